What follows belongs to an exercise in optimizing a design on an open flow for small area; a production flow would make more cautious choices.
Only simulation tests tie the RTL to the original design; equivalence was not proved.
Runs are listed by start time; runs that overlapped did not see each other's results, and the first one shown may already differ from the original design.
The series may have gaps, and a smaller design here may also do less where the tests do not look.
Power and IR drop assume default switching activity.

==> design/flow/design.v <==
`timescale 1ns / 1ps
module uart_top #(
    parameter OPERAND_WIDTH = 512,
    parameter ADDER_WIDTH   = 32,
    parameter NBYTES        = OPERAND_WIDTH / 8,
    parameter CLK_FREQ      = 125_000_000,
    parameter BAUD_RATE     = 115_200
) (
    input wire iClk, iRst,
    input wire iRx,
    output wire oTx
);
    reg [511:0] rRing;
    reg [8:0]   rPh;
    reg [10:0]  rCyc;
    reg [3:0]   rBit;
    reg [6:0]   rByte;
    reg         rTx;      
    reg         rBusy;    
    reg         rC;       
    reg         rCout;    
    reg         rNext;    
    reg         rOut;
    wire wBnd   = rCyc[10] & rCyc[5] & rCyc[4] & rCyc[3] & rCyc[2];  
    wire wWin   = ~rCyc[10] & (rCyc[9] ^ rCyc[8]);                   
    wire wHit   = (rPh == {rByte[5:0], rBit[2:0]});
    wire wEn    = rBusy & ~rBit[3] & wWin & wHit;
    wire wInA   = ~rTx & rByte[6];
    wire wInB   = ~rTx & ~rByte[6];
    wire wLast  = &rPh;
    wire wCin   = rC | (wEn & wInB & iRx);
    wire wNew   = (wEn & wInA) ? iRx : (rRing[0] ^ wCin);
    wire wGen   = rRing[0] & wCin;
    wire wEnd   = rBusy & rBit[3] & (rBit[0] ^ ~rTx);
    wire wStart = ~rBusy & (rTx ? wBnd : ~iRx);
    always @(posedge iClk) begin
        rRing <= {wNew, rRing[511:1]};
        rPh   <= rPh + 1'b1;
        rC    <= wGen & ~wLast;
        rCout <= ~wInA & (rCout | (wGen & wLast));
        if (wBnd | (~rBusy & ~rTx & ~iRx)) rCyc <= 0;
        else                               rCyc <= rCyc + 1'b1;
        if (wStart)             rBit <= {4{~rTx}};
        else if (rBusy & wBnd)  rBit <= rBit + 1'b1;
        if (wEn) rNext <= (rTx & rByte[6]) ? (rCout & ~|rBit[2:0]) : rRing[0];
        if (iRst) begin
            rBusy <= 1'b0;
            rTx   <= 1'b0;
            rByte <= 7'd127;
            rOut  <= 1'b1;
        end else begin
            rBusy <= wStart | (rBusy & ~wEnd);
            if (wEnd) begin
                if (rTx & rByte[6]) rByte[6] <= 1'b0;
                else                rByte    <= rByte - 1'b1;
                if (rByte == 7'd0)  rTx      <= ~rTx;
            end
            if (~rBusy & rTx & wBnd) rOut <= 1'b0;
            else if (rBusy & wBnd)   rOut <= ~rTx | rBit[3] | rNext;
        end
    end
    assign oTx = rOut;
endmodule
==> design/flow/run.sh <==
#!/bin/bash
# synth_recipe.tcl (not shown) runs the flow's synth.tcl, then flattens the netlist and writes it again
# the make line also repeats each setting of config.mk as NAME=value (left out here)
make -C /OpenROAD-flow-scripts/flow DESIGN_CONFIG=/design/flow/config.mk WORK_HOME=/design/flow/orfs CLKGATE_MAP_FILE= SYNTH_SCRIPT=/design/flow/synth_recipe.tcl finish
==> design/flow/config.mk <==
export PLATFORM = sky130hd
export DESIGN_NAME = uart_top
export DESIGN_NICKNAME = uart_top
export VERILOG_FILES = /design/flow/design.v
export SDC_FILE = /design/flow/constraint.sdc
export NUM_CORES = 4
export LEC_CHECK = 0
export CAP_MARGIN = 20
export CORE_MARGIN = 2
export CORE_UTILIZATION = 40
export PLACE_DENSITY = 0.6
export SLEW_MARGIN = 20
==> design/flow/constraint.sdc <==
create_clock -name core_clock -period 13.0 [get_ports {iClk}]
set_input_delay 2.6000 -clock core_clock [delete_from_list [all_inputs] [get_ports {iClk}]]
set_output_delay 2.6000 -clock core_clock [all_outputs]
set_load 0.01 [all_outputs]
==> results of run 1 <==
[how the worst max path moves through the flow]
stage / start / to / slack [ns] / cells after the start
CTS: iRx / rCyc[10]$_SDFF_PP0_ / 8.77 / 4
floorplan: iRx / rCyc[2]$_SDFF_PP0_ / 9.46 / 4
finish: rOut$_SDFFE_PP1P_ / oTx / 9.02 / 1
global route: rOut$_SDFFE_PP1P_ / oTx / 8.95 / 1
global placement: iRx / rCyc[10]$_SDFF_PP0_ / 8.26 / 4
detailed placement: iRx / rCyc[10]$_SDFF_PP0_ / 8.19 / 4
[metrics by stage]
| step | setup slack (ns) | hold slack, ns | instances |
|---|---|---|---|
| 3_3_place_gp | 8.26 | 0.310 | 1096 |
| 5_1_grt | 8.95 | 0.322 | 1181 |
| 4_1_cts | 8.77 | 0.315 | 1181 |
| 3_5_place_dp | 8.19 | 0.312 | 1096 |
| 6_report | 9.02 | 0.318 | 1181 |
| 2_1_floorplan | 9.46 | 0.310 | 710 |
[registers in the layout (all words and copies together) (netlist names)]
name / count
rBit: 4
rBusy: 1
rByte: 7
rC: 1
rCout: 1
rCyc: 11
rNext: 1
rOut: 1
rPh: 9
rRing: 512
rTx: 1
[metal layers]
metal | track usage | routed length, µm | share of wire
met2 | 0.106 | 4270 | 0.35
met5 | 0 | 0 | 0
met1 | 0.126 | 7030 | 0.57
met3 | 0.0298 | 689 | 0.056
met4 | 0.0417 | 382 | 0.031
[cell usage after synthesis (all sizes together) (2+ instances only)]
cell    number  share of area
a21oi        5         0.0021
a31o         2         0.0014
and3         5         0.0026
and4         2         0.0014
buf          3         0.0018
clkbuf       4         0.0029
dfxtp      544           0.90
edfxtp       5          0.012
ha           8         0.0083
inv         10         0.0031
mux2i        2         0.0017
nand2       14         0.0043
nand3        7         0.0029
nand4        6         0.0031
nor2        21         0.0065
nor2b        3         0.0016
nor3         6         0.0029
nor4         2         0.0010
o21ai       12         0.0050
o21bai       3         0.0028
o31ai        2         0.0012
or3b         2         0.0014
or4          2         0.0012
xnor2       18          0.013
xor2         9         0.0065
[cells by family (layout without fill, tap and decap cells)]
family	Yosys count	after routing	share of synthesized area
compound gates	29	29	0.0158
xor+xnor	27	27	0.0195
fa+ha+maj	8	8	0.00827
buf+inv	17	98	0.00776
flops	549	549	0.912
mux	3	3	0.00258
simple gates	77	77	0.0337
[power by group through the flow]
| stage | Clock (W) | Combinational (W) | Sequential (W) |
|---|---|---|---|
| global route | 0.00161 | 0.0000200 | 0.00169 |
| CTS | 0.00155 | 0.0000175 | 0.00169 |
| finish | 0.00150 | 0.0000174 | 0.00169 |
| detailed placement | 0 | 0.0000174 | 0.00173 |
| global placement | 0 | 0.0000169 | 0.00173 |
| floorplan | 0 | 0.0000156 | 0.00173 |
[cell type report]
class                      instances  area [µm²]  area share
sequential                       549       11000       0.772
clock buffer                      67        1400      0.0976
multi-input combinational        144         967      0.0677
tap                              390         488      0.0341
clock inverter                    18         338      0.0236
inverter                          10        37.5     0.00263
timing repair buffer               3        30.0     0.00210
==> run summary, run 1 <==
Clock Power Share 0.467; Vias/cell about 3.9; Final setup violation count 0; Arrival @ worst endpoint approximately 1.4 ns; vias post-DR roughly 4,500; R2R cell count 6; slowest stage delay, CP 0.53 ns; period utilisation layout 0.306; Tmin final between 3 and 4 ns; Clock Latency Late Sink 0.53 ns; area delta synth->final 18.1%; ys flop type dfxtp_1; initial antenna violation count 0; synthesized net count between 700 and 800; crit path kind reg -> out; final WL between 10,000 and 15,000 µm; Worst Path Buf+Inv 1; Tot Pwr 0.00321 W; # clock sinks between 500 and 600; die area 31,700 µm²; Clock transition at path regs 0.06 ns; Post-CTS Resized 0; Post-Layout Inst Area 14,300 µm²; Worst EP required roughly 10 ns; HP Start rRing[181]$_DFF_P_; Syn Inst Count 710; R2R Setup Slk 10.97 ns; Power Dens Cells about 220 nW/µm²; Cell Area, Placed 12,600 µm²; # H-tree levels 2; CP cell instances clkdlybuf4s50_1; FILL cells 2,454; DPL Wire Length 5740 µm; initial DRC count 227; routability cong. 0.717; capturing point of the worst reg2reg path rRing[511]$_DFF_P_; CTS Buffer Depth 3; reg2reg start rBit[0]$_DFFE_PP_; Die Y 178 µm; Routed wire per std cell 10.5 µm; row count 63; Max Freq 0.251 GHz; clk root buf clkbuf_16; async set-reset flop share out of synthesis 0; Crit. End Element output port; core area 29,700 µm²; CP delay by family, top buffers and inverters; commonest non-fill, non-tap cell in the layout dfxtp_1; switch share 0.182; Max VDD drop 0.107 mV; ANT nets after route 0; Initial Utilization 0.407; Slew Viols, Final 0; status complete, no violations; total CTS buffers 47; # port buffers 3; WHS Path Cells 0; first-pass GRT wire length 21,600 µm; Comb pwr share 0.005; TNS Setup 0 ns; register area share after synthesis 0.912; Seq cells post-synth 549; Antenna diodes 0; slowest CP cell clkdlybuf4s50_1; CP max FO 2; Die Span X 178 µm; skew final approximately 0.0097 ns; commonest cells after routing, fill and taps aside dfxtp_1 (544), clkbuf_16 (50), nor2_1 (21), xnor2_1 (18), nand2_1 (14); max-cap viol count 0; Post-synth EDFFs 5; Final #Nets 766; Netlist cell types 44; Pint approximately 0.0026 W; Worst-Margin Slew between 0.7 and 0.8 ns; largest net degree at the start of global routing 19; Hold Path Class reg -> reg; drt drc 0; TritonCTS clock tree built; Slew HR 0.522; post-CTS setup buffers 0; Psw 0.000583 W; final hold violation count 0; Syn Area/Cell 17.0 µm²; grt ovf 0; I/O pins 4; RSZ-0062 raised after global routing false; Hold EP rRing[180]$_DFF_P_; Mapped Area 12,100 µm²; gr usage total 0.0842; startpoint types flip-flop; share of layout cells above drive strength 1 0.104; fin util 0.481; DR pass1 iterations 5; LEAKAGE between 5 and 6 nW; Seq pwr share 0.528; yosys warns 1; hold buffers post-CTS 0; vias in the first global route 4,540
==> run 2: changes to the inputs <==
==> design/flow/design.v (replaced) <==
`timescale 1ns / 1ps
module uart_top #(
    parameter OPERAND_WIDTH = 512,
    parameter ADDER_WIDTH   = 32,
    parameter NBYTES        = OPERAND_WIDTH / 8,
    parameter CLK_FREQ      = 125_000_000,
    parameter BAUD_RATE     = 115_200
) (
    input wire iClk, iRst,
    input wire iRx,
    output wire oTx
);
    reg [511:0] rRing;
    reg [8:0]   rPh;
    reg [10:0]  rCyc;
    reg [3:0]   rBit;
    reg [6:0]   rByte;
    reg         rTx;      
    reg         rC;       
    reg         rNext;    
    reg         rOut;
    wire wBnd   = rCyc[10] & rCyc[5] & rCyc[4] & rCyc[3] & rCyc[2];  
    wire wWin   = ~rCyc[10] & (rCyc[9] ^ rCyc[8]);                   
    wire wHit   = (rPh == {rByte[5:0], rBit[2:0]});
    wire wEn    = ~rBit[3] & wWin & wHit;
    wire wInA   = ~rTx & rByte[6];
    wire wInB   = ~rTx & ~rByte[6];
    wire wLast  = &rPh;
    wire wCin   = rC | (wEn & wInB & iRx);
    wire wNew   = (wEn & wInA) ? iRx : (rRing[0] ^ wCin);
    wire wGen   = rRing[0] & wCin;
    wire wBit8  = rBit[3] & ~rBit[0];
    wire wBit9  = rBit[3] & ~rBit[2] & rBit[0];
    wire wStart = ~rTx & ~iRx & rBit[3] & ~rBit[2];                  
    wire wByte  = wBit8 & (wBnd | wStart);
    always @(posedge iClk) begin
        rRing <= {wNew, rRing[511:1]};
        rPh   <= rPh + 1'b1;
        rC    <= wGen & ~wLast;
        if (wBnd | wStart) rCyc <= 0;
        else               rCyc <= rCyc + 1'b1;
        if (wInA)
            rNext <= 1'b0;
        else if (~rTx)
            rNext <= rNext | (wGen & wLast);
        else if (wEn)
            rNext <= rByte[6] ? (rNext & ~|rBit[2:0]) : rRing[0];
        if (iRst) begin
            rBit  <= 4'd9;
            rTx   <= 1'b0;
            rByte <= 7'd127;
            rOut  <= 1'b1;
        end else begin
            if (wStart)
                rBit <= 4'd15;
            else if (wBnd)
                rBit <= wBit9 ? {~rTx, 2'b00, ~rTx} : rBit + 1'b1;
            if (wByte) begin
                if (rTx & rByte[6]) rByte[6] <= 1'b0;
                else                rByte    <= rByte - 1'b1;
                if (rByte == 7'd0)  rTx      <= ~rTx;
            end
            if (rTx & wBnd) rOut <= ~wBit9 & (rBit[3] | rNext);
        end
    end
    assign oTx = rOut;
endmodule
--- a/design/flow/config.mk
+++ b/design/flow/config.mk
@@ -9,4 +9,5 @@
 export CORE_MARGIN = 2
 export CORE_UTILIZATION = 40
+export CTS_BUF_LIST = sky130_fd_sc_hd__clkbuf_8
 export PLACE_DENSITY = 0.6
 export SLEW_MARGIN = 20
==> run summary, run 2 <==
status complete, no violations; Post-synth EDFFs 0; Syn Area/Cell 17.1 µm²; # H-tree levels 3; Worst-Margin Slew 0.676 ns; total CTS buffers 76; post-synthesis simple-gate area fraction 0.0350; gr usage total 0.0886; Antenna diodes 0; hold buffers post-CTS 0; startpoint types flip-flop; top flop regs rRing x512, rCyc x11, rPh x9; routability cong. 0.723; ys flop type dfxtp_1; Yosys top cell area share 0.913; CP max FO 2; Multi-input gate area 992 µm²; commonest cells after routing, fill and taps aside dfxtp_1 (547), clkbuf_8 (99), inv_1 (27), nor2_1 (16), xnor2_1 (16); Cell Area, Placed 12,500 µm²; Worst EP required approximately 10 ns; Max VDD drop 0.0990 mV; die area 31,400 µm²; Post-Layout Inst Area 14,000 µm²; Hold Path Class reg -> reg; # port buffers 3; CP cell instances clkdlybuf4s50_1; Top reg by flops rRing; Tmin final 4.06 ns; core area 29,600 µm²; synth top area cells dfxtp_1 (91%), xnor2_1 (1.2%), ha_1 (0.83%); Crit. End Element output port; LEAKAGE 5.69 nW; commonest cells in the synthesized netlist dfxtp_1 (547), nor2_1 (16), xnor2_1 (16), nand3_1 (11); hold slack 0.317 ns; largest family of logic cells by synthesized area simple AND/OR/NAND/NOR gates; most common cell in the synthesized netlist dfxtp_1; area delta synth->final 17.0%; period utilisation layout 0.312; slowest CP cell clkdlybuf4s50_1; mux contribution to synthesized area 0.00271; ANT nets after route 0; Arrival @ worst endpoint 1.46 ns; area leader, netlist dfxtp_1; largest net degree at the start of global routing 22; first-pass GRT wire length between 20,000 and 25,000 µm; commonest non-fill, non-tap cell in the layout dfxtp_1; share of layout cells above drive strength 1 0.149; fin util 0.475; post-CTS setup buffers 0; DPL Wire Length between 6000 and 7000 µm; RSZ-0062 raised after global routing false; final WL 13,000 µm; Post-CTS Resized 0; Max Freq 0.246 GHz; Mapped Area roughly 12,000 µm²; skew final roughly 0.0091 ns; Compound-Gate Fraction of Synth Area 0.0198; initial antenna violation count 0; clk root buf clkbuf_8; Slew Viols, Final 0; Layout Cells excl Fill around 1,200; Synth Area in XOR/XNOR 0.0168; max-cap viol count 0; max reg flops 512; vias in the first global route 4,697; crit path kind reg -> out; CTS Buffer Depth 3; drt drc 0; yosys warns 1; slowest stage delay, CP approximately 0.54 ns; synthesized-area fraction occupied by adder cells 0.00834; TNS Setup 0 ns; Final setup violation count 0; I/O pins 4; Final #Nets about 790; # clock sinks 547; Syn Inst Count 701; FILL cells 2,566; async set-reset flop share out of synthesis 0; vias post-DR approximately 4,700; Worst Path Buf+Inv 1; Clock transition at path regs 0.06 ns; Clock Latency Late Sink 0.56 ns; Netlist cell types 44; grt ovf 0; register area share after synthesis 0.913; Register Area 11,000 µm²; Vias/cell 3.83; CP delay by family, top buffers and inverters; initial DRC count 219; Initial Utilization 0.406; Die Span X 177 µm; DR pass1 iterations 4; Routed wire per std cell ~11 µm; row count 63; Die Y 177 µm; placed insts 1,088; final hold violation count 0; TritonCTS clock tree built; synthesized net count 712; Seq cells post-synth 547; Power Dens Cells between 200 and 250 nW/µm²; Slew HR 0.549
[run 2: path summary, 6_finish.rpt]
path | start | endpoint | slack [ns] | cells after the start
min | rRing[260]$_DFF_P_ | rRing[259]$_DFF_P_ | 0.32 | 0
min reg2reg | rRing[260]$_DFF_P_ | rRing[259]$_DFF_P_ | 0.32 | 0
max | rOut$_SDFFE_PP1P_ | oTx | 8.94 | 1
max reg2reg | rTx$_SDFFE_PP0P_ | rTx$_SDFFE_PP0P_ | 10.98 | 4
[run 2: cells by family after synthesis]
| logic type | Yosys count |
|---|---|
| buffers and inverters | 13 |
| XOR/XNOR | 23 |
| AND/OR/NAND/NOR | 76 |
| adder cells (fa/ha/maj) | 8 |
| flip-flops | 547 |
| multiplexers | 3 |
| AO/OA/AOI/OAI | 31 |
[run 2: worst register-to-register path, delay by kind of cell (launching register included)]
kind / cells / cell delay (ns)
simple gates: 2 / 0.91
flops: 1 / 0.46
mux: 1 / 0.36
compound gates: 1 / 0.18
[run 2: per-stage QoR]
step	worst slack [ns]	total power, W
CTS	8.89	0.00302
finish	8.94	0.00297
global route	8.89	0.00310
global placement	8.47	0.00173
floorplan	9.01	0.00173
detailed placement	8.47	0.00173
[run 2: per-layer routing]
layer,GRT usage,up-vias,part of all wire
met5,0,-,0
met4,0.0613,0,0.034
met3,0.0337,36,0.047
li1,-,2434,-
met1,0.131,2131,0.56
met2,0.103,78,0.35
[run 2: layout make-up]
type	count	area share
clock buffer	99	0.0971
clock inverter	34	0.0131
inverter	6	0.00160
multi-input combinational	141	0.0707
sequential	547	0.780
tap	390	0.0348
timing repair buffer	4	0.00267
[run 2: where the power goes]
group	leakage, nW	total [W]	switching (W)	internal [W]
combinational	0.412	0.0000128	0.00000673	0.00000605
clock	0.875	0.00128	0.000574	0.000703
sequential	4.40	0.00168	0.00000418	0.00168
==> run 3: changes to the inputs <==
--- a/design/flow/config.mk
+++ b/design/flow/config.mk
@@ -10,4 +10,6 @@
 export CORE_UTILIZATION = 40
 export CTS_BUF_LIST = sky130_fd_sc_hd__clkbuf_8
+export CTS_CLUSTER_DIAMETER = 60
+export CTS_CLUSTER_SIZE = 22
 export PLACE_DENSITY = 0.6
 export SLEW_MARGIN = 20
==> run summary, run 3 <==
status complete, no violations; CP max FO 2; # port buffers 3; TNS Setup 0 ns; Top reg by flops rRing; Antenna diodes 0; Slew HR 0.544; commonest cells in the synthesized netlist dfxtp_1 (547), nor2_1 (16), xnor2_1 (16), nand3_1 (11); area delta synth->final 8.08%; Post-CTS Resized 0; Pint ~0.0019 W; most common cell in the synthesized netlist dfxtp_1; area leader, netlist dfxtp_1; LEAKAGE 5.08 nW; ANT nets after route 0; Clock transition at path regs 0.12 ns; skew final about 0.016 ns; Die Y 177 µm; Psw 0.000456 W; commonest non-fill, non-tap cell in the layout dfxtp_1; async set-reset flop share out of synthesis 0; RSZ-0062 raised after global routing false; Layout Cells excl Fill 1,125; CP cell instances clkdlybuf4s50_1; initial DRC count 207; Final setup violation count 0; yosys warns 1; Worst Path Buf+Inv 1; Final #Nets 740; final hold violation count 0; startpoint types flip-flop; Slew Viols, Final 0; commonest cells after routing, fill and taps aside dfxtp_1 (547), clkbuf_8 (29), nor2_1 (16), xnor2_1 (16), nand3_1 (11); Syn Area/Cell 17.1 µm²; core area around 30,000 µm²; # clock sinks 547; ys flop type dfxtp_1; max reg flops 512; Mapped Area approximately 12,000 µm²; GRT busiest layer met1; max-cap viol count 0; Comb pwr share 0.005; Vias/cell 3.90; largest net degree at the start of global routing 23; CTS Buffer Depth 3; Register Area between 10,000 and 15,000 µm²; Post-synth EDFFs 0; drt drc 0; Power Dens Cells 183 nW/µm²; Worst EP required 10.40 ns; Netlist cell types 44; GR Util met2 0.0953; Seq cells post-synth 547; total CTS buffers 29; grt ovf 0; Max VDD drop 0.0727 mV; DPL Wire Length ~6000 µm; Crit. End Element output port; Die Span X 177 µm; Routed wire per std cell 10.7 µm; CP delay by family, top buffers and inverters; routability cong. between 0.7 and 0.8; Clock Latency Late Sink 0.59 ns; slowest stage delay, CP 0.54 ns; Max Freq 0.244 GHz; I/O pins 4; Arrival @ worst endpoint 1.50 ns; Syn Inst Count 701; row count 63; share of layout cells above drive strength 1 0.0626; Initial Utilization 0.406; synth top area cells dfxtp_1 (91%), xnor2_1 (1.2%), ha_1 (0.83%); synthesized net count a little over 700; die area 31,400 µm²; final WL 12,000 µm; vias post-DR 4,384; GR Util met1 0.129; slowest CP cell clkdlybuf4s50_1; switch share 0.192; Seq pwr share 0.710; placed insts 1,088; Tot Pwr between 0.002 and 0.0025 W; Multi-input gate area between 900 and 1000 µm²; R2R Setup Slk about 11 ns; FILL cells around 2,600; register area share after synthesis 0.913; post-CTS setup buffers 0; hold buffers post-CTS 0; Tmin final around 4 ns; Hold Path Class reg -> reg; crit path kind reg -> out; Clock Power Share 0.285; vias in the first global route 4,154; hold slack approximately 0.33 ns; Yosys top cell area share 0.913; # H-tree levels 1; initial antenna violation count 0; first-pass GRT wire length 20,400 µm; Worst-Margin Slew slightly below 0.7 ns; DR pass1 iterations 4; gr usage total 0.0797; TritonCTS clock tree built; GRT met3 Usage 0.0219; top flop regs rRing x512, rCyc x11, rPh x9; period utilisation layout 0.315; clk root buf clkbuf_8
run 3: cell counts after synthesis:
Identical to the previous run, type by type.
run 3: area by class of cell:
class,instances,share of cell area
inverters,6,0.00174
flip-flops and latches,547,0.844
repair buffers,4,0.00289
clock inverters,8,0.00608
clock buffers,29,0.0308
multi-input cells,141,0.0765
well taps,390,0.0376
run 3: metrics by stage:
stage,area [µm²],worst slack [ns],util
global placement,12500,8.47,0.423
global route,13000,8.82,0.439
finish,13000,8.90,0.439
CTS,13000,8.83,0.439
floorplan,12000,9.01,-
detailed placement,12500,8.47,0.423
run 3: worst paths after layout:
path | startpoint | cells past startpoint | end
setup / recovery | rOut$_SDFFE_PP1P_ | 1 | oTx
hold / removal | rRing[47]$_DFF_P_ | 0 | rRing[46]$_DFF_P_
setup reg to reg | rTx$_SDFFE_PP0P_ | 4 | rTx$_SDFFE_PP0P_
hold reg to reg | rRing[47]$_DFF_P_ | 0 | rRing[46]$_DFF_P_
run 3: power groups by stage:
stage | clock network [W] | registers, W | logic [W]
global placement | 0 | 0.00172 | 0.0000127
detailed placement | 0 | 0.00172 | 0.0000129
finish | 0.000674 | 0.00168 | 0.0000128
CTS | 0.000709 | 0.00168 | 0.0000129
floorplan | 0 | 0.00172 | 0.00000979
global route | 0.000773 | 0.00168 | 0.0000145
run 3: per-layer routing:
metal / wire, µm / vias to the layer above
li1: - / 2290
met3: 441 / 33
met5: 0 / -
met4: 402 / 0
met1: 7070 / 2012
met2: 4070 / 49
run 3: logic make-up after synthesis:
family | Yosys count | share of synthesized area
AO/OA/AOI/OAI | 31 | 0.0198
XOR/XNOR | 23 | 0.0168
adder cells (fa/ha/maj) | 8 | 0.00834
buffers and inverters | 13 | 0.00469
flip-flops | 547 | 0.913
multiplexers | 3 | 0.00271
AND/OR/NAND/NOR | 76 | 0.0350
==> run 4: changes to the inputs <==
--- a/design/flow/config.mk
+++ b/design/flow/config.mk
@@ -9,7 +9,7 @@
 export CORE_MARGIN = 2
 export CORE_UTILIZATION = 40
-export CTS_BUF_LIST = sky130_fd_sc_hd__clkbuf_8
+export CTS_BUF_LIST = sky130_fd_sc_hd__clkbuf_16
 export CTS_CLUSTER_DIAMETER = 60
-export CTS_CLUSTER_SIZE = 22
+export CTS_CLUSTER_SIZE = 32
 export PLACE_DENSITY = 0.6
 export SLEW_MARGIN = 20
==> run summary, run 4 <==
total CTS buffers 24; placed insts between 1,000 and 1,500; crit path kind reg -> out; Pint 0.00206 W; routability cong. 0.723; hold buffers post-CTS 0; CP delay by family, top buffers and inverters; drt drc 0; Tmin final 4.04 ns; ys flop type dfxtp_1; yosys warns 1; RSZ-0062 raised after global routing false; CP cell instances clkdlybuf4s50_1; TNS Setup 0 ns; gr usage total 0.0783; Die Y 177 µm; synth top area cells dfxtp_1 (91%), xnor2_1 (1.2%), ha_1 (0.83%); skew final 0.0164 ns; register area share after synthesis 0.913; Antenna diodes 0; Routed wire per std cell 10.6 µm; commonest non-fill, non-tap cell in the layout dfxtp_1; area delta synth->final 10.6%; die area about 31,000 µm²; Slew Viols, Final 0; slowest stage delay, CP 0.54 ns; Initial Utilization 0.406; top flop regs rRing x512, rCyc x11, rPh x9; Worst-Margin Slew between 0.6 and 0.7 ns; row count 63; largest net degree at the start of global routing 33; Yosys top cell area share 0.913; most common cell in the synthesized netlist dfxtp_1; Netlist cell types 44; Layout Cells excl Fill 1,125; slowest CP cell clkdlybuf4s50_1; Syn Area/Cell 17.1 µm²; Clock transition at path regs roughly 0.11 ns; vias in the first global route just over 4,000; Hold Path Class reg -> reg; Top reg by flops rRing; grt ovf 0; DR pass1 iterations 4; Vias/cell between 3 and 4; FILL cells between 2,000 and 3,000; startpoint types flip-flop; Seq cells post-synth 547; Multi-input gate area 992 µm²; Post-synth EDFFs 0; CP max FO 2; max-cap viol count 0; status complete, no violations; Post-CTS Resized 0; final WL about 12,000 µm; commonest cells after routing, fill and taps aside dfxtp_1 (547), clkbuf_16 (25), nor2_1 (16), xnor2_1 (16), nand3_1 (11); Die Span X ~180 µm; Final setup violation count 0; Worst Path Buf+Inv 1; Final #Nets 735; # H-tree levels 1; synthesized net count a little over 700; Mapped Area around 12,000 µm²; switch share 0.200; Slew HR 0.547; period utilisation layout 0.311; DPL Wire Length 6000 µm; Comb pwr share 0.005; vias post-DR 4,325; area leader, netlist dfxtp_1; Clock Latency Late Sink 0.54 ns; first-pass GRT wire length 20,100 µm; Max Freq roughly 0.25 GHz; max reg flops 512; Worst EP required ~10 ns; Psw 0.000514 W; initial antenna violation count 0; share of layout cells above drive strength 1 0.0667; CTS Buffer Depth 3; commonest cells in the synthesized netlist dfxtp_1 (547), nor2_1 (16), xnor2_1 (16), nand3_1 (11); Clock Power Share 0.341; Seq pwr share 0.654; Arrival @ worst endpoint ~1.4 ns; # port buffers 3; ANT nets after route 0; async set-reset flop share out of synthesis 0; Syn Inst Count 701; I/O pins 4; Power Dens Cells 194 nW/µm²; LEAKAGE 5.20 nW; post-CTS setup buffers 0; core area 29,600 µm²; # clock sinks 547; clk root buf clkbuf_16; TritonCTS clock tree built; initial DRC count 192; Register Area roughly 11,000 µm²; Max VDD drop 0.117 mV; Crit. End Element output port; final hold violation count 0
run 4: cell counts after synthesis:
Identical to the previous run, type by type.
run 4: metrics by stage:
stage	worst slack (ns)	util	total power [W]	hold WS (ns)	instance area (µm²)
floorplan	9.01	-	0.00173	0.310	12000
global placement	8.47	0.423	0.00173	0.310	12500
detailed placement	8.47	0.423	0.00173	0.312	12500
CTS	8.92	0.449	0.00261	0.324	13300
global route	8.91	0.449	0.00267	0.322	13300
finish	8.96	0.449	0.00257	0.318	13300
run 4: layer usage:
layer	share of wire	wire [µm]	global-route usage
met1	0.60	7130	0.127
met4	0.029	347	0.0324
met5	0	0	0
met3	0.037	440	0.0202
met2	0.34	4040	0.0952
run 4: cell type report:
cell class                 count  share of cell area
timing repair buffer           4             0.00283
sequential                   547               0.825
tap                          390              0.0368
inverter                       6             0.00170
multi-input combinational    141              0.0748
clock inverter                12              0.0115
clock buffer                  25              0.0471
run 4: power by group through the flow:
stage / clock network (W) / logic, W / registers, W
floorplan: 0 / 0.00000979 / 0.00172
global placement: 0 / 0.0000127 / 0.00172
detailed placement: 0 / 0.0000129 / 0.00172
CTS: 0.000910 / 0.0000129 / 0.00168
global route: 0.000971 / 0.0000145 / 0.00168
finish: 0.000877 / 0.0000128 / 0.00168
run 4: worst paths after layout:
path	slack [ns]	cells after the start	endpoint	start
hold / removal	0.32	0	rRing[170]$_DFF_P_	rRing[171]$_DFF_P_
setup reg to reg	10.97	4	rTx$_SDFFE_PP0P_	rTx$_SDFFE_PP0P_
setup / recovery	8.96	1	oTx	rOut$_SDFFE_PP1P_
hold reg to reg	0.32	0	rRing[170]$_DFF_P_	rRing[171]$_DFF_P_
run 4: logic make-up (layout without fill, tap and decap cells):
kind of cell             after synthesis  count (layout)  share of synthesized area
AO/OA/AOI/OAI                         31              31                     0.0198
XOR/XNOR                              23              23                     0.0168
adder cells (fa/ha/maj)                8               8                    0.00834
buffers and inverters                 13              47                    0.00469
flip-flops                           547             547                      0.913
multiplexers                           3               3                    0.00271
AND/OR/NAND/NOR                       76              76                     0.0350
==> run 5: changes to the inputs <==
--- a/design/flow/design.v
+++ b/design/flow/design.v
@@ -20,6 +20,6 @@
     reg         rNext;    
     reg         rOut;
-    wire wBnd   = rCyc[10] & rCyc[5] & rCyc[4] & rCyc[3] & rCyc[2];  
-    wire wWin   = ~rCyc[10] & (rCyc[9] ^ rCyc[8]);                   
+    wire wBnd   = rCyc[10] & rCyc[6];    
+    wire wWin   = rCyc[9];               
     wire wHit   = (rPh == {rByte[5:0], rBit[2:0]});
     wire wEn    = ~rBit[3] & wWin & wHit;
@@ -38,5 +38,5 @@
         rPh   <= rPh + 1'b1;
         rC    <= wGen & ~wLast;
-        if (wBnd | wStart) rCyc <= 0;
+        if (wBnd | wStart) rCyc <= 11'd4;
         else               rCyc <= rCyc + 1'b1;
         if (wInA)
==> design/flow/flow/run.sh (new file) <==
#!/bin/bash
# The standard layout, with clock tree synthesis told not to add dummy loads.
set -euo pipefail
export CTS_ARGS="-sink_clustering_enable -repair_clock_nets -dont_use_dummy_load -buf_list sky130_fd_sc_hd__clkbuf_8 -sink_clustering_size 22 -sink_clustering_max_diameter 60"
bash standard.sh > standard.log 2>&1
==> design/flow/standard.sh (new file) <==
#!/bin/bash
# synth_recipe.tcl (not shown) runs the flow's synth.tcl, then flattens the netlist and writes it again
# the make line also repeats each setting of config.mk as NAME=value (left out here)
make -C /OpenROAD-flow-scripts/flow DESIGN_CONFIG=/design/flow/config.mk WORK_HOME=/design/flow/orfs CLKGATE_MAP_FILE= SYNTH_SCRIPT=/design/flow/synth_recipe.tcl "${@:-finish}"
--- a/design/flow/config.mk
+++ b/design/flow/config.mk
@@ -9,7 +9,7 @@
 export CORE_MARGIN = 2
 export CORE_UTILIZATION = 40
-export CTS_BUF_LIST = sky130_fd_sc_hd__clkbuf_16
+export CTS_BUF_LIST = sky130_fd_sc_hd__clkbuf_8
 export CTS_CLUSTER_DIAMETER = 60
-export CTS_CLUSTER_SIZE = 32
+export CTS_CLUSTER_SIZE = 22
 export PLACE_DENSITY = 0.6
 export SLEW_MARGIN = 20
removed: design/flow/run.sh
==> run summary, run 5 <==
max reg flops 512; Power Dens Cells 182 nW/µm²; reg2reg start rBit[2]$_SDFFE_PP0P_; initial DRC count 200; total CTS buffers 30; row count 63; fin util 0.436; Syn Inst Count around 700; # port buffers 3; FILL cells 2,618; Post-synth EDFFs 0; Tmin final 4.09 ns; CP max FO 3; Seq pwr share 0.720; Clock Power Share 0.274; initial antenna violation count 0; commonest non-fill, non-tap cell in the layout dfxtp_1; async set-reset flop share out of synthesis 0; most common cell in the synthesized netlist dfxtp_1; startpoint types primary input; Vias/cell 3.87; Psw 0.000444 W; switch share 0.190; ys flop type dfxtp_1; clk root buf clkbuf_8; commonest cells in the synthesized netlist dfxtp_1 (547), nand2_1 (17), xnor2_1 (17), nor2_1 (16), nand3_1 (10); Hold Path Class reg -> reg; TNS Setup 0 ns; LEAKAGE 5.03 nW; drt drc 0; Routed wire per std cell 10.7 µm; TritonCTS clock tree built; Clock transition at path regs 0.12 ns; grt ovf 0; Antenna diodes 0; ANT nets after route 0; Yosys top cell area share 0.913; Slew Viols, Final 0; Seq cells post-synth between 500 and 600; skew final between 0.05 and 0.06 ns; final WL 12,000 µm; post-CTS setup buffers 0; Mapped Area 12,000 µm²; DPL Wire Length roughly 6000 µm; share of layout cells above drive strength 1 0.0550; Max Freq between 0.2 and 0.25 GHz; largest net degree at the start of global routing 23; Netlist cell types 45; RSZ-0062 raised after global routing false; I/O pins 4; # clock sinks roughly 550; Initial Utilization 0.406; CTS Buffer Depth 3; routability cong. slightly below 0.8; Clock Latency Late Sink 0.58 ns; core area 29,600 µm²; Crit. End Element flip-flop; register area share after synthesis 0.913; gr usage total 0.0806; Tot Pwr between 0.002 and 0.0025 W; Comb pwr share 0.005; synth top area cells dfxtp_1 (91%), xnor2_1 (1.2%), ha_1 (0.83%); slowest CP cell clkdlybuf4s50_1; Max VDD drop 0.0917 mV; slowest stage delay, CP 0.48 ns; Cell Area, Placed 12,500 µm²; Top reg by flops rRing; max-cap viol count 0; die area 31,400 µm²; Slew HR 0.647; HP Start rRing[240]$_DFF_P_; Worst EP required 13.43 ns; Die Y 177 µm; status complete, no violations; area leader, netlist dfxtp_1; DR pass1 iterations 4; Pint ~0.0019 W; Worst-Margin Slew 0.528 ns; Critical Path Start iRx; Post-Layout Inst Area 12,900 µm²; first-pass GRT wire length 20,900 µm; Arrival @ worst endpoint 4.51 ns; synthesized net count a little over 700; Syn Area/Cell 17.1 µm²; Final #Nets 740; Final setup violation count 0; # H-tree levels 1; Post-CTS Resized 0; CP cell instances clkdlybuf4s50_1 > a31o_2 > ha_1 > and3b_1 > a2111oi_0 > nor3_1 > or3_1; vias in the first global route ~4,200; yosys warns 1; hold buffers post-CTS 0; final hold violation count 0; Die Span X 177 µm; commonest cells after routing, fill and taps aside dfxtp_1 (547), clkbuf_8 (30), nand2_1 (17), xnor2_1 (17), nor2_1 (16); crit path kind in -> reg; period utilisation layout 0.314; area delta synth->final 7.30%; vias post-DR roughly 4,300; top flop regs rRing x512, rCyc x11, rPh x9
-- run 5: cell count changes after synthesis, sizes merged, moves of 3 or more --
cell    change
nand2       +8
nand4       -4
a21o        -3
a31o        -3
o211ai      +3
o21bai      -3
-- run 5: critical path, delay by kind of cell --
kind | cells | cell delay, ns
buffers and inverters | 1 | 0.48
adder cells (fa/ha/maj) | 1 | 0.18
AO/OA/AOI/OAI | 2 | 0.61
AND/OR/NAND/NOR | 3 | 0.64
-- run 5: layer usage --
layer	wire length, µm	track usage	up-vias
li1	-	-	2249
met5	0	0	-
met4	369	0.0286	0
met1	7100	0.129	1990
met3	509	0.0226	31
met2	4010	0.100	57
-- run 5: cell type report --
class,count,area [µm²],share of cell area
Sequential cell,547,11000,0.851
Multi-Input combinational cell,139,962,0.0747
Tap cell,390,488,0.0379
Clock buffer,30,413,0.0321
Timing Repair Buffer,3,30.0,0.00233
Inverter,8,30.0,0.00233
-- run 5: final timing paths --
path	end	slack, ns	depth (start not counted)
hold / removal	rRing[239]$_DFF_P_	0.26	0
setup reg to reg	rNext$_SDFFE_PP0P_	10.47	9
hold reg to reg	rRing[239]$_DFF_P_	0.26	0
setup / recovery	rNext$_SDFFE_PP0P_	8.91	7
-- run 5: metrics by stage --
stage / worst slack, ns / hold WS [ns] / cells
6_report: 8.91 / 0.260 / 1117
3_5_place_dp: 8.37 / 0.312 / 1087
2_1_floorplan: 9.00 / 0.310 / 701
3_3_place_gp: 8.39 / 0.310 / 1087
4_1_cts: 8.94 / 0.267 / 1117
5_1_grt: 8.80 / 0.259 / 1117
-- run 5: kinds of logic (layout without fill, tap and decap cells) --
kind of cell / Yosys count / in the layout / share of synthesized area
flops: 547 / 547 / 0.913
simple gates: 78 / 78 / 0.0356
xor+xnor: 26 / 26 / 0.0190
compound gates: 25 / 25 / 0.0155
buf+inv: 15 / 41 / 0.00709
fa+ha+maj: 8 / 8 / 0.00834
mux: 2 / 2 / 0.00177
-- run 5: power groups by stage --
stage	Sequential, W	Combinational (W)	Clock, W
6_report	0.00168	0.0000123	0.000641
5_1_grt	0.00169	0.0000143	0.000738
4_1_cts	0.00168	0.0000124	0.000675
3_5_place_dp	0.00172	0.0000124	0
3_3_place_gp	0.00172	0.0000121	0
2_1_floorplan	0.00172	0.0000107	0
==> run 6: changes to the inputs <==
==> design/flow/flow/run.sh (replaced) <==
#!/bin/bash
# The standard layout with two changes:
#  - synthesis maps the logic with an area-oriented ABC script (flow/abc_area.script);
#    everything else in synth_recipe.tcl, and so every register, stays as it is;
#  - clock tree synthesis adds no dummy loads.
set -euo pipefail
here=$(pwd)
{
  echo 'proc abc {args} {'
  echo '  set i [lsearch -exact $args -script]'
  echo "  lset args [expr {\$i+1}] $here/flow/abc_area.script"
  echo '  yosys abc {*}$args'
  echo '}'
  cat synth_recipe.tcl
} > area_synth.tcl
sed "s#SYNTH_SCRIPT=[^ ]*#SYNTH_SCRIPT=$here/area_synth.tcl#" standard.sh > area_standard.sh
grep -q "SYNTH_SCRIPT=$here/area_synth.tcl" area_standard.sh
export CTS_ARGS="-sink_clustering_enable -repair_clock_nets -dont_use_dummy_load -buf_list sky130_fd_sc_hd__clkbuf_8 -sink_clustering_size 22 -sink_clustering_max_diameter 60"
bash area_standard.sh > standard.log 2>&1
==> design/flow/flow/abc_area.script (new file) <==
&get -n
&st
&syn2
&synch2
&dch -f
&nf -a
&put
strash
dch -f
map -a
topo
stime -c
==> run summary, run 6 <==
Max Freq 0.217 GHz; Layout Cells excl Fill 1,126; pre-CTS setup slack 7.82 ns; synth top area cells dfxtp_1 (93%), clkinv_1 (0.98%), ha_1 (0.85%); WHS Path Cells 0; share of layout cells above drive strength 1 0.0418; RSZ-0062 raised after global routing false; # port buffers 3; most common cell in the synthesized netlist dfxtp_1; Clock Latency Late Sink 0.58 ns; row count between 60 and 70; Clock transition at path regs approximately 0.12 ns; drt drc 0; skew final between 0.03 and 0.04 ns; top flop regs rRing x512, rCyc x11, rPh x9; commonest cells in the synthesized netlist dfxtp_1 (547), clkinv_1 (31), nor2_1 (21), nand2_1 (17), o21ai_0 (16); Mapped Area 11,800 µm²; Final setup violation count 0; core area 28,900 µm²; Slew HR 0.701; final hold violation count 0; area delta synth->final 7.69%; vias post-DR roughly 4,300; Routed wire per std cell 10.4 µm; initial DRC count between 200 and 250; vias in the first global route 4,123; TNS Setup 0 ns; Final #Nets 755; Syn Area/Cell 16.7 µm²; startpoint types primary input; grt ovf 0; initial antenna violation count 0; Syn Inst Count just over 700; commonest cells after routing, fill and taps aside dfxtp_1 (547), clkinv_1 (31), clkbuf_8 (29), nor2_1 (21), nand2_1 (17); Vias/cell 3.83; Seq cells post-synth 547; first-pass GRT wire length 20,200 µm; # H-tree levels 1; ys flop type dfxtp_1; R2R cell count 11; clk root buf clkbuf_8; Antenna diodes 0; CTS Buffer Depth 3; total CTS buffers 29; routed wl met3 502 µm; final WL 11,700 µm; LEAKAGE slightly below 5 nW; Post-synth EDFFs 0; post-CTS setup buffers 0; async set-reset flop share out of synthesis 0; fin util 0.440; Crit. End Element flip-flop; Arrival @ worst endpoint 5.02 ns; synthesized net count 721; Post-CTS Resized 0; largest net degree at the start of global routing 23; DRT met1 WL 7000 µm; Hold Path Class reg -> reg; Yosys top cell area share 0.926; CP max FO 10; Max VDD drop between 0.07 and 0.08 mV; Final WS setup 8.40 ns; hold buffers post-CTS 0; Top reg by flops rRing; DR pass1 iterations 4; commonest non-fill, non-tap cell in the layout dfxtp_1; die area 31,000 µm²; period utilisation layout 0.354; max layer used met4; area leader, netlist dfxtp_1; gr usage total 0.0785; Worst-Margin Slew 0.449 ns; max reg flops 512; crit path kind in -> reg; TritonCTS clock tree built; I/O pins 4; met2 routed WL 3800 µm; Power Dens Cells about 180 nW/µm²; Die Span X ~180 µm; hold slack between 0.2 and 0.3 ns; Tmin final roughly 4.6 ns; register area share after synthesis 0.926; max-cap viol count 0; DPL Wire Length 5850 µm; ANT nets after route 0; Worst EP required 13.43 ns; FILL cells roughly 2,500; # clock sinks 547; R2R Setup Slk 10.07 ns; Die Y around 180 µm; routability cong. ~0.76; placed insts about 1,100; status complete, no violations; yosys warns 1; Netlist cell types 22; Initial Utilization 0.409; Slew Viols, Final 0
[run 6: cell types whose count changed after synthesis, sizes merged, moves of 4 or more]
cell and delta:
or3 -4, buf -6, a21oi +11, xnor2 -15
nand3 +4, inv -8, o21ai +11, nor2 +5
clkinv +31
[run 6: worst paths after layout]
path	startpoint	to
max	iRx	rByte[5]$_SDFFE_PP1P_
min	rRing[201]$_DFF_P_	rRing[200]$_DFF_P_
max reg2reg	rCyc[6]$_SDFF_PP0_	rByte[5]$_SDFFE_PP1P_
min reg2reg	rRing[201]$_DFF_P_	rRing[200]$_DFF_P_
[run 6: kinds of logic after synthesis]
logic type	share of synthesized area
fa+ha+maj	0.00846
buf+inv	0.00984
xor+xnor	0.00888
simple gates	0.0253
flops	0.926
compound gates	0.0219
[run 6: final cells by class]
type	count	area, µm²	share of cell area
multi-input cells	132	763	0.0599
clock buffers	29	399	0.0313
flip-flops and latches	547	11000	0.860
repair buffers	3	30.0	0.00236
inverters	31	116	0.00913
well taps	384	480	0.0377
[run 6: per-stage QoR]
step | area, µm² | power, W
floorplan | 11800 | 0.00173
global placement | 12300 | 0.00173
detailed placement | 12300 | 0.00174
finish | 12700 | 0.00233
global route | 12700 | 0.00243
CTS | 12700 | 0.00236
[run 6: metal layers]
| layer | GRT usage | vias up |
|---|---|---|
| met5 | 0 | - |
| met4 | 0.0317 | 0 |
| met3 | 0.0205 | 28 |
| met2 | 0.0935 | 58 |
| met1 | 0.130 | 1941 |
| li1 | - | 2287 |
[run 6: critical path: stages]
cell,delay (ns)
clkdlybuf4s50_1,0.44
clkinv_1,0.07
nand3_1,0.15
nand2_1,0.33
clkinv_1,0.17
nor3_1,0.29
clkinv_1,0.14
a21oi_1,0.39
nand2_1,0.15
o21ai_0,0.20
nand3_1,0.10
[run 6: power by group]
group,switching [W],internal (W),total (W)
clock network,0.000429,0.000202,0.000631
registers,0.00000418,0.00168,0.00168
logic,0.00000798,0.00000523,0.0000132
total,0.000441,0.00189,0.00233
==> run 7: changes to the inputs <==
--- a/design/flow/flow/run.sh
+++ b/design/flow/flow/run.sh
@@ -1,5 +1,6 @@
 #!/bin/bash
 # The standard layout with two changes:
-#  - synthesis maps the logic with an area-oriented ABC script (flow/abc_area.script);
+#  - synthesis maps the logic with an area-oriented ABC script (flow/abc_area.script)
+#    and leaves adders to ABC instead of mapping them to half/full adder cells first;
 #    everything else in synth_recipe.tcl, and so every register, stays as it is;
 #  - clock tree synthesis adds no dummy loads.
@@ -7,4 +8,5 @@
 here=$(pwd)
 {
+  echo 'set ::env(ADDER_MAP_FILE) ""'
   echo 'proc abc {args} {'
   echo '  set i [lsearch -exact $args -script]'
==> design/flow/flow/abc_area.script (replaced) <==
&get -n
&st
&synch2
&dch -f
&nf -a -R 1000
&put
stime -c
==> run summary, run 7 <==
Antenna diodes 0; Syn Inst Count about 680; drt drc 0; die area 30,700 µm²; grt ovf 0; core area 28,800 µm²; Die Span X ~180 µm; first-pass GRT wire length just under 20,000 µm; ys flop type dfxtp_1; most common cell in the synthesized netlist dfxtp_1; I/O pins 4; Slew HR 0.535; Power Dens Cells 184 nW/µm²; Post-Layout Inst Area 12,600 µm²; Syn Area/Cell roughly 17 µm²; TNS Setup 0 ns; commonest non-fill, non-tap cell in the layout dfxtp_1; largest net degree at the start of global routing 23; register area share after synthesis 0.935; Critical Path Sink rByte[4]$_SDFFE_PP1P_; Seq cells post-synth between 500 and 600; hold buffers post-CTS 0; final hold violation count 0; placed insts 1,064; Final #Nets between 700 and 800; RSZ-0062 raised after global routing false; Top reg by flops rRing; Worst-Margin Slew just under 0.7 ns; Critical Path Start iRx; Die Y 175 µm; routability cong. 0.723; Netlist cell types 31; Mapped Area ~12,000 µm²; fin util 0.439; capturing point of the worst reg2reg path rByte[4]$_SDFFE_PP1P_; post-CTS setup buffers 0; Post-synth EDFFs 0; # H-tree levels 1; synthesized net count 680; max-cap viol count 0; synth top area cells dfxtp_1 (94%), xor2_1 (0.82%), nor2_1 (0.67%); TritonCTS clock tree built; reg2reg start rBit[3]$_SDFFE_PP1P_; Post-CTS Resized 0; Slew Viols, Final 0; crit path kind in -> reg; Final setup violation count 0; R2R Setup Slk approximately 10 ns; status complete, no violations; row count 62; commonest cells after routing, fill and taps aside dfxtp_1 (547), clkbuf_8 (29), nor2_1 (21), nand2_1 (13), nor3_1 (12); Routed wire per std cell slightly above 10 µm; max reg flops 512; R2R cell count 11; Layout Cells excl Fill 1,093; Yosys top cell area share 0.935; area leader, netlist dfxtp_1; area delta synth->final 7.77%; CTS Buffer Depth 3; final WL 11,300 µm; vias post-DR 4,116; gr usage total 0.0763; LEAKAGE ~5 nW; Vias/cell 3.77; skew final 0.0480 ns; Arrival @ worst endpoint 4.93 ns; Crit. End Element flip-flop; period utilisation layout 0.345; total CTS buffers 29; Clock Latency Late Sink roughly 0.60 ns; Clock transition at path regs 0.12 ns; initial DRC count around 220; Max Freq 0.223 GHz; Hold Path Class reg -> reg; yosys warns 1; # port buffers 3; Tmin final 4.49 ns; Worst EP required between 10 and 15 ns; Max VDD drop 0.0885 mV; clk root buf clkbuf_8; Cell Area, Placed between 10,000 and 15,000 µm²; # clock sinks 547; async set-reset flop share out of synthesis 0; ANT nets after route 0; DR pass1 iterations 4; initial antenna violation count 0; CP max FO 12; top flop regs rRing x512, rCyc x11, rPh x9; commonest cells in the synthesized netlist dfxtp_1 (547), nor2_1 (21), nand2_1 (13), nor3_1 (12), xor2_1 (11); vias in the first global route 3,972; share of layout cells above drive strength 1 0.0409; Initial Utilization 0.407; DPL Wire Length 5470 µm; startpoint types primary input
[run 7: layout make-up]
class                           instances  area (µm²)
Tap cell                              384         480
Sequential cell                       547       11000
Multi-Input combinational cell        127         749
Timing Repair Buffer                    3        30.0
Fill cell                            2494       16200
Clock buffer                           29         399
Inverter                                3        11.3
[run 7: worst min path at each step]
stage	start	end	cells after the start
floorplan	rRing[1]$_DFF_P_	rRing[0]$_DFF_P_	0
CTS	rRing[20]$_DFF_P_	rRing[19]$_DFF_P_	0
finish	rRing[20]$_DFF_P_	rRing[19]$_DFF_P_	0
global route	rRing[407]$_DFF_P_	rRing[406]$_DFF_P_	0
detailed placement	rRing[272]$_DFF_P_	rRing[271]$_DFF_P_	0
global placement	rRing[21]$_DFF_P_	rRing[20]$_DFF_P_	0
[run 7: cell families (layout without fill, tap and decap cells)]
group / Yosys count / in the layout / synth area share
flip-flops: 547 / 547 / 0.935
AO/OA/AOI/OAI: 28 / 28 / 0.0149
multiplexers: 1 / 1 / 0.000855
XOR/XNOR: 19 / 19 / 0.0142
buffers and inverters: 3 / 35 / 0.000961
AND/OR/NAND/NOR: 79 / 79 / 0.0341
[run 7: power by group]
part	internal (W)	switching, W
Combinational	0.00000414	0.00000468
Clock	0.000202	0.000430
Sequential	0.00168	0.00000266
[run 7: layer usage]
metal	vias up	track usage	share of wire
li1	2184	-	-
met1	1861	0.122	0.59
met2	40	0.0948	0.34
met3	31	0.0194	0.034
met4	0	0.0333	0.038
met5	-	0	0
[run 7: critical path, cell delays in order]
cell and delay (ns):
clkdlybuf4s50_1 0.47, nand2b_1 0.23, nand2_1 0.33, nand3b_1 0.21
a21o_1 0.21, or2_0 0.25, nor2_1 0.21, nand2_1 0.16
a21oi_1 0.16, o21ai_0 0.09
[run 7: through the flow]
stage	setup WS [ns]	power (W)	hold slack, ns
5_1_grt	8.29	0.00242	0.294
4_1_cts	8.53	0.00236	0.292
2_1_floorplan	8.76	0.00173	0.310
6_report	8.51	0.00232	0.289
3_3_place_gp	7.98	0.00173	0.311
3_5_place_dp	7.92	0.00173	0.312
==> run 8: changes to the inputs <==
--- a/design/flow/flow/run.sh
+++ b/design/flow/flow/run.sh
@@ -4,4 +4,5 @@
 #    and leaves adders to ABC instead of mapping them to half/full adder cells first;
 #    everything else in synth_recipe.tcl, and so every register, stays as it is;
+#  - the port buffers are the smallest buffer cell;
 #  - clock tree synthesis adds no dummy loads.
 set -euo pipefail
@@ -18,4 +19,5 @@
 sed "s#SYNTH_SCRIPT=[^ ]*#SYNTH_SCRIPT=$here/area_synth.tcl#" standard.sh > area_standard.sh
 grep -q "SYNTH_SCRIPT=$here/area_synth.tcl" area_standard.sh
-export CTS_ARGS="-sink_clustering_enable -repair_clock_nets -dont_use_dummy_load -buf_list sky130_fd_sc_hd__clkbuf_8 -sink_clustering_size 22 -sink_clustering_max_diameter 60"
+export BUFFER_PORTS_ARGS="-buffer_cell sky130_fd_sc_hd__buf_1"
+export CTS_ARGS="-sink_clustering_enable -repair_clock_nets -dont_use_dummy_load -buf_list sky130_fd_sc_hd__clkbuf_8 -sink_clustering_size 24 -sink_clustering_max_diameter 60"
 bash area_standard.sh > standard.log 2>&1
==> run summary, run 8 <==
slowest CP cell nand2_1; Die Span X 175 µm; final WL between 10,000 and 15,000 µm; max reg flops slightly above 500; startpoint types primary input; Routed wire per std cell 10.2 µm; clk root buf clkbuf_8; RSZ-0062 raised after global routing false; CP cell instances buf_1 > nand2b_1 > nand2_1 > nand3b_1 > a21o_1 > or2_0 > nor2_1 > nand2_1 > nor3_1 > nor2_1 > nand2_1; Mapped Area 11,700 µm²; commonest cells in the synthesized netlist dfxtp_1 (547), nor2_1 (21), nand2_1 (13), nor3_1 (12), xor2_1 (11); skew final 0.0309 ns; # clock sinks between 500 and 600; period utilisation layout 0.322; die area between 30,000 and 40,000 µm²; # H-tree levels 1; area delta synth->final 7.37%; Tot Pwr 0.00231 W; hold buffers post-CTS 0; routability cong. roughly 0.75; placed insts 1,064; yosys warns 1; fin util 0.437; Slew HR 0.560; Hold Path Class reg -> reg; pre-CTS setup slack 8.28 ns; ANT nets after route 0; # port buffers 3; TNS Setup 0 ns; Arrival @ worst endpoint between 4 and 5 ns; max layer used met4; DPL Wire Length 5380 µm; Layout Cells excl Fill between 1,000 and 1,500; Worst-Margin Slew 0.654 ns; DRT met1 WL 6680 µm; Yosys top cell area share 0.935; Syn Area/Cell 17.3 µm²; total CTS buffers 27; Syn Inst Count 677; Final setup violation count 0; Initial Utilization 0.407; Post-synth EDFFs 0; Antenna diodes 0; Vias/cell roughly 3.8; Top reg by flops rRing; post-CTS setup buffers 0; Final WS setup 8.81 ns; LEAKAGE 4.84 nW; CP max FO 12; Netlist cell types 31; CTS Buffer Depth 3; crit-path most repeated cell nand2_1; gr usage total 0.0753; Worst EP required 13.48 ns; area leader, netlist dfxtp_1; vias in the first global route 4,009; Tmin final around 4.2 ns; Seq cells post-synth 547; I/O pins 4; commonest cells after routing, fill and taps aside dfxtp_1 (547), clkbuf_8 (27), nor2_1 (21), nand2_1 (13), nor3_1 (12); Die Y 175 µm; Slew Viols, Final 0; Post-CTS Resized 0; core area around 29,000 µm²; grt ovf 0; register area share after synthesis 0.935; status complete, no violations; ys flop type dfxtp_1; vias post-DR 4,139; drt drc 0; commonest non-fill, non-tap cell in the layout dfxtp_1; most common cell in the synthesized netlist dfxtp_1; Power Dens Cells around 180 nW/µm²; first-pass GRT wire length 19,300 µm; met2 routed WL 3670 µm; DR pass1 iterations 3; crit path kind in -> reg; slowest stage delay, CP between 0.3 and 0.4 ns; max-cap viol count 0; Max VDD drop 0.116 mV; final hold violation count 0; Clock Latency Late Sink 0.55 ns; synthesized net count 680; Max Freq 0.239 GHz; row count 62; initial DRC count 178; largest net degree at the start of global routing 25; routed wl met3 463 µm; Crit. End Element flip-flop; synth top area cells dfxtp_1 (94%), xor2_1 (0.82%), nor2_1 (0.67%); top flop regs rRing x512, rCyc x11, rPh x9; Clock transition at path regs approximately 0.12 ns; Final #Nets 712; async set-reset flop share out of synthesis 0; TritonCTS clock tree built; share of layout cells above drive strength 1 0.0382; initial antenna violation count 0
[run 8: critical path, delay by kind of cell]
| kind | cells | cell delay [ns] |
|---|---|---|
| AND/OR/NAND/NOR | 9 | 1.74 |
| AO/OA/AOI/OAI | 1 | 0.21 |
| buffers and inverters | 1 | 0.13 |
[run 8: metrics by stage]
stage          cell area [µm²]  hold slack, ns
2_1_floorplan            11700           0.310
3_3_place_gp             12200           0.311
3_5_place_dp             12200           0.312
4_1_cts                  12600           0.300
5_1_grt                  12600           0.297
6_report                 12600           0.299
[run 8: logic make-up after synthesis]
family	synth area share
DFF	0.935
and+or+nand+nor	0.0341
AOI/OAI and AO/OA	0.0149
xor gates and xnor gates	0.0142
buffers and inverters	0.000961
muxes	0.000855
[run 8: per-layer routing]
| layer | global-route usage | up-vias |
|---|---|---|
| met5 | 0 | - |
| met4 | 0.0236 | 0 |
| met3 | 0.0220 | 21 |
| met2 | 0.0937 | 34 |
| met1 | 0.122 | 1891 |
| li1 | - | 2193 |
[run 8: layout make-up]
cell class | count | area [µm²]
fill | 2483 | 16200
sequential | 547 | 11000
multi-input combinational | 127 | 749
tap | 384 | 480
clock buffer | 27 | 372
timing repair buffer | 3 | 11.3
inverter | 3 | 11.3
[run 8: worst paths after layout]
path | start | endpoint | slack (ns) | cells after the start
min reg2reg | rRing[490]$_DFF_P_ | rRing[489]$_DFF_P_ | 0.30 | 0
max reg2reg | rBit[3]$_SDFFE_PP1P_ | rByte[5]$_SDFFE_PP1P_ | 10.11 | 12
max | iRx | rByte[5]$_SDFFE_PP1P_ | 8.81 | 11
min | rRing[490]$_DFF_P_ | rRing[489]$_DFF_P_ | 0.30 | 0
[run 8: report_power, final]
group          switching (W)  internal, W
combinational     0.00000484   0.00000374
clock               0.000427     0.000189
sequential        0.00000260      0.00168
total               0.000434      0.00187
==> run 9: changes to the inputs <==
--- a/design/flow/flow/run.sh
+++ b/design/flow/flow/run.sh
@@ -20,4 +20,4 @@
 grep -q "SYNTH_SCRIPT=$here/area_synth.tcl" area_standard.sh
 export BUFFER_PORTS_ARGS="-buffer_cell sky130_fd_sc_hd__buf_1"
-export CTS_ARGS="-sink_clustering_enable -repair_clock_nets -dont_use_dummy_load -buf_list sky130_fd_sc_hd__clkbuf_8 -sink_clustering_size 24 -sink_clustering_max_diameter 60"
+export CTS_ARGS="-sink_clustering_enable -repair_clock_nets -dont_use_dummy_load -buf_list sky130_fd_sc_hd__clkbuf_8 -sink_clustering_size 22 -sink_clustering_max_diameter 60"
 bash area_standard.sh > standard.log 2>&1
==> run summary, run 9 <==
status complete, no violations; total CTS buffers 29; Die Span X 175 µm; Slew HR 0.573; Max VDD drop 0.113 mV; max layer used met4; commonest cells in the synthesized netlist dfxtp_1 (547), nor2_1 (21), nand2_1 (13), nor3_1 (12), xor2_1 (11); Worst-Margin Slew 0.635 ns; share of layout cells above drive strength 1 0.0409; Final setup violation count 0; synth top area cells dfxtp_1 (94%), xor2_1 (0.82%), nor2_1 (0.67%); clk root buf clkbuf_8; Crit. End Element flip-flop; drt drc 0; synthesized-area fraction occupied by adder cells 0; Initial Utilization 0.407; synthesized net count 680; CP max FO 12; Antenna diodes 0; Netlist cell types 31; async set-reset flop share out of synthesis 0; largest net degree at the start of global routing 23; Yosys top cell area share 0.935; DPL Wire Length 5380 µm; core area 28,800 µm²; commonest cells after routing, fill and taps aside dfxtp_1 (547), clkbuf_8 (29), nor2_1 (21), nand2_1 (13), nor3_1 (12); post-synthesis simple-gate area fraction 0.0341; final hold violation count 0; Hold Path Class reg -> reg; Post-CTS Resized 0; Seq cells post-synth 547; gr usage total 0.0759; first-pass GRT wire length 19,500 µm; Cell Area, Placed 12,200 µm²; max-cap viol count 0; TNS Setup 0 ns; CTS Buffer Depth 3; DRT met1 WL around 6800 µm; Compound-Gate Fraction of Synth Area 0.0149; Routed wire per std cell approximately 10 µm; Mapped Area 11,700 µm²; Post-synth EDFFs 0; area delta synth->final 7.61%; crit path kind in -> reg; Syn Inst Count ~680; ANT nets after route 0; initial DRC count 185; register area share after synthesis 0.935; Post-Layout Inst Area ~13,000 µm²; fin util 0.438; Vias/cell 3.79; FILL cells between 2,000 and 2,500; row count 62; Final #Nets 714; post-CTS setup buffers 0; vias post-DR approximately 4,100; Top reg by flops rRing; startpoint types primary input; max reg flops 512; final WL 11,200 µm; period utilisation layout 0.321; vias in the first global route just over 4,000; Clock Latency Late Sink ~0.6 ns; Syn Area/Cell 17.3 µm²; # clock sinks 547; Power Dens Cells ~180 nW/µm²; yosys warns 1; LEAKAGE 4.85 nW; Worst EP required 13.50 ns; routability cong. 0.746; skew final 0.0361 ns; I/O pins 4; area leader, netlist dfxtp_1; Clock transition at path regs between 0.1 and 0.15 ns; initial antenna violation count 0; hold buffers post-CTS 0; largest family of logic cells by synthesized area simple AND/OR/NAND/NOR gates; TritonCTS clock tree built; Die Y 175 µm; most common cell in the synthesized netlist dfxtp_1; Synth Area in XOR/XNOR 0.0142; top flop regs rRing x512, rCyc x11, rPh x9; commonest non-fill, non-tap cell in the layout dfxtp_1; met2 routed WL between 3000 and 4000 µm; grt ovf 0; ys flop type dfxtp_1; # H-tree levels 1; # port buffers 3; Max Freq between 0.2 and 0.25 GHz; Slew Viols, Final 0; routed wl met3 about 390 µm; RSZ-0062 raised after global routing false; die area 30,700 µm²; mux contribution to synthesized area 0.000855; Tmin final 4.18 ns; DR pass1 iterations 3; Arrival @ worst endpoint roughly 4.7 ns
[run 9: power breakdown]
part	switching, W	internal (W)
Sequential	0.00000260	0.00168
Combinational	0.00000488	0.00000374
Clock	0.000432	0.000202
Total	0.000439	0.00188
[run 9: critical path: stages]
cell and delay (ns):
buf_1 0.13, nand2b_1 0.21, nand2_1 0.36, nand3b_1 0.22, a21o_1 0.21, or2_0 0.25
nor2_1 0.22, nand2_1 0.16, nor3_1 0.18, nor2_1 0.06, nand2_1 0.08
[run 9: logic make-up (layout without fill, tap and decap cells)]
kind of cell	count (synthesis)	after routing
buffers and inverters	3	35
and+or+nand+nor	79	79
muxes	1	1
AOI/OAI and AO/OA	28	28
DFF	547	547
xor gates and xnor gates	19	19
[run 9: layout make-up]
class / instances / area [µm²] / area share
clock buffer: 29 / 399 / 0.0317
inverter: 3 / 11.3 / 0.000894
multi-input combinational: 127 / 749 / 0.0595
sequential: 547 / 11000 / 0.869
tap: 384 / 480 / 0.0381
timing repair buffer: 3 / 11.3 / 0.000894
[run 9: worst paths after layout]
path	start	to	slack, ns	cells after the start
max	iRx	rByte[5]$_SDFFE_PP1P_	8.82	11
min	rRing[234]$_DFF_P_	rRing[233]$_DFF_P_	0.30	0
max reg2reg	rBit[3]$_SDFFE_PP1P_	rByte[5]$_SDFFE_PP1P_	10.10	12
min reg2reg	rRing[234]$_DFF_P_	rRing[233]$_DFF_P_	0.30	0
[run 9: per-stage QoR]
stage / hold slack, ns / power, W / setup slack [ns] / instances
after floorplan: 0.310 / 0.00173 / 8.76 / 677
after global placement: 0.311 / 0.00173 / 8.35 / 1064
after detailed placement: 0.312 / 0.00173 / 8.28 / 1064
after CTS: 0.301 / 0.00236 / 8.88 / 1093
after global routing: 0.304 / 0.00241 / 8.64 / 1093
final: 0.296 / 0.00232 / 8.82 / 1093
[run 9: layer usage]
| metal | vias up | global-route usage |
|---|---|---|
| li1 | 2191 | - |
| met5 | - | 0 |
| met1 | 1890 | 0.123 |
| met2 | 38 | 0.0942 |
| met4 | 0 | 0.0292 |
| met3 | 28 | 0.0200 |
==> run 10: changes to the inputs <==
==> design/flow/flow/abc_area.script (replaced) <==
&get -n
&st
&synch2
&dch -f
&nf -a -R 1000
&put
strash
&get -n
&synch2
&dch -f
&nf -a -R 1000
&put
stime -c
==> run summary, run 10 <==
Final setup violation count 0; DR pass1 iterations 4; max-cap viol count 0; ANT nets after route 0; max reg flops ~510; area leader, netlist dfxtp_1; CP max FO 12; initial antenna violation count 0; register area share after synthesis 0.936; Die Span X 175 µm; TritonCTS clock tree built; I/O pins 4; initial DRC count roughly 190; Clock Latency Late Sink 0.58 ns; Netlist cell types 26; async set-reset flop share out of synthesis 0; # H-tree levels 1; grt ovf 0; RSZ-0062 raised after global routing false; clk root buf clkbuf_8; final hold violation count 0; total CTS buffers 30; Routed wire per std cell about 10 µm; LEAKAGE 4.86 nW; Critical Path Start iRx; placed insts 1,063; top flop regs rRing x512, rCyc x11, rPh x9; Post-synth EDFFs 0; Seq cells post-synth between 500 and 600; Final #Nets 714; startpoint types primary input; vias in the first global route between 3,000 and 4,000; Clock transition at path regs approximately 0.12 ns; gr usage total 0.0744; Vias/cell 3.82; CTS Buffer Depth 3; largest net degree at the start of global routing 23; Arrival @ worst endpoint 4.62 ns; TNS Setup 0 ns; share of layout cells above drive strength 1 0.0423; # clock sinks 547; DPL Wire Length 5300 µm; Slew HR 0.616; Max VDD drop 0.0812 mV; Layout Cells excl Fill approximately 1,100; commonest cells after routing, fill and taps aside dfxtp_1 (547), clkbuf_8 (30), nor2_1 (20), a21oi_1 (14), nand2_1 (13); crit path kind in -> reg; row count 62; Die Y 175 µm; reg2reg start rBit[3]$_SDFFE_PP1P_; die area 30,600 µm²; status complete, no violations; hold buffers post-CTS 0; period utilisation layout 0.319; Post-Layout Inst Area approximately 13,000 µm²; Worst EP required 13.47 ns; # port buffers 3; post-CTS setup buffers 0; Syn Inst Count 676; yosys warns 1; Max Freq ~0.24 GHz; final WL 11,000 µm; Initial Utilization 0.406; synthesized net count 679; commonest cells in the synthesized netlist dfxtp_1 (547), nor2_1 (20), a21oi_1 (14), nand2_1 (13), xnor2_1 (12); Cell Area, Placed 12,200 µm²; HP Start rRing[308]$_DFF_P_; synth top area cells dfxtp_1 (94%), xnor2_1 (0.90%), nor2_1 (0.64%); Tmin final 4.15 ns; Post-CTS Resized 0; skew final 0.0412 ns; Syn Area/Cell 17.3 µm²; first-pass GRT wire length about 19,000 µm; routability cong. 0.686; Worst-Margin Slew 0.576 ns; Hold Path Class reg -> reg; Slew Viols, Final 0; most common cell in the synthesized netlist dfxtp_1; Top reg by flops rRing; Crit. End Element flip-flop; core area 28,800 µm²; Power Dens Cells roughly 190 nW/µm²; vias post-DR 4,173; commonest non-fill, non-tap cell in the layout dfxtp_1; drt drc 0; R2R Setup Slk 10.46 ns; Antenna diodes 0; ys flop type dfxtp_1; Yosys top cell area share 0.936; area delta synth->final 7.74%; Mapped Area 11,700 µm²
## run 10: cell types whose count changed after synthesis, sizes merged, moves of 3 or more
cell and change:
and2 -3, nor3 -5, xnor2 +4, xor2 -3
o21ai +5, a21oi +5, and3 +4, nand3 -3
## run 10: final timing paths
path | to | cells after the start
setup / recovery | rByte[4]$_SDFFE_PP1P_ | 9
hold / removal | rRing[307]$_DFF_P_ | 0
setup reg to reg | rByte[4]$_SDFFE_PP1P_ | 9
hold reg to reg | rRing[307]$_DFF_P_ | 0
## run 10: area by class of cell
class	count	area, µm²
Fill cell	2502	16200
Sequential cell	547	11000
Multi-Input combinational cell	125	729
Tap cell	384	480
Clock buffer	30	413
Inverter	4	15.0
Timing Repair Buffer	3	11.3
## run 10: metal layers
layer | wire [µm] | track usage | vias up
met2 | 3550 | 0.0865 | 40
li1 | - | - | 2191
met5 | 0 | 0 | -
met3 | 421 | 0.0209 | 30
met4 | 415 | 0.0313 | 0
met1 | 6610 | 0.123 | 1912
## run 10: through the flow
| stage | power [W] | setup slack, ns | hold slack, ns | utilization |
|---|---|---|---|---|
| final | 0.00233 | 8.85 | 0.292 | 0.438 |
| after global routing | 0.00243 | 8.61 | 0.303 | 0.438 |
| after CTS | 0.00236 | 8.90 | 0.295 | 0.438 |
| after detailed placement | 0.00173 | 8.22 | 0.312 | 0.423 |
| after global placement | 0.00173 | 8.28 | 0.311 | 0.423 |
| after floorplan | 0.00173 | 8.66 | 0.310 | - |
## run 10: cells by family after synthesis
logic type | after synthesis | share of synthesized area
flip-flops | 547 | 0.936
buffers and inverters | 4 | 0.00128
XOR/XNOR | 20 | 0.0150
AO/OA/AOI/OAI | 35 | 0.0177
AND/OR/NAND/NOR | 70 | 0.0297
## run 10: report_power, final
| part | leakage [nW] | switching, W | total [W] | internal, W |
|---|---|---|---|---|
| sequential | 4.41 | 0.00000358 | 0.00168 | 0.00168 |
| combinational | 0.244 | 0.00000518 | 0.0000100 | 0.00000484 |
| clock | 0.216 | 0.000430 | 0.000638 | 0.000208 |
## run 10: critical path, stage by stage
cell and delay [ns]:
buf_1 0.10, or3_1 0.40, nand2_1 0.34, nand3b_1 0.18, a21o_1 0.23, nor3_1 0.30
nand2_1 0.20, a21oi_1 0.17, o21ai_0 0.10
==> run 11: changes to the inputs <==
--- a/design/flow/config.mk
+++ b/design/flow/config.mk
@@ -8,8 +8,8 @@
 export CAP_MARGIN = 20
 export CORE_MARGIN = 2
-export CORE_UTILIZATION = 40
+export CORE_UTILIZATION = 55
 export CTS_BUF_LIST = sky130_fd_sc_hd__clkbuf_8
 export CTS_CLUSTER_DIAMETER = 60
 export CTS_CLUSTER_SIZE = 22
-export PLACE_DENSITY = 0.6
+export PLACE_DENSITY = 0.7
 export SLEW_MARGIN = 20
==> run summary, run 11 <==
status complete, no violations; row count 53; Seq cells post-synth about 550; TritonCTS clock tree built; crit-path most repeated cell nand2_1; Final WS setup 8.76 ns; # H-tree levels 1; # port buffers 3; Post-Layout Inst Area ~12,000 µm²; core area 21,000 µm²; register area share after synthesis 0.936; R2R cell count 9; Die Span X 150 µm; Final setup violation count 0; Power Dens Cells about 190 nW/µm²; Max Freq between 0.2 and 0.25 GHz; hold slack 0.259 ns; ys flop type dfxtp_1; Slew HR 0.632; final WL 12,300 µm; async set-reset flop share out of synthesis 0; gr usage total 0.117; most common cell in the synthesized netlist dfxtp_1; startpoint types primary input; Netlist cell types 26; commonest non-fill, non-tap cell in the layout dfxtp_1; DPL Wire Length 6530 µm; CTS Buffer Depth 3; slowest CP cell or3_1; Max VDD drop 0.0709 mV; Comb pwr share 0.004; CP max FO 12; # clock sinks 547; crit path kind in -> reg; Critical Path Start iRx; Arrival @ worst endpoint approximately 4.7 ns; Yosys top cell area share 0.936; synthesized net count roughly 680; Seq pwr share 0.723; period utilisation layout 0.326; Clock transition at path regs about 0.11 ns; initial DRC count 168; Worst Path Buf+Inv 1; CP delay by family, top simple AND/OR/NAND/NOR gates; final hold violation count 0; HP Start rRing[350]$_DFF_P_; Tmin final 4.24 ns; Routed wire per std cell roughly 13 µm; die area 22,400 µm²; Worst EP required between 10 and 15 ns; TNS Setup 0 ns; pre-CTS setup slack 8.20 ns; Syn Area/Cell ~17 µm²; Final #Nets 714; commonest cells after routing, fill and taps aside dfxtp_1 (547), clkbuf_8 (30), nor2_1 (20), a21oi_1 (14), nand2_1 (13); synth top area cells dfxtp_1 (94%), xnor2_1 (0.90%), nor2_1 (0.64%); reg2reg start rBit[3]$_SDFFE_PP1P_; Clock Power Share 0.272; Clock Latency Late Sink 0.59 ns; Slew Viols, Final 0; skew final 0.0626 ns; switch share 0.187; drt drc 0; Worst-Margin Slew 0.552 ns; commonest cells in the synthesized netlist dfxtp_1 (547), nor2_1 (20), a21oi_1 (14), nand2_1 (13), xnor2_1 (12); first-pass GRT wire length 21,200 µm; max-cap viol count 0; LEAKAGE between 4 and 5 nW; Initial Utilization 0.558; total CTS buffers 30; Syn Inst Count 676; yosys warns 1; Post-synth EDFFs 0; Hold EP rRing[349]$_DFF_P_; Cell Area, Placed 12,100 µm²; Pint 0.00189 W; CP cell instances buf_1 > or3_1 > nand2_1 > nand3b_1 > a21o_1 > nor3_1 > nand2_1 > a21oi_1 > o21ai_0; ANT nets after route 0; capturing point of the worst reg2reg path rByte[4]$_SDFFE_PP1P_; area delta synth->final 6.57%; vias in the first global route 4,324; share of layout cells above drive strength 1 0.0423; routability cong. between 0.7 and 0.8; Top reg by flops rRing; Vias/cell about 4.3; Mapped Area between 10,000 and 15,000 µm²; area leader, netlist dfxtp_1; post-CTS setup buffers 0; Crit. End Element flip-flop; RSZ-0062 raised after global routing false; initial antenna violation count 0; Hold Path Class reg -> reg; largest net degree at the start of global routing 23; grt ovf 0; R2R Setup Slk approximately 10 ns; Post-CTS Resized 0; vias post-DR 4,257; slowest stage delay, CP 0.41 ns; Die Y 150 µm; max reg flops 512; Psw approximately 0.00043 W; I/O pins 4; DR pass1 iterations 4; clk root buf clkbuf_8; hold buffers post-CTS 0; top flop regs rRing x512, rCyc x11, rPh x9; WHS Path Cells 0; Antenna diodes 0
run 11: cell counts in the layout (fill, tap and decap cells not counted):
No cell type changed its count.
run 11: power groups by stage:
stage / registers [W] / logic [W] / clock network (W)
6_report: 0.00168 / 0.0000101 / 0.000633
3_5_place_dp: 0.00172 / 0.0000102 / 0
4_1_cts: 0.00168 / 0.0000102 / 0.000667
3_3_place_gp: 0.00172 / 0.00000977 / 0
2_1_floorplan: 0.00172 / 0.00000790 / 0
5_1_grt: 0.00168 / 0.0000115 / 0.000724
run 11: routing by layer:
metal / track usage / vias to the layer above / part of all wire
li1: - / 2190 / -
met1: 0.177 / 1972 / 0.53
met2: 0.164 / 61 / 0.40
met3: 0.0250 / 34 / 0.035
met4: 0.0472 / 0 / 0.032
met5: 0 / - / 0
run 11: final cells by class:
type / instances / area [µm²]
clock buffer: 30 / 413
fill: 1580 / 8490
inverter: 4 / 15.0
multi-input combinational: 125 / 729
sequential: 547 / 11000
tap: 275 / 344
timing repair buffer: 3 / 11.3
run 11: worst max-delay path by stage:
stage / end / cells past startpoint
after floorplan: rByte[4]$_SDFFE_PP1P_ / 8
after global placement: rByte[5]$_SDFFE_PP1P_ / 9
after detailed placement: rByte[4]$_SDFFE_PP1P_ / 9
after CTS: rByte[4]$_SDFFE_PP1P_ / 9
after global routing: rByte[4]$_SDFFE_PP1P_ / 9
final: rByte[4]$_SDFFE_PP1P_ / 9
run 11: logic make-up after synthesis:
logic type	after synthesis	share of synthesized area
flops	547	0.936
buf+inv	4	0.00128
xor+xnor	20	0.0150
compound gates	35	0.0177
simple gates	70	0.0297
run 11: worst register-to-register path, cell delays in order, from the launching register on:
cell	delay [ns]
dfxtp_1	0.46
nand2b_1	0.11
or3_1	0.37
nand2_1	0.34
nand3b_1	0.20
a21o_1	0.23
nor3_1	0.32
nand2_1	0.19
a21oi_1	0.17
o21ai_0	0.09
run 11: through the flow:
step,power [W],cells,utilization
finish,0.00233,984,0.595
global route,0.00242,984,0.595
CTS,0.00236,984,0.595
detailed placement,0.00173,954,0.575
global placement,0.00173,954,0.575
floorplan,0.00173,676,-
==> run 12: changes to the inputs <==
--- a/design/flow/flow/run.sh
+++ b/design/flow/flow/run.sh
@@ -20,4 +20,4 @@
 grep -q "SYNTH_SCRIPT=$here/area_synth.tcl" area_standard.sh
 export BUFFER_PORTS_ARGS="-buffer_cell sky130_fd_sc_hd__buf_1"
-export CTS_ARGS="-sink_clustering_enable -repair_clock_nets -dont_use_dummy_load -buf_list sky130_fd_sc_hd__clkbuf_8 -sink_clustering_size 22 -sink_clustering_max_diameter 60"
+export CTS_ARGS="-sink_clustering_enable -repair_clock_nets -dont_use_dummy_load -buf_list sky130_fd_sc_hd__clkbuf_8 -sink_clustering_size 24 -sink_clustering_max_diameter 60"
 bash area_standard.sh > standard.log 2>&1
--- a/design/flow/config.mk
+++ b/design/flow/config.mk
@@ -11,5 +11,5 @@
 export CTS_BUF_LIST = sky130_fd_sc_hd__clkbuf_8
 export CTS_CLUSTER_DIAMETER = 60
-export CTS_CLUSTER_SIZE = 22
+export CTS_CLUSTER_SIZE = 24
 export PLACE_DENSITY = 0.7
 export SLEW_MARGIN = 20
==> run summary, run 12 <==
status complete, no violations; Pint approximately 0.0019 W; # port buffers 3; drt drc 0; hold buffers post-CTS 0; synth top area cells dfxtp_1 (94%), xnor2_1 (0.90%), nor2_1 (0.64%); R2R Setup Slk 10.41 ns; Max Freq about 0.24 GHz; Comb pwr share 0.004; Arrival @ worst endpoint 4.66 ns; capturing point of the worst reg2reg path rByte[4]$_SDFFE_PP1P_; most common cell in the synthesized netlist dfxtp_1; commonest cells in the synthesized netlist dfxtp_1 (547), nor2_1 (20), a21oi_1 (14), nand2_1 (13), xnor2_1 (12); Clock transition at path regs between 0.1 and 0.15 ns; Mapped Area 11,700 µm²; Die Span X ~150 µm; Layout Cells excl Fill 982; gr usage total 0.114; Worst EP required around 13 ns; Top reg by flops rRing; Final setup violation count 0; DPL Wire Length 6530 µm; core area 21,000 µm²; Post-CTS Resized 0; Hold EP rRing[509]$_DFF_P_; largest net degree at the start of global routing 25; RSZ-0062 raised after global routing false; register area share after synthesis 0.936; Clock Latency Late Sink 0.57 ns; Psw 0.000432 W; Syn Inst Count just under 700; skew final 0.0547 ns; mux contribution to synthesized area 0; ys flop type dfxtp_1; Antenna diodes 0; R2R cell count 9; Syn Area/Cell 17.3 µm²; Compound-Gate Fraction of Synth Area 0.0177; synthesized net count 679; switch share 0.187; max reg flops 512; Hold Path Class reg -> reg; vias post-DR 4,186; grt ovf 0; CP max FO 12; Power Dens Cells 186 nW/µm²; # clock sinks roughly 550; DR pass1 iterations 4; FILL cells 1,585; HP Start rRing[510]$_DFF_P_; TritonCTS clock tree built; crit path kind in -> reg; die area between 20,000 and 25,000 µm²; row count 53; Netlist cell types 26; vias in the first global route 4,272; top flop regs rRing x512, rCyc x11, rPh x9; post-synthesis simple-gate area fraction 0.0297; reg2reg start rBit[2]$_SDFFE_PP0P_; max-cap viol count 0; fin util 0.593; initial DRC count between 150 and 200; async set-reset flop share out of synthesis 0; Crit. End Element flip-flop; Slew Viols, Final 0; first-pass GRT wire length 20,800 µm; Critical Path Start iRx; CTS Buffer Depth 3; yosys warns 1; Yosys top cell area share 0.936; post-CTS setup buffers 0; Seq pwr share 0.728; total CTS buffers 28; Routed wire per std cell 12.5 µm; area leader, netlist dfxtp_1; startpoint types primary input; # H-tree levels 1; final WL 12,300 µm; final hold violation count 0; Die Y 150 µm; Post-synth EDFFs 0; commonest non-fill, non-tap cell in the layout dfxtp_1; routability cong. between 0.7 and 0.8; Max VDD drop 0.0888 mV; Tmin final between 4 and 5 ns; TNS Setup 0 ns; synthesized-area fraction occupied by adder cells 0; Vias/cell 4.26; Slew HR 0.635; Seq cells post-synth 547; Worst-Margin Slew 0.548 ns; Initial Utilization 0.558; I/O pins 4; Synth Area in XOR/XNOR 0.0150; Clock Power Share 0.268; area delta synth->final 6.33%; LEAKAGE 4.85 nW; Final #Nets 712; ANT nets after route 0; period utilisation layout 0.327; clk root buf clkbuf_8; commonest cells after routing, fill and taps aside dfxtp_1 (547), clkbuf_8 (28), nor2_1 (20), a21oi_1 (14), nand2_1 (13); placed insts 954; share of layout cells above drive strength 1 0.0396; initial antenna violation count 0; WHS Path Cells 0; largest family of logic cells by synthesized area simple AND/OR/NAND/NOR gates
## run 12: changes by cell type in the layout (fill, tap and decap cells not counted)
cell | before | now
clkbuf_8 | 30 | 28
## run 12: cell type report
| type | count | area (µm²) | share of cell area |
|---|---|---|---|
| multi-input cells | 125 | 729 | 0.0587 |
| well taps | 275 | 344 | 0.0277 |
| flip-flops and latches | 547 | 11000 | 0.881 |
| inverters | 4 | 15.0 | 0.00121 |
| repair buffers | 3 | 11.3 | 0.000906 |
| clock buffers | 28 | 385 | 0.0310 |
## run 12: how the worst max path moves through the flow
stage                            end  slack (ns)  depth (start not counted)
2_1_floorplan  rByte[4]$_SDFFE_PP1P_        8.66                          8
6_report       rByte[4]$_SDFFE_PP1P_        8.75                          9
3_5_place_dp   rByte[4]$_SDFFE_PP1P_        8.20                          9
4_1_cts        rByte[5]$_SDFFE_PP1P_        8.77                          9
3_3_place_gp   rByte[5]$_SDFFE_PP1P_        8.30                          9
5_1_grt        rByte[5]$_SDFFE_PP1P_        8.55                          9
## run 12: per-stage QoR
| stage | power (W) | hold WS, ns | instance area [µm²] | setup slack (ns) |
|---|---|---|---|---|
| 2_1_floorplan | 0.00173 | 0.310 | 11700 | 8.66 |
| 3_3_place_gp | 0.00173 | 0.312 | 12100 | 8.30 |
| 3_5_place_dp | 0.00173 | 0.312 | 12100 | 8.20 |
| 4_1_cts | 0.00234 | 0.279 | 12400 | 8.77 |
| 5_1_grt | 0.00240 | 0.273 | 12400 | 8.55 |
| 6_report | 0.00231 | 0.278 | 12400 | 8.75 |
## run 12: metal layers
metal / routed length (µm) / track usage / part of all wire / vias up
li1: - / - / - / 2186
met1: 6650 / 0.175 / 0.54 / 1920
met2: 4850 / 0.161 / 0.40 / 54
met3: 447 / 0.0235 / 0.036 / 26
met4: 312 / 0.0396 / 0.025 / 0
met5: 0 / 0 / 0 / -
## run 12: worst max-delay path, cell delays in order
cell and delay (ns):
buf_1 0.12, or3_1 0.41, nand2_1 0.34, nand3b_1 0.20
a21o_1 0.23, nor3_1 0.31, nand2_1 0.19, a21oi_1 0.17
o21ai_0 0.10
## run 12: kinds of logic (layout without fill, tap and decap cells)
logic type | after synthesis | count (layout)
and+or+nand+nor | 70 | 70
DFF | 547 | 547
xor gates and xnor gates | 20 | 20
AOI/OAI and AO/OA | 35 | 35
buffers and inverters | 4 | 35
## run 12: power groups by stage
stage / registers, W / logic (W) / clock network (W)
global route: 0.00168 / 0.0000115 / 0.000701
global placement: 0.00172 / 0.00000977 / 0
CTS: 0.00168 / 0.0000102 / 0.000645
detailed placement: 0.00172 / 0.0000102 / 0
finish: 0.00168 / 0.0000100 / 0.000619
floorplan: 0.00172 / 0.00000790 / 0
==> run 13: changes to the inputs <==
--- a/design/flow/flow/run.sh
+++ b/design/flow/flow/run.sh
@@ -20,4 +20,4 @@
 grep -q "SYNTH_SCRIPT=$here/area_synth.tcl" area_standard.sh
 export BUFFER_PORTS_ARGS="-buffer_cell sky130_fd_sc_hd__buf_1"
-export CTS_ARGS="-sink_clustering_enable -repair_clock_nets -dont_use_dummy_load -buf_list sky130_fd_sc_hd__clkbuf_8 -sink_clustering_size 24 -sink_clustering_max_diameter 60"
+export CTS_ARGS="-sink_clustering_enable -repair_clock_nets -dont_use_dummy_load -buf_list sky130_fd_sc_hd__clkbuf_8 -root_buf sky130_fd_sc_hd__clkbuf_16 -sink_clustering_size 22 -sink_clustering_max_diameter 60"
 bash area_standard.sh > standard.log 2>&1
--- a/design/flow/config.mk
+++ b/design/flow/config.mk
@@ -8,8 +8,8 @@
 export CAP_MARGIN = 20
 export CORE_MARGIN = 2
-export CORE_UTILIZATION = 55
+export CORE_UTILIZATION = 40
 export CTS_BUF_LIST = sky130_fd_sc_hd__clkbuf_8
 export CTS_CLUSTER_DIAMETER = 60
-export CTS_CLUSTER_SIZE = 24
-export PLACE_DENSITY = 0.7
+export CTS_CLUSTER_SIZE = 22
+export PLACE_DENSITY = 0.6
 export SLEW_MARGIN = 20
==> run summary, run 13 <==
I/O pins 4; Hold Path Class reg -> reg; commonest cells in the synthesized netlist dfxtp_1 (547), nor2_1 (20), a21oi_1 (14), nand2_1 (13), xnor2_1 (12); status complete, no violations; period utilisation layout 0.324; die area roughly 30,000 µm²; CP max FO 12; Seq cells post-synth between 500 and 600; ys flop type dfxtp_1; Die Span X 175 µm; gr usage total 0.0746; Post-CTS Resized 0; final WL 11,000 µm; RSZ-0062 raised after global routing false; Psw around 0.00044 W; startpoint types primary input; Post-synth EDFFs 0; hold buffers post-CTS 0; hold slack a little under 0.3 ns; commonest cells after routing, fill and taps aside dfxtp_1 (547), clkbuf_8 (27), nor2_1 (20), a21oi_1 (14), nand2_1 (13); # port buffers 3; Hold EP rRing[307]$_DFF_P_; Max VDD drop 0.0814 mV; final hold violation count 0; area delta synth->final 8.02%; HP Start rRing[308]$_DFF_P_; ANT nets after route 0; drt drc 0; routability cong. 0.686; Clock Latency Late Sink 0.52 ns; Final setup violation count 0; Seq pwr share 0.715; R2R cell count 9; Vias/cell 3.82; TritonCTS clock tree built; Power Dens Cells between 150 and 200 nW/µm²; Comb pwr share 0.004; max reg flops a little over 500; Arrival @ worst endpoint 4.62 ns; initial antenna violation count 0; # clock sinks 547; core area 28,800 µm²; Crit. End Element flip-flop; top flop regs rRing x512, rCyc x11, rPh x9; skew final 0.0403 ns; Antenna diodes 0; CTS Buffer Depth 3; Pint ~0.0019 W; commonest non-fill, non-tap cell in the layout dfxtp_1; Netlist cell types 26; Max Freq 0.238 GHz; DPL Wire Length 5300 µm; row count between 60 and 70; Initial Utilization 0.406; share of layout cells above drive strength 1 0.0423; register area share after synthesis 0.936; Slew HR 0.618; # H-tree levels 1; LEAKAGE 4.88 nW; vias post-DR 4,170; WHS Path Cells 0; crit path kind in -> reg; clk root buf clkbuf_16; post-CTS setup buffers 0; TNS Setup 0 ns; Syn Area/Cell approximately 17 µm²; Clock transition at path regs 0.12 ns; Worst-Margin Slew 0.573 ns; first-pass GRT wire length 19,000 µm; capturing point of the worst reg2reg path rByte[4]$_SDFFE_PP1P_; Yosys top cell area share 0.936; R2R Setup Slk roughly 10 ns; reg2reg start rBit[3]$_SDFFE_PP1P_; synth top area cells dfxtp_1 (94%), xnor2_1 (0.90%), nor2_1 (0.64%); vias in the first global route around 3,900; Slew Viols, Final 0; max-cap viol count 0; Routed wire per std cell 10.1 µm; grt ovf 0; switch share 0.187; Mapped Area 11,700 µm²; synthesized net count 679; Syn Inst Count around 680; Clock Power Share 0.281; Final #Nets roughly 700; Cell Area, Placed 12,200 µm²; largest net degree at the start of global routing 23; Die Y 175 µm; Top reg by flops rRing; yosys warns 1; Post-Layout Inst Area about 13,000 µm²; total CTS buffers 30; Worst EP required 13.41 ns; Tmin final around 4.2 ns; async set-reset flop share out of synthesis 0; most common cell in the synthesized netlist dfxtp_1; DR pass1 iterations 4; initial DRC count 172; area leader, netlist dfxtp_1
## run 13: cell counts after synthesis
Identical to the previous run, type by type.
## run 13: how the worst max path moves through the flow
stage	startpoint	to	slack [ns]	cells after the start
finish	iRx	rByte[4]$_SDFFE_PP1P_	8.79	9
CTS	iRx	rByte[4]$_SDFFE_PP1P_	8.81	9
floorplan	iRx	rByte[4]$_SDFFE_PP1P_	8.66	8
detailed placement	iRx	rByte[4]$_SDFFE_PP1P_	8.22	9
global route	iRx	rByte[4]$_SDFFE_PP1P_	8.53	9
global placement	iRx	rByte[5]$_SDFFE_PP1P_	8.28	10
## run 13: cell type report
| cell class | instances | area (µm²) |
|---|---|---|
| Multi-Input combinational cell | 125 | 729 |
| Sequential cell | 547 | 11000 |
| Fill cell | 2497 | 16100 |
| Inverter | 4 | 15.0 |
| Timing Repair Buffer | 3 | 11.3 |
| Tap cell | 384 | 480 |
| Clock buffer | 30 | 447 |
## run 13: per-layer routing
metal,share of wire,track usage,wire length (µm)
met5,0,0,0
met4,0.038,0.0295,422
met3,0.038,0.0209,414
met2,0.32,0.0876,3580
met1,0.60,0.124,6600
## run 13: logic make-up (layout without fill, tap and decap cells)
family,Yosys count,count (layout),share of synthesized area
AOI/OAI and AO/OA,35,35,0.0177
buffers and inverters,4,37,0.00128
and+or+nand+nor,70,70,0.0297
xor gates and xnor gates,20,20,0.0150
DFF,547,547,0.936
## run 13: per-stage QoR
stage / setup slack, ns / total power, W / utilization / instances
final: 8.79 / 0.00235 / 0.439 / 1093
after global routing: 8.53 / 0.00245 / 0.439 / 1093
after CTS: 8.81 / 0.00239 / 0.439 / 1093
after detailed placement: 8.22 / 0.00173 / 0.423 / 1063
after global placement: 8.28 / 0.00173 / 0.423 / 1063
after floorplan: 8.66 / 0.00173 / - / 676
## run 13: worst max-delay path, cell delays in order
cell and delay [ns]:
buf_1 0.10, or3_1 0.40, nand2_1 0.34, nand3b_1 0.18, a21o_1 0.23, nor3_1 0.30
nand2_1 0.20, a21oi_1 0.17, o21ai_0 0.10
## run 13: power by group through the flow
stage | combinational [W] | clock (W) | sequential [W]
floorplan | 0.00000790 | 0 | 0.00172
global placement | 0.00000981 | 0 | 0.00172
detailed placement | 0.0000100 | 0 | 0.00172
CTS | 0.0000101 | 0.000697 | 0.00168
global route | 0.0000114 | 0.000756 | 0.00168
finish | 0.0000100 | 0.000662 | 0.00168
==> run 14: changes to the inputs <==
--- a/design/flow/flow/run.sh
+++ b/design/flow/flow/run.sh
@@ -20,4 +20,4 @@
 grep -q "SYNTH_SCRIPT=$here/area_synth.tcl" area_standard.sh
 export BUFFER_PORTS_ARGS="-buffer_cell sky130_fd_sc_hd__buf_1"
-export CTS_ARGS="-sink_clustering_enable -repair_clock_nets -dont_use_dummy_load -buf_list sky130_fd_sc_hd__clkbuf_8 -root_buf sky130_fd_sc_hd__clkbuf_16 -sink_clustering_size 22 -sink_clustering_max_diameter 60"
+export CTS_ARGS="-sink_clustering_enable -repair_clock_nets -dont_use_dummy_load -buf_list {sky130_fd_sc_hd__clkbuf_4 sky130_fd_sc_hd__clkbuf_8} -sink_clustering_size 22 -sink_clustering_max_diameter 60"
 bash area_standard.sh > standard.log 2>&1
==> run summary, run 14 <==
status complete, no violations; total CTS buffers 30; Cell Area, Placed 12,200 µm²; TritonCTS clock tree built; Hold Path Class reg -> reg; first-pass GRT wire length about 19,000 µm; Worst-Margin Slew 0.576 ns; area delta synth->final 7.74%; Slew HR 0.616; most common cell in the synthesized netlist dfxtp_1; commonest cells after routing, fill and taps aside dfxtp_1 (547), clkbuf_8 (30), nor2_1 (20), a21oi_1 (14), nand2_1 (13); CTS Buffer Depth 3; # clock sinks 547; Mapped Area 11,700 µm²; post-CTS setup buffers 0; # H-tree levels 1; startpoint types primary input; Post-Layout Inst Area between 10,000 and 15,000 µm²; Vias/cell roughly 3.8; max reg flops 512; Max VDD drop between 0.08 and 0.09 mV; synth top area cells dfxtp_1 (94%), xnor2_1 (0.90%), nor2_1 (0.64%); crit-path most repeated cell nand2_1; yosys warns 1; Power Dens Cells 185 nW/µm²; vias post-DR 4,173; hold slack slightly below 0.3 ns; Initial Utilization 0.406; largest net degree at the start of global routing 23; Yosys top cell area share 0.936; Antenna diodes 0; initial antenna violation count 0; routability cong. 0.686; LEAKAGE 4.86 nW; slowest stage delay, CP ~0.40 ns; vias in the first global route 3,894; DPL Wire Length 5300 µm; # port buffers 3; top flop regs rRing x512, rCyc x11, rPh x9; Top reg by flops rRing; gr usage total 0.0744; grt ovf 0; slowest CP cell or3_1; Arrival @ worst endpoint 4.62 ns; Final #Nets between 700 and 800; crit path kind in -> reg; drt drc 0; core area about 29,000 µm²; hold buffers post-CTS 0; TNS Setup 0 ns; skew final 0.0412 ns; RSZ-0062 raised after global routing false; I/O pins 4; CP max FO 12; die area 30,600 µm²; initial DRC count 185; Seq cells post-synth 547; commonest non-fill, non-tap cell in the layout dfxtp_1; ys flop type dfxtp_1; share of layout cells above drive strength 1 0.0423; Tmin final about 4.2 ns; Post-CTS Resized 0; Routed wire per std cell 10.1 µm; DR pass1 iterations 4; Netlist cell types 26; CP cell instances buf_1 > or3_1 > nand2_1 > nand3b_1 > a21o_1 > nor3_1 > nand2_1 > a21oi_1 > o21ai_0; Worst EP required 13.47 ns; commonest cells in the synthesized netlist dfxtp_1 (547), nor2_1 (20), a21oi_1 (14), nand2_1 (13), xnor2_1 (12); Die Y 175 µm; Die Span X between 150 and 200 µm; final hold violation count 0; row count 62; final WL 11,000 µm; Clock Latency Late Sink 0.58 ns; period utilisation layout 0.319; max-cap viol count 0; fin util 0.438; Final setup violation count 0; Clock transition at path regs about 0.12 ns; register area share after synthesis 0.936; Slew Viols, Final 0; ANT nets after route 0; Syn Inst Count 676; Crit. End Element flip-flop; Max Freq between 0.2 and 0.25 GHz; area leader, netlist dfxtp_1; Post-synth EDFFs 0; async set-reset flop share out of synthesis 0; synthesized net count a little under 700; clk root buf clkbuf_8; Syn Area/Cell 17.3 µm²
run 14: cell count changes in the layout (fill, tap and decap cells not counted):
cell,previous run,this run
clkbuf_16,3,0
clkbuf_8,27,30
run 14: routing by layer:
metal	track usage	routed length, µm	part of all wire	up-vias
met1	0.123	6610	0.60	1912
met5	0	0	0	-
met4	0.0313	415	0.038	0
li1	-	-	-	2191
met2	0.0865	3550	0.32	40
met3	0.0209	421	0.038	30
run 14: cell type report:
type | count | area (µm²)
multi-input combinational | 125 | 729
fill | 2502 | 16200
sequential | 547 | 11000
timing repair buffer | 3 | 11.3
inverter | 4 | 15.0
tap | 384 | 480
clock buffer | 30 | 413
run 14: final timing paths:
path              slack [ns]                    end  cells past startpoint            startpoint
setup / recovery        8.85  rByte[4]$_SDFFE_PP1P_                      9                   iRx
hold / removal          0.29     rRing[307]$_DFF_P_                      0    rRing[308]$_DFF_P_
setup reg to reg       10.46  rByte[4]$_SDFFE_PP1P_                      9  rBit[3]$_SDFFE_PP1P_
hold reg to reg         0.29     rRing[307]$_DFF_P_                      0    rRing[308]$_DFF_P_
run 14: critical path: cells and delay by family:
kind                   cells  cell delay (ns)
AND/OR/NAND/NOR            5             1.42
buffers and inverters      1             0.10
AO/OA/AOI/OAI              3             0.50
run 14: cell families after synthesis:
| family | share of synthesized area |
|---|---|
| xor+xnor | 0.0150 |
| simple gates | 0.0297 |
| compound gates | 0.0177 |
| buf+inv | 0.00128 |
| flops | 0.936 |
run 14: stage by stage:
| step | worst slack [ns] | total power [W] | instances |
|---|---|---|---|
| 3_3_place_gp | 8.28 | 0.00173 | 1063 |
| 3_5_place_dp | 8.22 | 0.00173 | 1063 |
| 5_1_grt | 8.61 | 0.00243 | 1093 |
| 4_1_cts | 8.90 | 0.00236 | 1093 |
| 2_1_floorplan | 8.66 | 0.00173 | 676 |
| 6_report | 8.85 | 0.00233 | 1093 |
run 14: where the power goes:
part / switching, W / internal (W)
registers: 0.00000358 / 0.00168
clock network: 0.000430 / 0.000208
logic: 0.00000518 / 0.00000484
==> run 15: changes to the inputs <==
--- a/design/flow/flow/run.sh
+++ b/design/flow/flow/run.sh
@@ -20,4 +20,4 @@
 grep -q "SYNTH_SCRIPT=$here/area_synth.tcl" area_standard.sh
 export BUFFER_PORTS_ARGS="-buffer_cell sky130_fd_sc_hd__buf_1"
-export CTS_ARGS="-sink_clustering_enable -repair_clock_nets -dont_use_dummy_load -buf_list {sky130_fd_sc_hd__clkbuf_4 sky130_fd_sc_hd__clkbuf_8} -sink_clustering_size 22 -sink_clustering_max_diameter 60"
+export CTS_ARGS="-sink_clustering_enable -repair_clock_nets -dont_use_dummy_load -buf_list sky130_fd_sc_hd__clkbuf_8 -sink_clustering_size 22 -sink_clustering_max_diameter 60 -sink_clustering_levels 1"
 bash area_standard.sh > standard.log 2>&1
==> run summary, run 15 <==
grt ovf 0; Tmin final 4.15 ns; drt drc 0; max reg flops between 500 and 600; die area 30,600 µm²; ys flop type dfxtp_1; # clock sinks between 500 and 600; CTS Buffer Depth 3; share of layout cells above drive strength 1 0.0423; Psw between 0.0004 and 0.0005 W; register area share after synthesis 0.936; Die Y roughly 170 µm; Comb pwr share 0.004; status complete, no violations; Pint 0.00189 W; Antenna diodes 0; LEAKAGE 4.86 nW; Clock transition at path regs between 0.1 and 0.15 ns; Syn Inst Count just under 700; hold buffers post-CTS 0; Die Span X 175 µm; initial DRC count around 190; commonest cells after routing, fill and taps aside dfxtp_1 (547), clkbuf_8 (30), nor2_1 (20), a21oi_1 (14), nand2_1 (13); most common cell in the synthesized netlist dfxtp_1; Post-CTS Resized 0; Max VDD drop slightly above 0.08 mV; DPL Wire Length 5300 µm; period utilisation layout 0.319; synth top area cells dfxtp_1 (94%), xnor2_1 (0.90%), nor2_1 (0.64%); vias in the first global route 3,894; row count 62; max-cap viol count 0; Initial Utilization 0.406; DR pass1 iterations 4; Yosys top cell area share 0.936; yosys warns 1; crit path kind in -> reg; Cell Area, Placed 12,200 µm²; TNS Setup 0 ns; largest net degree at the start of global routing 23; I/O pins 4; Worst-Margin Slew between 0.5 and 0.6 ns; skew final just over 0.04 ns; Slew Viols, Final 0; TritonCTS clock tree built; Syn Area/Cell around 17 µm²; Post-synth EDFFs 0; routability cong. 0.686; Tot Pwr 0.00233 W; pre-CTS setup slack 8.22 ns; Netlist cell types 26; async set-reset flop share out of synthesis 0; initial antenna violation count 0; FILL cells around 2,500; total CTS buffers 30; Final #Nets roughly 700; slowest CP cell or3_1; clk root buf clkbuf_8; CP cell instances buf_1 > or3_1 > nand2_1 > nand3b_1 > a21o_1 > nor3_1 > nand2_1 > a21oi_1 > o21ai_0; Arrival @ worst endpoint 4.62 ns; crit-path most repeated cell nand2_1; final WL approximately 11,000 µm; Final WS setup 8.85 ns; first-pass GRT wire length 18,900 µm; startpoint types primary input; Multi-input gate area 729 µm²; Register Area 11,000 µm²; slowest stage delay, CP 0.40 ns; ANT nets after route 0; Seq cells post-synth 547; # H-tree levels 1; # port buffers 3; Layout Cells excl Fill 1,093; post-CTS setup buffers 0; Slew HR 0.616; core area 28,800 µm²; commonest non-fill, non-tap cell in the layout dfxtp_1; Clock Latency Late Sink 0.58 ns; top flop regs rRing x512, rCyc x11, rPh x9; Post-Layout Inst Area between 10,000 and 15,000 µm²; vias post-DR 4,173; Mapped Area 11,700 µm²; area delta synth->final 7.74%; switch share 0.188; Final setup violation count 0; Power Dens Cells ~190 nW/µm²; Crit. End Element flip-flop; Hold Path Class reg -> reg; Vias/cell roughly 3.8; area leader, netlist dfxtp_1; CP max FO 12; placed insts 1,063; Max Freq between 0.2 and 0.25 GHz; Routed wire per std cell approximately 10 µm; Worst EP required 13.47 ns; commonest cells in the synthesized netlist dfxtp_1 (547), nor2_1 (20), a21oi_1 (14), nand2_1 (13), xnor2_1 (12); Seq pwr share 0.722; Clock Power Share 0.274; RSZ-0062 raised after global routing false; Top reg by flops rRing; final hold violation count 0; gr usage total 0.0744; synthesized net count 679
run 15: cell counts after synthesis:
Identical to the previous run, type by type.
run 15: worst paths after layout:
| path | start | end | slack [ns] | cells past startpoint |
|---|---|---|---|---|
| setup / recovery | iRx | rByte[4]$_SDFFE_PP1P_ | 8.85 | 9 |
| hold / removal | rRing[308]$_DFF_P_ | rRing[307]$_DFF_P_ | 0.29 | 0 |
| setup reg to reg | rBit[3]$_SDFFE_PP1P_ | rByte[4]$_SDFFE_PP1P_ | 10.46 | 9 |
| hold reg to reg | rRing[308]$_DFF_P_ | rRing[307]$_DFF_P_ | 0.29 | 0 |
run 15: cells by family (layout without fill, tap and decap cells):
logic type / Yosys count / in the layout / synth area share
xor+xnor: 20 / 20 / 0.0150
compound gates: 35 / 35 / 0.0177
simple gates: 70 / 70 / 0.0297
flops: 547 / 547 / 0.936
buf+inv: 4 / 37 / 0.00128
run 15: routing by layer:
| metal | track usage | share of wire |
|---|---|---|
| met1 | 0.123 | 0.60 |
| met2 | 0.0865 | 0.32 |
| met3 | 0.0209 | 0.038 |
| met4 | 0.0313 | 0.038 |
| met5 | 0 | 0 |
run 15: critical path: cells and delay by family:
kind / cells / cell delay (ns)
simple gates: 5 / 1.42
buf+inv: 1 / 0.10
compound gates: 3 / 0.50
run 15: stage by stage:
step / hold slack (ns) / utilization
floorplan: 0.310 / -
global route: 0.303 / 0.438
global placement: 0.311 / 0.423
finish: 0.292 / 0.438
detailed placement: 0.312 / 0.423
CTS: 0.295 / 0.438
run 15: final cells by class:
class,count,share of cell area
Sequential cell,547,0.869
Multi-Input combinational cell,125,0.0579
Clock buffer,30,0.0328
Inverter,4,0.00119
Timing Repair Buffer,3,0.000894
Tap cell,384,0.0381
run 15: power groups by stage:
stage	logic (W)	registers, W	clock network [W]
global placement	0.00000981	0.00172	0
global route	0.0000114	0.00168	0.000730
detailed placement	0.0000100	0.00172	0
CTS	0.0000101	0.00168	0.000671
floorplan	0.00000790	0.00172	0
finish	0.0000100	0.00168	0.000638
==> run 16: changes to the inputs <==
--- a/design/flow/flow/run.sh
+++ b/design/flow/flow/run.sh
@@ -20,4 +20,4 @@
 grep -q "SYNTH_SCRIPT=$here/area_synth.tcl" area_standard.sh
 export BUFFER_PORTS_ARGS="-buffer_cell sky130_fd_sc_hd__buf_1"
-export CTS_ARGS="-sink_clustering_enable -repair_clock_nets -dont_use_dummy_load -buf_list sky130_fd_sc_hd__clkbuf_8 -sink_clustering_size 22 -sink_clustering_max_diameter 60 -sink_clustering_levels 1"
+export CTS_ARGS="-sink_clustering_enable -repair_clock_nets -dont_use_dummy_load -buf_list sky130_fd_sc_hd__clkbuf_8 -tree_buf sky130_fd_sc_hd__clkbuf_4 -root_buf sky130_fd_sc_hd__clkbuf_4 -sink_clustering_size 22 -sink_clustering_max_diameter 60"
 bash area_standard.sh > standard.log 2>&1
==> run summary, run 16 <==
CP cell instances buf_1 > or3_1 > nand2_1 > nand3b_1 > a21o_1 > nor3_1 > nand2_1 > a21oi_1 > o21ai_0; ANT nets after route 0; Cell Area, Placed 12,200 µm²; yosys warns 1; initial DRC count 180; vias post-DR 4,180; Syn Inst Count 676; # port buffers 3; area leader, netlist dfxtp_1; max reg flops 512; Arrival @ worst endpoint 4.62 ns; # H-tree levels 1; Crit. End Element flip-flop; LEAKAGE 4.86 nW; most common cell in the synthesized netlist dfxtp_1; fin util 0.437; CP delay by family, top simple AND/OR/NAND/NOR gates; Die Y 175 µm; area delta synth->final 7.60%; crit path kind in -> reg; RSZ-0062 raised after global routing false; Final #Nets 714; Power Dens Cells 184 nW/µm²; DPL Wire Length 5300 µm; Yosys top cell area share 0.936; Hold Path Class reg -> reg; Seq cells post-synth 547; synth top area cells dfxtp_1 (94%), xnor2_1 (0.90%), nor2_1 (0.64%); Syn Area/Cell ~17 µm²; commonest non-fill, non-tap cell in the layout dfxtp_1; ys flop type dfxtp_1; Top reg by flops rRing; Slew Viols, Final 0; Mapped Area around 12,000 µm²; commonest cells in the synthesized netlist dfxtp_1 (547), nor2_1 (20), a21oi_1 (14), nand2_1 (13), xnor2_1 (12); R2R Setup Slk 10.46 ns; Max VDD drop ~0.081 mV; final WL about 11,000 µm; Layout Cells excl Fill approximately 1,100; largest net degree at the start of global routing 23; Worst EP required 13.63 ns; Max Freq 0.250 GHz; core area 28,800 µm²; routability cong. roughly 0.69; slowest CP cell or3_1; slowest stage delay, CP 0.40 ns; TNS Setup 0 ns; skew final 0.0407 ns; row count 62; register area share after synthesis 0.936; Worst-Margin Slew 0.576 ns; Worst Path Buf+Inv 1; gr usage total 0.0746; CTS Buffer Depth 3; CP max FO 12; Post-CTS Resized 0; Die Span X 175 µm; grt ovf 0; Post-Layout Inst Area 12,600 µm²; commonest cells after routing, fill and taps aside dfxtp_1 (547), clkbuf_8 (27), nor2_1 (20), a21oi_1 (14), nand2_1 (13); hold buffers post-CTS 0; # clock sinks 547; period utilisation layout 0.307; Clock transition at path regs 0.12 ns; share of layout cells above drive strength 1 0.0423; vias in the first global route 3,893; first-pass GRT wire length 19,000 µm; crit-path most repeated cell nand2_1; Initial Utilization 0.406; Vias/cell 3.82; top flop regs rRing x512, rCyc x11, rPh x9; I/O pins 4; Netlist cell types 26; Post-synth EDFFs 0; hold slack about 0.3 ns; async set-reset flop share out of synthesis 0; final hold violation count 0; post-CTS setup buffers 0; die area between 30,000 and 40,000 µm²; initial antenna violation count 1; startpoint types primary input; max-cap viol count 0; synthesized net count 679; drt drc 0; Tmin final 3.99 ns; Routed wire per std cell roughly 10 µm; status complete, no violations; clk root buf clkbuf_4; Clock Latency Late Sink 0.73 ns; Final setup violation count 0; TritonCTS clock tree built; placed insts roughly 1,100; DR pass1 iterations 4; total CTS buffers 30; Slew HR 0.616
run 16: through the flow:
stage	power (W)	setup slack (ns)
finish	0.00232	9.01
floorplan	0.00173	8.66
detailed placement	0.00173	8.22
global placement	0.00173	8.28
global route	0.00241	8.78
CTS	0.00235	9.06
run 16: worst paths after layout:
check,cells past startpoint,start,to
hold / removal,0,rRing[308]$_DFF_P_,rRing[307]$_DFF_P_
hold reg to reg,0,rRing[308]$_DFF_P_,rRing[307]$_DFF_P_
setup / recovery,9,iRx,rByte[4]$_SDFFE_PP1P_
setup reg to reg,9,rBit[3]$_SDFFE_PP1P_,rByte[4]$_SDFFE_PP1P_
run 16: logic make-up after synthesis:
family	Yosys count	synth area share
and+or+nand+nor	70	0.0297
AOI/OAI and AO/OA	35	0.0177
buffers and inverters	4	0.00128
xor gates and xnor gates	20	0.0150
DFF	547	0.936
run 16: layout make-up:
cell class | instances | area, µm²
Antenna cell | 1 | 2.50
Clock buffer | 30 | 394
Fill cell | 2502 | 16200
Inverter | 4 | 15.0
Multi-Input combinational cell | 125 | 729
Sequential cell | 547 | 11000
Tap cell | 384 | 480
Timing Repair Buffer | 3 | 11.3
run 16: power by group:
part | switching (W) | total [W] | leakage [nW] | internal, W
Clock | 0.000430 | 0.000625 | 0.208 | 0.000195
Combinational | 0.00000518 | 0.0000100 | 0.244 | 0.00000484
Sequential | 0.00000358 | 0.00168 | 4.41 | 0.00168
run 16: layer usage:
layer  global-route usage  share of wire
met5                    0              0
met2               0.0865           0.32
met3               0.0202          0.036
met1                0.123           0.60
met4               0.0337          0.043
==> run 17: changes to the inputs <==
--- a/design/flow/flow/run.sh
+++ b/design/flow/flow/run.sh
@@ -20,4 +20,4 @@
 grep -q "SYNTH_SCRIPT=$here/area_synth.tcl" area_standard.sh
 export BUFFER_PORTS_ARGS="-buffer_cell sky130_fd_sc_hd__buf_1"
-export CTS_ARGS="-sink_clustering_enable -repair_clock_nets -dont_use_dummy_load -buf_list sky130_fd_sc_hd__clkbuf_8 -tree_buf sky130_fd_sc_hd__clkbuf_4 -root_buf sky130_fd_sc_hd__clkbuf_4 -sink_clustering_size 22 -sink_clustering_max_diameter 60"
+export CTS_ARGS="-sink_clustering_enable -repair_clock_nets -dont_use_dummy_load -buf_list sky130_fd_sc_hd__clkbuf_8 -tree_buf sky130_fd_sc_hd__clkbuf_2 -root_buf sky130_fd_sc_hd__clkbuf_4 -sink_clustering_size 22 -sink_clustering_max_diameter 60"
 bash area_standard.sh > standard.log 2>&1
==> run summary, run 17 <==
largest family of logic cells by synthesized area simple AND/OR/NAND/NOR gates; Crit. End Element flip-flop; Mapped Area around 12,000 µm²; Compound-Gate Fraction of Synth Area 0.0177; Seq cells post-synth roughly 550; grt ovf 0; routability cong. 0.686; Clock Latency Late Sink between 0.7 and 0.8 ns; area leader, netlist dfxtp_1; crit path kind in -> reg; Worst EP required 13.63 ns; top flop regs rRing x512, rCyc x11, rPh x9; Vias/cell 3.82; skew final 0.0407 ns; total CTS buffers 30; Post-CTS Resized 0; final hold violation count 0; initial DRC count 180; Power Dens Cells 184 nW/µm²; core area 28,800 µm²; die area between 30,000 and 40,000 µm²; Syn Area/Cell about 17 µm²; Top reg by flops rRing; async set-reset flop share out of synthesis 0; Clock transition at path regs roughly 0.12 ns; Layout Cells excl Fill 1,094; Cell Area, Placed ~12,000 µm²; synth top area cells dfxtp_1 (94%), xnor2_1 (0.90%), nor2_1 (0.64%); placed insts 1,063; Slew HR 0.616; Syn Inst Count 676; synthesized net count 679; ys flop type dfxtp_1; ANT nets after route 0; Slew Viols, Final 0; drt drc 0; Netlist cell types 26; initial antenna violation count 1; clk root buf clkbuf_4; CTS Buffer Depth 3; share of layout cells above drive strength 1 0.0423; startpoint types primary input; gr usage total 0.0746; Die Y 175 µm; Post-synth EDFFs 0; DR pass1 iterations 4; Die Span X 175 µm; Routed wire per std cell 10.1 µm; Max VDD drop about 0.081 mV; LEAKAGE 4.86 nW; hold buffers post-CTS 0; max reg flops roughly 510; max-cap viol count 0; row count 62; commonest cells in the synthesized netlist dfxtp_1 (547), nor2_1 (20), a21oi_1 (14), nand2_1 (13), xnor2_1 (12); largest net degree at the start of global routing 23; # port buffers 3; area delta synth->final 7.60%; I/O pins 4; CP max FO 12; final WL 11,000 µm; commonest cells after routing, fill and taps aside dfxtp_1 (547), clkbuf_8 (27), nor2_1 (20), a21oi_1 (14), nand2_1 (13); Final setup violation count 0; vias in the first global route 3,893; post-synthesis simple-gate area fraction 0.0297; post-CTS setup buffers 0; Initial Utilization 0.406; register area share after synthesis 0.936; # clock sinks ~550; status complete, no violations; Worst-Margin Slew 0.576 ns; synthesized-area fraction occupied by adder cells 0; # H-tree levels 1; TNS Setup 0 ns; Max Freq 0.250 GHz; Tot Pwr 0.00232 W; Yosys top cell area share 0.936; commonest non-fill, non-tap cell in the layout dfxtp_1; vias post-DR approximately 4,200; Synth Area in XOR/XNOR 0.0150; Hold Path Class reg -> reg; mux contribution to synthesized area 0; most common cell in the synthesized netlist dfxtp_1; yosys warns 1; Tmin final 3.99 ns; first-pass GRT wire length 19,000 µm; period utilisation layout 0.307; Post-Layout Inst Area 12,600 µm²; TritonCTS clock tree built; RSZ-0062 raised after global routing false; Arrival @ worst endpoint 4.62 ns; DPL Wire Length approximately 5300 µm; Final #Nets 714
[run 17: cell counts in the layout (fill, tap and decap cells not counted)]
Identical to the previous run, type by type.
[run 17: area by class of cell]
cell class | count | area [µm²]
diodes | 1 | 2.50
well taps | 384 | 480
fillers | 2502 | 16200
flip-flops and latches | 547 | 11000
inverters | 4 | 15.0
multi-input cells | 125 | 729
repair buffers | 3 | 11.3
clock buffers | 30 | 394
[run 17: final timing paths]
| check | start | endpoint | slack, ns | depth (start not counted) |
|---|---|---|---|---|
| max | iRx | rByte[4]$_SDFFE_PP1P_ | 9.01 | 9 |
| min | rRing[308]$_DFF_P_ | rRing[307]$_DFF_P_ | 0.29 | 0 |
| max reg2reg | rBit[3]$_SDFFE_PP1P_ | rByte[4]$_SDFFE_PP1P_ | 10.46 | 9 |
| min reg2reg | rRing[308]$_DFF_P_ | rRing[307]$_DFF_P_ | 0.29 | 0 |
[run 17: critical path: stages]
cell,delay (ns)
buf_1,0.10
or3_1,0.40
nand2_1,0.34
nand3b_1,0.18
a21o_1,0.23
nor3_1,0.30
nand2_1,0.20
a21oi_1,0.17
o21ai_0,0.10
[run 17: logic make-up after synthesis]
kind of cell,after synthesis
DFF,547
and+or+nand+nor,70
AOI/OAI and AO/OA,35
xor gates and xnor gates,20
buffers and inverters,4
[run 17: power breakdown]
group	switching (W)	total (W)	leakage (nW)	internal, W
Clock	0.000430	0.000625	0.208	0.000195
Combinational	0.00000518	0.0000100	0.244	0.00000484
Sequential	0.00000358	0.00168	4.41	0.00168
Total	0.000439	0.00232	4.86	0.00188
[run 17: stage by stage]
step | hold WS (ns) | setup WS [ns] | util
3_5_place_dp | 0.312 | 8.22 | 0.423
4_1_cts | 0.296 | 9.06 | 0.437
2_1_floorplan | 0.310 | 8.66 | -
5_1_grt | 0.303 | 8.78 | 0.437
6_report | 0.292 | 9.01 | 0.437
3_3_place_gp | 0.311 | 8.28 | 0.423
[run 17: per-layer routing]
metal | global-route usage | wire, µm | vias to the layer above | share of wire
met5 | 0 | 0 | - | 0
met4 | 0.0337 | 478 | 0 | 0.043
met3 | 0.0202 | 393 | 36 | 0.036
met2 | 0.0865 | 3560 | 39 | 0.32
met1 | 0.123 | 6610 | 1913 | 0.60
li1 | - | - | 2192 | -
==> run 18: changes to the inputs <==
--- a/design/flow/flow/run.sh
+++ b/design/flow/flow/run.sh
@@ -20,4 +20,4 @@
 grep -q "SYNTH_SCRIPT=$here/area_synth.tcl" area_standard.sh
 export BUFFER_PORTS_ARGS="-buffer_cell sky130_fd_sc_hd__buf_1"
-export CTS_ARGS="-sink_clustering_enable -repair_clock_nets -dont_use_dummy_load -buf_list sky130_fd_sc_hd__clkbuf_8 -tree_buf sky130_fd_sc_hd__clkbuf_2 -root_buf sky130_fd_sc_hd__clkbuf_4 -sink_clustering_size 22 -sink_clustering_max_diameter 60"
+export CTS_ARGS="-sink_clustering_enable -repair_clock_nets -dont_use_dummy_load -buf_list sky130_fd_sc_hd__clkbuf_8 -tree_buf sky130_fd_sc_hd__clkbuf_2 -root_buf sky130_fd_sc_hd__clkbuf_2 -sink_clustering_size 22 -sink_clustering_max_diameter 60"
 bash area_standard.sh > standard.log 2>&1
==> run summary, run 18 <==
Final WS setup approximately 9 ns; I/O pins 4; slowest CP cell dfxtp_1; Hold Path Class reg -> reg; crit path kind reg -> out; DPL Wire Length 5300 µm; core area between 20,000 and 30,000 µm²; Clock transition at path regs ~0.12 ns; Crit. End Element output port; register area share after synthesis 0.936; Post-synth EDFFs 0; Post-CTS Resized 0; # clock sinks 547; fin util 0.437; CP max FO 2; vias post-DR between 4,000 and 5,000; Arrival @ worst endpoint 1.43 ns; async set-reset flop share out of synthesis 0; Layout Cells excl Fill about 1,100; DR pass1 iterations 4; Clock Latency Late Sink 0.94 ns; commonest cells after routing, fill and taps aside dfxtp_1 (547), clkbuf_8 (27), nor2_1 (20), a21oi_1 (14), nand2_1 (13); Slew Viols, Final 0; LEAKAGE 4.86 nW; Die Span X ~170 µm; period utilisation layout 0.310; final hold violation count 0; Mapped Area 11,700 µm²; Syn Inst Count 676; Slew HR 0.613; total CTS buffers 30; status complete, no violations; Worst-Margin Slew 0.581 ns; area leader, netlist dfxtp_1; Top reg by flops rRing; hold slack 0.293 ns; Netlist cell types 26; max reg flops 512; # port buffers 3; ANT nets after route 0; clk root buf clkbuf_2; synth top area cells dfxtp_1 (94%), xnor2_1 (0.90%), nor2_1 (0.64%); largest net degree at the start of global routing 23; initial DRC count 180; Die Y 175 µm; TNS Setup 0 ns; CP cell instances buf_1; placed insts 1,063; skew final between 0.04 and 0.05 ns; post-CTS setup buffers 0; commonest non-fill, non-tap cell in the layout dfxtp_1; slowest stage delay, CP about 0.34 ns; most common cell in the synthesized netlist dfxtp_1; Final #Nets 714; Max Freq 0.248 GHz; Yosys top cell area share 0.936; top flop regs rRing x512, rCyc x11, rPh x9; hold buffers post-CTS 0; Worst EP required 10.40 ns; first-pass GRT wire length 19,000 µm; CP delay by family, top flip-flops; vias in the first global route 3,893; share of layout cells above drive strength 1 0.0423; Tmin final 4.03 ns; pre-CTS setup slack 8.22 ns; Vias/cell 3.82; Routed wire per std cell 10.1 µm; area delta synth->final 7.53%; Seq cells post-synth 547; drt drc 0; initial antenna violation count 1; Max VDD drop about 0.081 mV; gr usage total 0.0746; Final setup violation count 0; TritonCTS clock tree built; synthesized net count 679; RSZ-0062 raised after global routing false; commonest cells in the synthesized netlist dfxtp_1 (547), nor2_1 (20), a21oi_1 (14), nand2_1 (13), xnor2_1 (12); Syn Area/Cell 17.3 µm²; ys flop type dfxtp_1; Initial Utilization 0.406; max-cap viol count 0; Power Dens Cells 184 nW/µm²; routability cong. 0.686; grt ovf 0; final WL 11,000 µm; # H-tree levels 1; startpoint types flip-flop; row count just over 60; CTS Buffer Depth 3; yosys warns 1; die area 30,600 µm²; Worst Path Buf+Inv 1
-- run 18: cell counts after synthesis --
No cell type changed its count.
-- run 18: worst paths after layout --
path	from	endpoint	slack, ns	depth (start not counted)
worst min register to register	rRing[308]$_DFF_P_	rRing[307]$_DFF_P_	0.29	0
worst min-delay path	rRing[308]$_DFF_P_	rRing[307]$_DFF_P_	0.29	0
worst max register to register	rBit[3]$_SDFFE_PP1P_	rByte[4]$_SDFFE_PP1P_	10.46	9
worst max-delay path	rOut$_SDFFE_PP1P_	oTx	8.97	1
-- run 18: area by class of cell --
| class | count | area, µm² |
|---|---|---|
| Timing Repair Buffer | 3 | 11.3 |
| Multi-Input combinational cell | 125 | 729 |
| Clock buffer | 30 | 387 |
| Inverter | 4 | 15.0 |
| Tap cell | 384 | 480 |
| Sequential cell | 547 | 11000 |
| Antenna cell | 1 | 2.50 |
| Fill cell | 2503 | 16200 |
-- run 18: cell families (layout without fill, tap and decap cells) --
logic type                Yosys count  count (layout)  synth area share
DFF                               547             547             0.936
and+or+nand+nor                    70              70            0.0297
AOI/OAI and AO/OA                  35              35            0.0177
xor gates and xnor gates           20              20            0.0150
buffers and inverters               4              37           0.00128
other                               0               1                 0
-- run 18: layer usage --
layer | share of wire | global-route usage | vias up
met2 | 0.32 | 0.0865 | 39
met1 | 0.60 | 0.123 | 1911
met3 | 0.036 | 0.0202 | 36
met5 | 0 | 0 | -
met4 | 0.043 | 0.0337 | 0
li1 | - | - | 2192
-- run 18: metrics by stage --
stage	instance area [µm²]	power, W
global route	12600	0.00241
floorplan	11700	0.00173
detailed placement	12200	0.00173
CTS	12600	0.00235
finish	12600	0.00231
global placement	12200	0.00173
-- run 18: where the power goes --
| part | switching, W | internal (W) | leakage [nW] |
|---|---|---|---|
| logic | 0.00000518 | 0.00000484 | 0.244 |
| registers | 0.00000358 | 0.00168 | 4.41 |
| clock network | 0.000431 | 0.000190 | 0.207 |
==> run 19: changes to the inputs <==
==> design/flow/flow/run.sh (replaced) <==
#!/bin/bash
# The standard layout with these changes:
#  - synthesis maps the logic with an area-oriented ABC script (flow/abc_area.script)
#    and leaves adders to ABC instead of mapping them to half/full adder cells first;
#    everything else in synth_recipe.tcl, and so every register, stays as it is;
#  - the port buffers are the smallest buffer cell;
#  - clock tree synthesis adds no dummy loads, and uses clkbuf_4 above the leaf
#    buffers, which drive the registers and stay clkbuf_8.
set -euo pipefail
here=$(pwd)
{
  echo 'set ::env(ADDER_MAP_FILE) ""'
  echo 'proc abc {args} {'
  echo '  set i [lsearch -exact $args -script]'
  echo "  lset args [expr {\$i+1}] $here/flow/abc_area.script"
  echo '  yosys abc {*}$args'
  echo '}'
  cat synth_recipe.tcl
} > area_synth.tcl
sed "s#SYNTH_SCRIPT=[^ ]*#SYNTH_SCRIPT=$here/area_synth.tcl#" standard.sh > area_standard.sh
grep -q "SYNTH_SCRIPT=$here/area_synth.tcl" area_standard.sh
export BUFFER_PORTS_ARGS="-buffer_cell sky130_fd_sc_hd__buf_1"
export CTS_ARGS="-sink_clustering_enable -repair_clock_nets -dont_use_dummy_load -buf_list sky130_fd_sc_hd__clkbuf_8 -tree_buf sky130_fd_sc_hd__clkbuf_4 -root_buf sky130_fd_sc_hd__clkbuf_4 -sink_clustering_size 22 -sink_clustering_max_diameter 60"
bash area_standard.sh > standard.log 2>&1
==> run summary, run 19 <==
gr usage total 0.0746; area leader, netlist dfxtp_1; skew final just over 0.04 ns; initial antenna violation count 1; total CTS buffers 30; # clock sinks ~550; max-cap viol count 0; Tmin final around 4.0 ns; Initial Utilization 0.406; synth top area cells dfxtp_1 (94%), xnor2_1 (0.90%), nor2_1 (0.64%); Vias/cell 3.82; largest net degree at the start of global routing 23; synthesized net count 679; pre-CTS setup slack 8.22 ns; vias in the first global route 3,893; capturing point of the worst reg2reg path rByte[4]$_SDFFE_PP1P_; DR pass1 iterations 4; post-CTS setup buffers 0; TNS Setup 0 ns; Hold EP rRing[307]$_DFF_P_; Post-CTS Resized 0; Power Dens Cells 184 nW/µm²; WHS Path Cells 0; Syn Inst Count 676; final WL 11,000 µm; reg2reg start rBit[3]$_SDFFE_PP1P_; Clock Latency Late Sink 0.73 ns; Max Freq roughly 0.25 GHz; die area 30,600 µm²; share of layout cells above drive strength 1 0.0423; Top reg by flops rRing; Post-synth EDFFs 0; R2R cell count 9; Slew Viols, Final 0; Seq cells post-synth roughly 550; LEAKAGE a little under 5 nW; register area share after synthesis 0.936; Hold Path Class reg -> reg; Final WS setup 9.01 ns; Worst EP required 13.63 ns; clk root buf clkbuf_4; # H-tree levels 1; Netlist cell types 26; Die Span X 175 µm; I/O pins 4; Die Y 175 µm; CP max FO 12; Crit. End Element flip-flop; async set-reset flop share out of synthesis 0; status complete, no violations; HP Start rRing[308]$_DFF_P_; Yosys top cell area share 0.936; Worst-Margin Slew 0.576 ns; drt drc 0; grt ovf 0; DPL Wire Length 5300 µm; initial DRC count 180; top flop regs rRing x512, rCyc x11, rPh x9; Clock transition at path regs ~0.12 ns; core area 28,800 µm²; Syn Area/Cell 17.3 µm²; hold buffers post-CTS 0; final hold violation count 0; TritonCTS clock tree built; first-pass GRT wire length 19,000 µm; period utilisation layout 0.307; RSZ-0062 raised after global routing false; startpoint types primary input; area delta synth->final 7.60%; commonest cells after routing, fill and taps aside dfxtp_1 (547), clkbuf_8 (27), nor2_1 (20), a21oi_1 (14), nand2_1 (13); commonest cells in the synthesized netlist dfxtp_1 (547), nor2_1 (20), a21oi_1 (14), nand2_1 (13), xnor2_1 (12); Max VDD drop a little over 0.08 mV; vias post-DR 4,180; ANT nets after route 0; CTS Buffer Depth 3; Final #Nets between 700 and 800; # port buffers 3; yosys warns 1; max reg flops around 510; Slew HR 0.616; crit path kind in -> reg; Final setup violation count 0; R2R Setup Slk 10.46 ns; Routed wire per std cell 10.1 µm; routability cong. ~0.69; most common cell in the synthesized netlist dfxtp_1; row count 62; commonest non-fill, non-tap cell in the layout dfxtp_1; Mapped Area ~12,000 µm²; ys flop type dfxtp_1; Arrival @ worst endpoint 4.62 ns
-- run 19: cell types whose count changed in the layout (fill, tap and decap cells not counted) --
cell | before | now
clkbuf_4 | 0 | 3
clkbuf_2 | 3 | 0
-- run 19: layout make-up --
cell class / count / area (µm²)
multi-input cells: 125 / 729
inverters: 4 / 15.0
repair buffers: 3 / 11.3
fillers: 2502 / 16200
well taps: 384 / 480
diodes: 1 / 2.50
flip-flops and latches: 547 / 11000
clock buffers: 30 / 394
-- run 19: layer usage --
layer | up-vias | wire length [µm] | global-route usage
li1 | 2192 | - | -
met1 | 1913 | 6610 | 0.123
met2 | 39 | 3560 | 0.0865
met3 | 36 | 393 | 0.0202
met4 | 0 | 478 | 0.0337
met5 | - | 0 | 0
-- run 19: worst max path at each step --
stage                     slack, ns                     to         startpoint
after floorplan                8.66  rByte[4]$_SDFFE_PP1P_                iRx
after global placement         8.28  rByte[5]$_SDFFE_PP1P_                iRx
final                          9.01  rByte[4]$_SDFFE_PP1P_                iRx
after CTS                      9.06                    oTx  rOut$_SDFFE_PP1P_
after global routing           8.78  rByte[4]$_SDFFE_PP1P_                iRx
after detailed placement       8.22  rByte[4]$_SDFFE_PP1P_                iRx
-- run 19: kinds of logic (layout without fill, tap and decap cells) --
group | after synthesis | after routing | synth area share
compound gates | 35 | 35 | 0.0177
xor+xnor | 20 | 20 | 0.0150
buf+inv | 4 | 37 | 0.00128
flops | 547 | 547 | 0.936
other cells | 0 | 1 | 0
simple gates | 70 | 70 | 0.0297
-- run 19: critical path: stages --
cell,delay [ns]
buf_1,0.10
or3_1,0.40
nand2_1,0.34
nand3b_1,0.18
a21o_1,0.23
nor3_1,0.30
nand2_1,0.20
a21oi_1,0.17
o21ai_0,0.10
-- run 19: per-stage QoR --
stage | instance area, µm² | hold WS [ns] | power (W) | instances | utilization
6_report | 12600 | 0.292 | 0.00232 | 1094 | 0.437
5_1_grt | 12600 | 0.303 | 0.00241 | 1094 | 0.437
4_1_cts | 12600 | 0.296 | 0.00235 | 1093 | 0.437
3_5_place_dp | 12200 | 0.312 | 0.00173 | 1063 | 0.423
3_3_place_gp | 12200 | 0.311 | 0.00173 | 1063 | 0.423
2_1_floorplan | 11700 | 0.310 | 0.00173 | 676 | -
-- run 19: where the power goes --
part | switching [W] | internal (W) | leakage, nW
Combinational | 0.00000518 | 0.00000484 | 0.244
Clock | 0.000430 | 0.000195 | 0.208
Sequential | 0.00000358 | 0.00168 | 4.41

[what the ideal ports hide]
Ports are ideal in the flow. The routed layouts listed here were re-timed in OpenROAD. Step 1 assumes that a clkbuf_16 drives the clock port and a buf_2 every other input. Step 2 adds t to the input delays and takes it off the output delays; t is the mean of the earliest and latest rising clock arrival at the registers after step 1. Input paths then give back, and output paths get back, about the clock's delay inside the block. Slacks: ideal / step 1 / step 2; pairs: ideal / step 1.
run	t (ns)	setup WS [ns]	worst slew at a driven data input, ns
run 1	0.578	9.018 / 8.970 / 8.551	0.03
run 2	0.601	8.942 / 8.902 / 8.456	0.03
run 3	0.631	8.899 / 8.855 / 8.475	0.03
run 4	0.581	8.963 / 8.917 / 8.466	0.03
run 5	0.597	8.915 / 8.933 / 8.336	0.03
run 6	0.599	8.402 / 8.419 / 7.820	0.03
run 7	0.609	8.513 / 8.532 / 7.923	0.03
run 8	0.591	8.815 / 8.831 / 8.240	0.03
run 9	0.599	8.825 / 8.840 / 8.240	0.03
run 10	0.605	8.850 / 8.871 / 8.265	0.03
run 11	0.600	8.759 / 8.773 / 8.173	0.04
run 12	0.580	8.751 / 8.764 / 8.184	0.04
run 13	0.545	8.791 / 8.814 / 8.269	0.03
run 14	0.605	8.850 / 8.871 / 8.265	0.03
run 15	0.605	8.850 / 8.871 / 8.265	0.03
run 16	0.760	9.007 / 9.027 / 8.268	0.03
run 17	0.760	9.007 / 9.027 / 8.268	0.03
run 18	0.951	8.968 / 8.928 / 8.265	0.03
run 19	0.760	9.007 / 9.027 / 8.268	0.03
After both steps every run listed still meets setup and hold.
